Source: an optimization exercise on an open RTL-to-GDS flow (aim: small area and a short achievable clock period). Production flows keep margins and buffers that such runs may drop.
RTL that was checked went through simulation tests only; none was proved equivalent to the original.
Order is by start time. A run may have started before the one above it ended, and the first run may already hold edits.
Not every run is shown, and edits may drop behaviour that the tests do not exercise.
Only the layout flow was run in run 2; the RTL was not checked for function there.

==> design.v <==
module mul (
	clk,
	reset,
	is_signed,
	is_high,
	go,
	is_mulw,
	src_A,
	src_B,
	rob_ptr_in,
	prf_ptr_in,
	y,
	complete,
	rob_ptr_out,
	prf_ptr_val_out,
	prf_ptr_out
);
	input wire clk;
	input wire reset;
	input wire is_signed;
	input wire is_high;
	input wire go;
	input wire is_mulw;
	input wire [63:0] src_A;
	input wire [63:0] src_B;
	input wire [4:0] rob_ptr_in;
	input wire [6:0] prf_ptr_in;
	output reg [63:0] y;
	output wire complete;
	output wire [4:0] rob_ptr_out;
	output wire prf_ptr_val_out;
	output wire [6:0] prf_ptr_out;
	reg [3:0] r_is_high;
	reg [3:0] r_is_mulw;
	reg [3:0] r_complete;
	reg [3:0] r_gpr_val;
	reg [6:0] r_gpr_ptr [3:0];
	reg [4:0] r_rob_ptr [3:0];
	assign complete = r_complete[3];
	assign rob_ptr_out = r_rob_ptr[3];
	assign prf_ptr_val_out = r_gpr_val[3];
	assign prf_ptr_out = r_gpr_ptr[3];
	reg [127:0] t_mul;
	reg [127:0] r_mul [3:0];
	wire signed [64:0] w_ext_A = {is_signed & src_A[63], src_A};
	wire signed [64:0] w_ext_B = {is_signed & src_B[63], src_B};
	wire signed [129:0] w_prod = w_ext_A * w_ext_B;
	wire [63:0] w_mulw = {{32 {r_mul[3][31]}}, r_mul[3][31:0]};
	always @(*) begin
		t_mul = w_prod[127:0];
		if (r_is_high[3])
			y = r_mul[3][127:64];
		else
			y = (r_is_mulw[3] ? w_mulw : r_mul[3][63:0]);
	end
	always @(posedge clk) begin
		r_mul[0] <= t_mul;
		begin : sv2v_autoblock_1
			integer i;
			for (i = 1; i <= 3; i = i + 1)
				r_mul[i] <= r_mul[i - 1];
		end
	end
	always @(posedge clk)
		if (reset) begin
			begin : sv2v_autoblock_2
				integer i;
				for (i = 0; i <= 3; i = i + 1)
					begin
						r_rob_ptr[i] <= 'd0;
						r_gpr_ptr[i] <= 'd0;
					end
			end
			r_complete <= 'd0;
			r_gpr_val <= 'd0;
			r_is_high <= 'd0;
			r_is_mulw <= 'd0;
		end
		else begin : sv2v_autoblock_3
			integer i;
			for (i = 0; i <= 3; i = i + 1)
				if (i == 0) begin
					r_complete[0] <= go;
					r_is_high[0] <= is_high;
					r_rob_ptr[0] <= rob_ptr_in;
					r_gpr_val[0] <= go;
					r_gpr_ptr[0] <= prf_ptr_in;
					r_is_mulw[0] <= is_mulw;
				end
				else begin
					r_complete[i] <= r_complete[i - 1];
					r_is_high[i] <= r_is_high[i - 1];
					r_rob_ptr[i] <= r_rob_ptr[i - 1];
					r_gpr_val[i] <= r_gpr_val[i - 1];
					r_gpr_ptr[i] <= r_gpr_ptr[i - 1];
					r_is_mulw[i] <= r_is_mulw[i - 1];
				end
		end
endmodule
==> run.sh <==
#!/bin/bash
# synth_recipe.tcl (not shown) runs the flow's synth.tcl, then flattens the netlist and writes it again
# the make line also repeats each setting of config.mk as NAME=value (left out here)
make -C /OpenROAD-flow-scripts/flow DESIGN_CONFIG=/design/flow/config.mk WORK_HOME=/design/flow/orfs CLKGATE_MAP_FILE= SYNTH_SCRIPT=/design/flow/synth_recipe.tcl finish
==> config.mk <==
export PLATFORM = sky130hd
export DESIGN_NAME = mul
export DESIGN_NICKNAME = mul
export VERILOG_FILES = /design/flow/design.v
export SDC_FILE = /design/flow/constraint.sdc
export NUM_CORES = 4
export LEC_CHECK = 0
export ABC_CLOCK_PERIOD_IN_PS = 7000
export CAP_MARGIN = 20
export CORE_MARGIN = 2
export CORE_UTILIZATION = 40
export SETUP_SLACK_MARGIN = 3
export SLEW_MARGIN = 20
export TNS_END_PERCENT = 20
==> constraint.sdc <==
create_clock -name core_clock -period 11.5 [get_ports {clk}]
set_input_delay 2.3000 -clock core_clock [delete_from_list [all_inputs] [get_ports {clk}]]
set_output_delay 2.3000 -clock core_clock [all_outputs]
set_load 0.01 [all_outputs]
==> flow_results.xml, run 1 <==
<?xml version="1.0" encoding="UTF-8"?>
<metrics>
  <group name="route">
    <metric name="dr.first_iter.drc_count" unit="">9701</metric>
    <metric name="route.detailed.wl_per_inst" unit="um">24.85</metric>
    <metric name="drc_markers" unit="">0</metric>
    <metric name="detail_route.first_pass.iterations" unit="">5</metric>
    <metric name="route.vias.total" unit="">110800</metric>
    <metric name="avgViaCountPerCell" unit="">5.069</metric>
    <metric name="route.antenna.remaining_nets" unit="">0</metric>
    <metric name="routed_wirelength" unit="um">543400</metric>
  </group>
  <group name="global_route">
    <metric name="antenna_found_initial" unit="">54</metric>
    <metric name="met1_usage" unit="%">38.87</metric>
    <metric name="busiest_layer" unit="">met2</metric>
    <metric name="wire_length_of_the_first_global_routing_pass" unit="um">790700</metric>
    <metric name="globalRouteMet3Util" unit="%">7.277</metric>
    <metric name="globalRoute.totalOverflow" unit="">0</metric>
    <metric name="grt_pass1_vias" unit="">119200</metric>
    <metric name="groute.usage.overall" unit="%">27.73</metric>
    <metric name="grt_max_degree" unit="">66</metric>
    <metric name="use_met2" unit="%">41.09</metric>
  </group>
  <group name="die">
    <metric name="die-width" unit="um">621.1</metric>
    <metric name="rows" unit="">226</metric>
    <metric name="core" unit="um^2">378900</metric>
    <metric name="die_height" unit="um">621.1</metric>
    <metric name="design.die.area" unit="um^2">385800</metric>
    <metric name="starting_utilization_of_the_core_area" unit="%">40.21</metric>
    <metric name="pin_count" unit="">224</metric>
  </group>
  <group name="placed_design">
    <metric name="buffer_ports.inserted" unit="">223</metric>
    <metric name="detailedPlacementHpwl" unit="um">443900</metric>
    <metric name="globalplace.congestion" unit="">0.9675</metric>
  </group>
  <group name="synth">
    <metric name="synth_top_cells_by_area" unit="">sky130_fd_sc_hd__fa_1 59%, sky130_fd_sc_hd__inv_1 10%, sky130_fd_sc_hd__dfxtp_1 7.5%, sky130_fd_sc_hd__nand2_1 7.2%, sky130_fd_sc_hd__and2_1 5.6%</metric>
    <metric name="seq_area_frac_synth" unit="%">7.516</metric>
    <metric name="synth.yosys.warnings" unit="">4</metric>
    <metric name="synth-async-reset-ratio" unit="%">0</metric>
    <metric name="synth_edf_count" unit="">0</metric>
    <metric name="netlist-cell-type-count" unit="">71</metric>
    <metric name="synth.avg_cell_area" unit="um^2">9.514</metric>
    <metric name="yosys_register_bits" unit="">572</metric>
    <metric name="ys_dominant_reg_cell" unit="">sky130_fd_sc_hd__dfxtp_1</metric>
    <metric name="synth.most_common_cell" unit="">sky130_fd_sc_hd__fa_1</metric>
    <metric name="postSynthCellCount" unit="">16010</metric>
    <metric name="netlist_area_before_placement" unit="um^2">152300</metric>
    <metric name="netlist_top_cells_count" unit="">4468 x sky130_fd_sc_hd__fa_1, 4161 x sky130_fd_sc_hd__inv_1, 2910 x sky130_fd_sc_hd__nand2_1</metric>
    <metric name="synth_largest_type_area_fraction" unit="%">58.71</metric>
    <metric name="synth_largest_area_cell" unit="">sky130_fd_sc_hd__fa_1</metric>
  </group>
  <group name="sta">
    <metric name="fin_worst_hold_slack" unit="ns">0.2809</metric>
    <metric name="timing.final.crit_period" unit="ns">10.84</metric>
    <metric name="timing.final.setup_violations" unit="">0</metric>
    <metric name="final-max-slew-violation-count" unit="">0</metric>
    <metric name="period_share" unit="%">94.29</metric>
    <metric name="maximum_frequency_from_static_timing_analysis" unit="MHz">92.23</metric>
    <metric name="tightestPinTransition" unit="ns">0.9903</metric>
    <metric name="rsz0062_at_grt" unit="">yes</metric>
    <metric name="hold_viol" unit="">0</metric>
    <metric name="final.setup_skew" unit="ns">0.04562</metric>
    <metric name="relSlewSlack" unit="%">33.91</metric>
  </group>
  <group name="critical_path">
    <metric name="r2r_cells" unit="">1</metric>
    <metric name="critical_path.most_common_cell" unit="">sky130_fd_sc_hd__fa_1</metric>
    <metric name="crit_type" unit="">in -&gt; reg</metric>
    <metric name="cp_data_arrival_time" unit="ns">11.35</metric>
    <metric name="setup.worst_path.start_class" unit="">input pin</metric>
    <metric name="worst_setup_path_endpoint" unit="">r_mul[0][126]</metric>
    <metric name="critical_path.slowest_cell" unit="">sky130_fd_sc_hd__fa_2</metric>
    <metric name="worstSetupEndpointType" unit="">flip-flop</metric>
    <metric name="timing.critical_path.required" unit="ns">12.01</metric>
    <metric name="critical_path_peak_fanout" unit="">11</metric>
    <metric name="crit_start" unit="">src_B[29]</metric>
    <metric name="r2r_path_start" unit="">r_is_mulw[2]</metric>
    <metric name="timing.critical_path.slowest_cell_delay" unit="ns">0.63</metric>
    <metric name="worst_r2r_endpoint" unit="">r_is_mulw[3]</metric>
    <metric name="rrSetupSlack" unit="ns">10.90</metric>
  </group>
  <group name="clocking">
    <metric name="worstSkewPairLatency" unit="ns">0.62</metric>
    <metric name="cts-root-to-sink-buffers" unit="">3</metric>
    <metric name="cts_buffers" unit="">54</metric>
    <metric name="ctsHoldBuffers" unit="">0</metric>
    <metric name="cts_tree" unit="">built</metric>
    <metric name="cts-htree-levels" unit="">2</metric>
    <metric name="clockRootBuffer" unit="">sky130_fd_sc_hd__clkbuf_16</metric>
    <metric name="clk_pin_slew_worst_paths" unit="ns">0.06</metric>
    <metric name="clkSinkCount" unit="">572</metric>
  </group>
  <group name="run_status">
    <metric name="status" unit="">finished clean</metric>
  </group>
  <group name="min_path">
    <metric name="timing.hold.worst.class" unit="">reg -&gt; reg</metric>
    <metric name="min_delay_path_depth" unit="">0</metric>
  </group>
  <group name="flow_run">
    <metric name="drv.max_cap_violation_count" unit="">0</metric>
  </group>
  <group name="finish">
    <metric name="nNetsFinal" unit="">21830</metric>
    <metric name="filler_cell_count" unit="">35630</metric>
    <metric name="area.growth.synth_to_final" unit="%">16.49</metric>
    <metric name="post_route_cells_drive_above_1_share" unit="%">13.78</metric>
  </group>
</metrics>
## placed cells by master, fill, tap and decap left out, drive strengths merged, types with 43 or more instances in the layout
cell type / count
a21o: 77
a21oi: 205
and2: 1373
and3: 46
buf: 1568
clkbuf: 106
clkdlybuf4s50: 93
dfxtp: 572
fa: 4468
ha: 445
inv: 4162
nand2: 2910
nand4: 43
nor2: 138
nor2b: 73
o21ai: 115
xnor2: 99
xor2: 50
## how the worst min path moves through the flow
stage,from,slack [ns],end
2_1_floorplan,r_mul[0][0],0.31,r_mul[1][0]
3_3_place_gp,r_mul[2][30],0.31,r_mul[3][30]
3_5_place_dp,r_mul[0][33],0.31,r_mul[1][33]
4_1_cts,r_mul[2][30],0.27,r_mul[3][30]
5_1_grt,r_mul[0][26],0.28,r_mul[1][26]
6_report,r_mul[2][30],0.28,r_mul[3][30]
## flip-flops by register name (all words and copies together) (netlist names)
name        cells
r_rob_ptr      20
r_mul         512
r_complete      4
r_is_mulw       4
r_is_high       4
r_gpr_ptr      28
## per-layer routing
layer | share of wire [%] | vias up
met5 | 0.042 | -
met4 | 5.0 | 22
met3 | 12 | 775
met2 | 42 | 5411
met1 | 41 | 58660
li1 | - | 45950
## repair_timing
item                       in CTS  in global routing
cloned                         11                 25
gates resized for setup       302                591
setup endpoints to repair     112                113
pin swaps                     108                403
setup buffers                  84                 92
## area by class of cell
cell class                 count  area, um^2  area share, %
clock buffer                  72        1510         0.8509
inverter                    4161       15630          8.809
timing repair buffer        1699       18290          10.31
tap                         5016        6276          3.536
antenna                       29       72.57        0.04089
multi-input combinational  10290      123900          69.81
clock inverter                28       345.3         0.1946
sequential                   572       11450          6.454
## cells by family after synthesis
group	count (synthesis)	synth area share (%)
XOR/XNOR	149	0.8566
flip-flops	572	7.516
multiplexers	33	0.2431
AND/OR/NAND/NOR	4675	14.18
buffers and inverters	5153	12.71
adder cells (fa/ha/maj)	4913	62.37
AO/OA/AOI/OAI	517	2.127
## per-stage QoR
stage | instances | setup TNS (ns) | worst slack [ns] | util [%] | instance area, um^2
finish | 21860 | 0 | 0.6570 | 46.84 | 177500
global route | 21850 | 0 | 0.4681 | 46.83 | 177400
CTS | 21720 | 0 | 0.7060 | 45.82 | 173600
detailed placement | 21520 | -6.428 | -0.5836 | 44.64 | 169100
global placement | 21520 | -5.437 | -0.5423 | 44.64 | 169100
floorplan | 16010 | -0.8862 | -0.3518 | - | 152600
## critical path, delay by kind of cell
family	cells	cell delay, ns
multiplexers	1	0.21
AND/OR/NAND/NOR	1	0.22
AO/OA/AOI/OAI	11	1.87
buffers and inverters	11	1.28
adder cells (fa/ha/maj)	11	5.39
Power of run 1 is left out: the tool's default activity adds up to more than one toggle a clock period on the data nets, which glitch-free logic cannot reach.
## Run 2: large edit since run 1, in outline
design.v: 99 -> 11524 lines; modules unchanged: 0
  mul: edited, 99 -> 11507 lines, shown in part
  mul_fa: new, 6 lines
  mul_ha: new, 6 lines
  mul_bsel: new, 5 lines
==> module mul, changes in run 2, first 66 of 11577 lines <==
@@ -1,17 +1,4 @@
 module mul (
-	clk,
-	reset,
-	is_signed,
-	is_high,
-	go,
-	is_mulw,
-	src_A,
-	src_B,
-	rob_ptr_in,
-	prf_ptr_in,
-	y,
-	complete,
-	rob_ptr_out,
-	prf_ptr_val_out,
-	prf_ptr_out
+	clk, reset, is_signed, is_high, go, is_mulw, src_A, src_B, rob_ptr_in, prf_ptr_in,
+	y, complete, rob_ptr_out, prf_ptr_val_out, prf_ptr_out
 );
@@ -27,3 +14,3 @@
 	input wire [6:0] prf_ptr_in;
-	output reg [63:0] y;
+	output wire [63:0] y;
 	output wire complete;
@@ -32,68 +19,11489 @@
 	output wire [6:0] prf_ptr_out;
-	reg [3:0] r_is_high;
-	reg [3:0] r_is_mulw;
-	reg [3:0] r_complete;
-	reg [3:0] r_gpr_val;
-	reg [6:0] r_gpr_ptr [3:0];
-	reg [4:0] r_rob_ptr [3:0];
-	assign complete = r_complete[3];
-	assign rob_ptr_out = r_rob_ptr[3];
-	assign prf_ptr_val_out = r_gpr_val[3];
-	assign prf_ptr_out = r_gpr_ptr[3];
-	reg [127:0] t_mul;
-	reg [127:0] r_mul [3:0];
-	wire signed [64:0] w_ext_A = {is_signed & src_A[63], src_A};
-	wire signed [64:0] w_ext_B = {is_signed & src_B[63], src_B};
-	wire signed [129:0] w_prod = w_ext_A * w_ext_B;
-	wire [63:0] w_mulw = {{32 {r_mul[3][31]}}, r_mul[3][31:0]};
-	always @(*) begin
-		t_mul = w_prod[127:0];
-		if (r_is_high[3])
-			y = r_mul[3][127:64];
-		else
-			y = (r_is_mulw[3] ? w_mulw : r_mul[3][63:0]);
+	reg [3:0] r_v;
+	reg [11:0] r_tag0, r_tag1, r_tag2, r_tag3;
+	always @(posedge clk) begin
+		if (reset) r_v <= 4'd0;
+		else r_v <= {r_v[2:0], go};
+		r_tag0 <= {rob_ptr_in, prf_ptr_in};
+		r_tag1 <= r_tag0;
+		r_tag2 <= r_tag1;
+		r_tag3 <= r_tag2;
+	end
+	assign complete = r_v[3];
+	assign prf_ptr_val_out = r_v[3];
+	assign rob_ptr_out = r_tag3[11:7];
+	assign prf_ptr_out = r_tag3[6:0];
+	wire sa = is_signed & src_A[63];
+	wire sb = is_signed & src_B[63];
+	wire [66:0] bx = {sb, sb, src_B, 1'b0};    
==> module mul_fa as of run 2 <==
module mul_fa (a, b, c, s, co);
	input wire a, b, c;
	output wire s, co;
	assign s = a ^ b ^ c;
	assign co = (a & b) | (a & c) | (b & c);
endmodule
==> module mul_ha as of run 2 <==
module mul_ha (a, b, s, co);
	input wire a, b;
	output wire s, co;
	assign s = a ^ b;
	assign co = a & b;
endmodule
==> module mul_bsel as of run 2 <==
module mul_bsel (xn0, xn1, onen, twon, pp);
	input wire xn0, xn1, onen, twon;
	output wire pp;
	assign pp = ~((onen | xn0) & (twon | xn1));
endmodule
removed: run.sh
==> flow/run.sh (new file) <==
#!/bin/bash
set -euo pipefail
bash standard.sh SETUP_SLACK_MARGIN=8.3 finish > make_finish.log 2>&1
==> standard.sh (new file) <==
#!/bin/bash
# synth_recipe.tcl (not shown) runs the flow's synth.tcl, then flattens the netlist and writes it again
# the make line also repeats each setting of config.mk as NAME=value (left out here)
make -C /OpenROAD-flow-scripts/flow DESIGN_CONFIG=/design/flow/config.mk WORK_HOME=/design/flow/orfs CLKGATE_MAP_FILE= SYNTH_SCRIPT=/design/flow/synth_recipe.tcl "${@:-finish}"
--- a/config.mk
+++ b/config.mk
@@ -7,8 +7,9 @@
 export LEC_CHECK = 0
-export ABC_CLOCK_PERIOD_IN_PS = 7000
+export ABC_CLOCK_PERIOD_IN_PS = 3000
 export CAP_MARGIN = 20
 export CORE_MARGIN = 2
-export CORE_UTILIZATION = 40
+export CORE_UTILIZATION = 60
 export SETUP_SLACK_MARGIN = 3
 export SLEW_MARGIN = 20
-export TNS_END_PERCENT = 20
+export SYNTH_HIERARCHICAL = 1
+export TNS_END_PERCENT = 100
==> flow_results.xml, run 2 <==
<?xml version="1.0" encoding="UTF-8"?>
<metrics>
  <group name="run_status">
    <metric name="status" unit="">stopped before the end</metric>
    <metric name="failing_step" unit="">5_1_grt</metric>
    <metric name="tool.error" unit="">[ERROR GRT-0116] Global routing finished with congestion. Check the congestion regions in the DRC Viewer.</metric>
  </group>
  <group name="synth">
    <metric name="synth.yosys.warnings" unit="">7</metric>
    <metric name="synth-async-reset-ratio" unit="%">0</metric>
    <metric name="synth_top_cells_by_area" unit="">sky130_fd_sc_hd__fa_1 39%, sky130_fd_sc_hd__dfxtp_1 19%, sky130_fd_sc_hd__xnor2_1 19%, sky130_fd_sc_hd__o22ai_1 13%, sky130_fd_sc_hd__ha_1 1.7%</metric>
    <metric name="synth.most_common_cell" unit="">sky130_fd_sc_hd__xnor2_1</metric>
    <metric name="synth_largest_type_area_fraction" unit="%">38.78</metric>
    <metric name="seq_area_frac_synth" unit="%">19.39</metric>
    <metric name="netlist-cell-type-count" unit="">81</metric>
    <metric name="synth_edf_count" unit="">0</metric>
    <metric name="netlist_area_before_placement" unit="um^2">104600</metric>
    <metric name="postSynthCellCount" unit="">9366</metric>
    <metric name="synth_largest_area_cell" unit="">sky130_fd_sc_hd__fa_1</metric>
    <metric name="yosys_register_bits" unit="">1013</metric>
    <metric name="synth.avg_cell_area" unit="um^2">11.17</metric>
    <metric name="post_synth_xor_area_fraction" unit="%">19.39</metric>
    <metric name="main_combinational_cell_family_by_area_after_synthesis" unit="">adder cells</metric>
    <metric name="synth_compound_gate_area_share" unit="%">15.24</metric>
    <metric name="post_synthesis_share_of_cell_area_spent_on_full_adders_half_adders_and_majority_gates" unit="%">40.51</metric>
    <metric name="yosys-mux-area-fraction" unit="%">0.08853</metric>
    <metric name="synthSimpleGateAreaFrac" unit="%">2.546</metric>
    <metric name="netlist_top_cells_count" unit="">2236 x sky130_fd_sc_hd__xnor2_1, 2146 x sky130_fd_sc_hd__o22ai_1, 2026 x sky130_fd_sc_hd__fa_1</metric>
    <metric name="ys_dominant_reg_cell" unit="">sky130_fd_sc_hd__dfxtp_1</metric>
  </group>
  <group name="global_route">
    <metric name="grt_max_degree" unit="">80</metric>
  </group>
  <group name="clocking">
    <metric name="clkSinkCount" unit="">1013</metric>
    <metric name="cts-root-to-sink-buffers" unit="">3</metric>
    <metric name="clockRootBuffer" unit="">sky130_fd_sc_hd__clkbuf_16</metric>
    <metric name="cts-htree-levels" unit="">3</metric>
    <metric name="cts_buffers" unit="">109</metric>
  </group>
  <group name="placed_design">
    <metric name="buffer_ports.inserted" unit="">223</metric>
    <metric name="area_of_placed_instances" unit="um^2">109700</metric>
    <metric name="globalplace.congestion" unit="">1.031</metric>
    <metric name="detailedPlacementHpwl" unit="um">321300</metric>
  </group>
  <group name="die">
    <metric name="pin_count" unit="">224</metric>
    <metric name="starting_utilization_of_the_core_area" unit="%">60.30</metric>
    <metric name="die-width" unit="um">421.5</metric>
    <metric name="die_height" unit="um">421.5</metric>
    <metric name="rows" unit="">153</metric>
  </group>
</metrics>
==> run 2: changes by cell type after synthesis, sizes merged, moves of 441 or more <==
cell and change:
dfxtp +441, and2 -1360, xnor2 +2137, o22ai +2144, inv -3949, clkbuf -597
nand2 -2697, fa -2442
==> run 2: modules after synthesis, one instance, submodules excluded <==
module    flip-flops and latches  cell area [um^2]  cells inside  times used
mul_bsel                       0             6.256             1        2144
mul_ha                         0             12.51             1          28
mul_fa                         0             20.02             1        2026
mul                         1013             50270          5168           1
==> run 2: stage by stage <==
step           setup slack, ns  std cells
3_5_place_dp             6.481      11600
4_1_cts                  7.879      12700
3_3_place_gp             6.352      11600
2_1_floorplan            8.264       9429
==> run 2: cells by family after synthesis <==
logic type	after synthesis
mux	9
other cells	2
flops	1013
simple gates	552
xor+xnor	2316
buf+inv	781
fa+ha+maj	2171
compound gates	2522
==> run 2: how the worst max path moves through the flow <==
stage	endpoint	cells past startpoint	slack [ns]
after CTS	complete	1	7.88
after detailed placement	r1_cs[516]	7	6.48
after global placement	r1_cs[429]	7	6.35
after floorplan	r1_cs[260]	9	8.26
==> run 2: what timing repair did <==
action | in CTS
gates resized for setup | 3001
pin swaps | 688
setup buffers | 646
setup endpoints to repair | 682
cloned | 248
hold buffers | 0
==> inputs of run 3 (changes only) <==
--- a/design.v
+++ b/design.v
@@ -6441,65 +6441,33 @@
 	assign xn0 = ~({r_sa, r_a} ^ {65{r_neg[0]}});
-	assign ps0 = ~((~(r_onen[0] & r_twon[0]) & r_sa) ^ r_neg[0]);
 	assign xn1 = ~({r_sa, r_a} ^ {65{r_neg[1]}});
-	assign ps1 = ~((~(r_onen[1] & r_twon[1]) & r_sa) ^ r_neg[1]);
 	assign xn2 = ~({r_sa, r_a} ^ {65{r_neg[2]}});
-	assign ps2 = ~((~(r_onen[2] & r_twon[2]) & r_sa) ^ r_neg[2]);
 	assign xn3 = ~({r_sa, r_a} ^ {65{r_neg[3]}});
-	assign ps3 = ~((~(r_onen[3] & r_twon[3]) & r_sa) ^ r_neg[3]);
 	assign xn4 = ~({r_sa, r_a} ^ {65{r_neg[4]}});
-	assign ps4 = ~((~(r_onen[4] & r_twon[4]) & r_sa) ^ r_neg[4]);
 	assign xn5 = ~({r_sa, r_a} ^ {65{r_neg[5]}});
-	assign ps5 = ~((~(r_onen[5] & r_twon[5]) & r_sa) ^ r_neg[5]);
 	assign xn6 = ~({r_sa, r_a} ^ {65{r_neg[6]}});
-	assign ps6 = ~((~(r_onen[6] & r_twon[6]) & r_sa) ^ r_neg[6]);
 	assign xn7 = ~({r_sa, r_a} ^ {65{r_neg[7]}});
-	assign ps7 = ~((~(r_onen[7] & r_twon[7]) & r_sa) ^ r_neg[7]);
 	assign xn8 = ~({r_sa, r_a} ^ {65{r_neg[8]}});
-	assign ps8 = ~((~(r_onen[8] & r_twon[8]) & r_sa) ^ r_neg[8]);
 	assign xn9 = ~({r_sa, r_a} ^ {65{r_neg[9]}});
-	assign ps9 = ~((~(r_onen[9] & r_twon[9]) & r_sa) ^ r_neg[9]);
 	assign xn10 = ~({r_sa, r_a} ^ {65{r_neg[10]}});
-	assign ps10 = ~((~(r_onen[10] & r_twon[10]) & r_sa) ^ r_neg[10]);
 	assign xn11 = ~({r_sa, r_a} ^ {65{r_neg[11]}});
-	assign ps11 = ~((~(r_onen[11] & r_twon[11]) & r_sa) ^ r_neg[11]);
 	assign xn12 = ~({r_sa, r_a} ^ {65{r_neg[12]}});
-	assign ps12 = ~((~(r_onen[12] & r_twon[12]) & r_sa) ^ r_neg[12]);
 	assign xn13 = ~({r_sa, r_a} ^ {65{r_neg[13]}});
-	assign ps13 = ~((~(r_onen[13] & r_twon[13]) & r_sa) ^ r_neg[13]);
 	assign xn14 = ~({r_sa, r_a} ^ {65{r_neg[14]}});
-	assign ps14 = ~((~(r_onen[14] & r_twon[14]) & r_sa) ^ r_neg[14]);
 	assign xn15 = ~({r_sa, r_a} ^ {65{r_neg[15]}});
-	assign ps15 = ~((~(r_onen[15] & r_twon[15]) & r_sa) ^ r_neg[15]);
 	assign xn16 = ~({r_sa, r_a} ^ {65{r_neg[16]}});
-	assign ps16 = ~((~(r_onen[16] & r_twon[16]) & r_sa) ^ r_neg[16]);
 	assign xn17 = ~({r_sa, r_a} ^ {65{r_neg[17]}});
-	assign ps17 = ~((~(r_onen[17] & r_twon[17]) & r_sa) ^ r_neg[17]);
 	assign xn18 = ~({r_sa, r_a} ^ {65{r_neg[18]}});
-	assign ps18 = ~((~(r_onen[18] & r_twon[18]) & r_sa) ^ r_neg[18]);
 	assign xn19 = ~({r_sa, r_a} ^ {65{r_neg[19]}});
-	assign ps19 = ~((~(r_onen[19] & r_twon[19]) & r_sa) ^ r_neg[19]);
 	assign xn20 = ~({r_sa, r_a} ^ {65{r_neg[20]}});
-	assign ps20 = ~((~(r_onen[20] & r_twon[20]) & r_sa) ^ r_neg[20]);
 	assign xn21 = ~({r_sa, r_a} ^ {65{r_neg[21]}});
-	assign ps21 = ~((~(r_onen[21] & r_twon[21]) & r_sa) ^ r_neg[21]);
 	assign xn22 = ~({r_sa, r_a} ^ {65{r_neg[22]}});
-	assign ps22 = ~((~(r_onen[22] & r_twon[22]) & r_sa) ^ r_neg[22]);
 	assign xn23 = ~({r_sa, r_a} ^ {65{r_neg[23]}});
-	assign ps23 = ~((~(r_onen[23] & r_twon[23]) & r_sa) ^ r_neg[23]);
 	assign xn24 = ~({r_sa, r_a} ^ {65{r_neg[24]}});
-	assign ps24 = ~((~(r_onen[24] & r_twon[24]) & r_sa) ^ r_neg[24]);
 	assign xn25 = ~({r_sa, r_a} ^ {65{r_neg[25]}});
-	assign ps25 = ~((~(r_onen[25] & r_twon[25]) & r_sa) ^ r_neg[25]);
 	assign xn26 = ~({r_sa, r_a} ^ {65{r_neg[26]}});
-	assign ps26 = ~((~(r_onen[26] & r_twon[26]) & r_sa) ^ r_neg[26]);
 	assign xn27 = ~({r_sa, r_a} ^ {65{r_neg[27]}});
-	assign ps27 = ~((~(r_onen[27] & r_twon[27]) & r_sa) ^ r_neg[27]);
 	assign xn28 = ~({r_sa, r_a} ^ {65{r_neg[28]}});
-	assign ps28 = ~((~(r_onen[28] & r_twon[28]) & r_sa) ^ r_neg[28]);
 	assign xn29 = ~({r_sa, r_a} ^ {65{r_neg[29]}});
-	assign ps29 = ~((~(r_onen[29] & r_twon[29]) & r_sa) ^ r_neg[29]);
 	assign xn30 = ~({r_sa, r_a} ^ {65{r_neg[30]}});
-	assign ps30 = ~((~(r_onen[30] & r_twon[30]) & r_sa) ^ r_neg[30]);
 	assign xn31 = ~({r_sa, r_a} ^ {65{r_neg[31]}});
-	assign ps31 = ~((~(r_onen[31] & r_twon[31]) & r_sa) ^ r_neg[31]);
 	assign xn32 = ~({r_sa, r_a} ^ {65{r_neg[32]}});
@@ -6637,2 +6605,3 @@
 	mul_bsel u_pp0_64 (.xn0(xn0[64]), .xn1(xn0[63]), .onen(r_onen[0]), .twon(r_twon[0]), .pp(pp0_64));
+	mul_bsgn u_ps0 (.xn(xn0[64]), .onen(r_onen[0]), .twon(r_twon[0]), .ps(ps0));
 	mul_bsel u_pp1_0 (.xn0(xn1[0]), .xn1(~r_neg[1]), .onen(r_onen[1]), .twon(r_twon[1]), .pp(pp1_0));
@@ -6702,2 +6671,3 @@
 	mul_bsel u_pp1_64 (.xn0(xn1[64]), .xn1(xn1[63]), .onen(r_onen[1]), .twon(r_twon[1]), .pp(pp1_64));
+	mul_bsgn u_ps1 (.xn(xn1[64]), .onen(r_onen[1]), .twon(r_twon[1]), .ps(ps1));
 	mul_bsel u_pp2_0 (.xn0(xn2[0]), .xn1(~r_neg[2]), .onen(r_onen[2]), .twon(r_twon[2]), .pp(pp2_0));
@@ -6767,2 +6737,3 @@
 	mul_bsel u_pp2_64 (.xn0(xn2[64]), .xn1(xn2[63]), .onen(r_onen[2]), .twon(r_twon[2]), .pp(pp2_64));
+	mul_bsgn u_ps2 (.xn(xn2[64]), .onen(r_onen[2]), .twon(r_twon[2]), .ps(ps2));
 	mul_bsel u_pp3_0 (.xn0(xn3[0]), .xn1(~r_neg[3]), .onen(r_onen[3]), .twon(r_twon[3]), .pp(pp3_0));
@@ -6832,2 +6803,3 @@
 	mul_bsel u_pp3_64 (.xn0(xn3[64]), .xn1(xn3[63]), .onen(r_onen[3]), .twon(r_twon[3]), .pp(pp3_64));
+	mul_bsgn u_ps3 (.xn(xn3[64]), .onen(r_onen[3]), .twon(r_twon[3]), .ps(ps3));
 	mul_bsel u_pp4_0 (.xn0(xn4[0]), .xn1(~r_neg[4]), .onen(r_onen[4]), .twon(r_twon[4]), .pp(pp4_0));
@@ -6897,2 +6869,3 @@
 	mul_bsel u_pp4_64 (.xn0(xn4[64]), .xn1(xn4[63]), .onen(r_onen[4]), .twon(r_twon[4]), .pp(pp4_64));
+	mul_bsgn u_ps4 (.xn(xn4[64]), .onen(r_onen[4]), .twon(r_twon[4]), .ps(ps4));
 	mul_bsel u_pp5_0 (.xn0(xn5[0]), .xn1(~r_neg[5]), .onen(r_onen[5]), .twon(r_twon[5]), .pp(pp5_0));
@@ -6962,2 +6935,3 @@
 	mul_bsel u_pp5_64 (.xn0(xn5[64]), .xn1(xn5[63]), .onen(r_onen[5]), .twon(r_twon[5]), .pp(pp5_64));
+	mul_bsgn u_ps5 (.xn(xn5[64]), .onen(r_onen[5]), .twon(r_twon[5]), .ps(ps5));
 	mul_bsel u_pp6_0 (.xn0(xn6[0]), .xn1(~r_neg[6]), .onen(r_onen[6]), .twon(r_twon[6]), .pp(pp6_0));
@@ -7027,2 +7001,3 @@
 	mul_bsel u_pp6_64 (.xn0(xn6[64]), .xn1(xn6[63]), .onen(r_onen[6]), .twon(r_twon[6]), .pp(pp6_64));
+	mul_bsgn u_ps6 (.xn(xn6[64]), .onen(r_onen[6]), .twon(r_twon[6]), .ps(ps6));
 	mul_bsel u_pp7_0 (.xn0(xn7[0]), .xn1(~r_neg[7]), .onen(r_onen[7]), .twon(r_twon[7]), .pp(pp7_0));
@@ -7092,2 +7067,3 @@
 	mul_bsel u_pp7_64 (.xn0(xn7[64]), .xn1(xn7[63]), .onen(r_onen[7]), .twon(r_twon[7]), .pp(pp7_64));
+	mul_bsgn u_ps7 (.xn(xn7[64]), .onen(r_onen[7]), .twon(r_twon[7]), .ps(ps7));
 	mul_bsel u_pp8_0 (.xn0(xn8[0]), .xn1(~r_neg[8]), .onen(r_onen[8]), .twon(r_twon[8]), .pp(pp8_0));
@@ -7157,2 +7133,3 @@
 	mul_bsel u_pp8_64 (.xn0(xn8[64]), .xn1(xn8[63]), .onen(r_onen[8]), .twon(r_twon[8]), .pp(pp8_64));
+	mul_bsgn u_ps8 (.xn(xn8[64]), .onen(r_onen[8]), .twon(r_twon[8]), .ps(ps8));
 	mul_bsel u_pp9_0 (.xn0(xn9[0]), .xn1(~r_neg[9]), .onen(r_onen[9]), .twon(r_twon[9]), .pp(pp9_0));
@@ -7222,2 +7199,3 @@
 	mul_bsel u_pp9_64 (.xn0(xn9[64]), .xn1(xn9[63]), .onen(r_onen[9]), .twon(r_twon[9]), .pp(pp9_64));
+	mul_bsgn u_ps9 (.xn(xn9[64]), .onen(r_onen[9]), .twon(r_twon[9]), .ps(ps9));
 	mul_bsel u_pp10_0 (.xn0(xn10[0]), .xn1(~r_neg[10]), .onen(r_onen[10]), .twon(r_twon[10]), .pp(pp10_0));
@@ -7287,2 +7265,3 @@
 	mul_bsel u_pp10_64 (.xn0(xn10[64]), .xn1(xn10[63]), .onen(r_onen[10]), .twon(r_twon[10]), .pp(pp10_64));
+	mul_bsgn u_ps10 (.xn(xn10[64]), .onen(r_onen[10]), .twon(r_twon[10]), .ps(ps10));
 	mul_bsel u_pp11_0 (.xn0(xn11[0]), .xn1(~r_neg[11]), .onen(r_onen[11]), .twon(r_twon[11]), .pp(pp11_0));
@@ -7352,2 +7331,3 @@
 	mul_bsel u_pp11_64 (.xn0(xn11[64]), .xn1(xn11[63]), .onen(r_onen[11]), .twon(r_twon[11]), .pp(pp11_64));
+	mul_bsgn u_ps11 (.xn(xn11[64]), .onen(r_onen[11]), .twon(r_twon[11]), .ps(ps11));
 	mul_bsel u_pp12_0 (.xn0(xn12[0]), .xn1(~r_neg[12]), .onen(r_onen[12]), .twon(r_twon[12]), .pp(pp12_0));
@@ -7417,2 +7397,3 @@
 	mul_bsel u_pp12_64 (.xn0(xn12[64]), .xn1(xn12[63]), .onen(r_onen[12]), .twon(r_twon[12]), .pp(pp12_64));
+	mul_bsgn u_ps12 (.xn(xn12[64]), .onen(r_onen[12]), .twon(r_twon[12]), .ps(ps12));
 	mul_bsel u_pp13_0 (.xn0(xn13[0]), .xn1(~r_neg[13]), .onen(r_onen[13]), .twon(r_twon[13]), .pp(pp13_0));
@@ -7482,2 +7463,3 @@
 	mul_bsel u_pp13_64 (.xn0(xn13[64]), .xn1(xn13[63]), .onen(r_onen[13]), .twon(r_twon[13]), .pp(pp13_64));
+	mul_bsgn u_ps13 (.xn(xn13[64]), .onen(r_onen[13]), .twon(r_twon[13]), .ps(ps13));
 	mul_bsel u_pp14_0 (.xn0(xn14[0]), .xn1(~r_neg[14]), .onen(r_onen[14]), .twon(r_twon[14]), .pp(pp14_0));
@@ -7547,2 +7529,3 @@
 	mul_bsel u_pp14_64 (.xn0(xn14[64]), .xn1(xn14[63]), .onen(r_onen[14]), .twon(r_twon[14]), .pp(pp14_64));
+	mul_bsgn u_ps14 (.xn(xn14[64]), .onen(r_onen[14]), .twon(r_twon[14]), .ps(ps14));
 	mul_bsel u_pp15_0 (.xn0(xn15[0]), .xn1(~r_neg[15]), .onen(r_onen[15]), .twon(r_twon[15]), .pp(pp15_0));
@@ -7612,2 +7595,3 @@
 	mul_bsel u_pp15_64 (.xn0(xn15[64]), .xn1(xn15[63]), .onen(r_onen[15]), .twon(r_twon[15]), .pp(pp15_64));
+	mul_bsgn u_ps15 (.xn(xn15[64]), .onen(r_onen[15]), .twon(r_twon[15]), .ps(ps15));
 	mul_bsel u_pp16_0 (.xn0(xn16[0]), .xn1(~r_neg[16]), .onen(r_onen[16]), .twon(r_twon[16]), .pp(pp16_0));
@@ -7677,2 +7661,3 @@
 	mul_bsel u_pp16_64 (.xn0(xn16[64]), .xn1(xn16[63]), .onen(r_onen[16]), .twon(r_twon[16]), .pp(pp16_64));
+	mul_bsgn u_ps16 (.xn(xn16[64]), .onen(r_onen[16]), .twon(r_twon[16]), .ps(ps16));
 	mul_bsel u_pp17_0 (.xn0(xn17[0]), .xn1(~r_neg[17]), .onen(r_onen[17]), .twon(r_twon[17]), .pp(pp17_0));
@@ -7742,2 +7727,3 @@
 	mul_bsel u_pp17_64 (.xn0(xn17[64]), .xn1(xn17[63]), .onen(r_onen[17]), .twon(r_twon[17]), .pp(pp17_64));
+	mul_bsgn u_ps17 (.xn(xn17[64]), .onen(r_onen[17]), .twon(r_twon[17]), .ps(ps17));
 	mul_bsel u_pp18_0 (.xn0(xn18[0]), .xn1(~r_neg[18]), .onen(r_onen[18]), .twon(r_twon[18]), .pp(pp18_0));
@@ -7807,2 +7793,3 @@
 	mul_bsel u_pp18_64 (.xn0(xn18[64]), .xn1(xn18[63]), .onen(r_onen[18]), .twon(r_twon[18]), .pp(pp18_64));
+	mul_bsgn u_ps18 (.xn(xn18[64]), .onen(r_onen[18]), .twon(r_twon[18]), .ps(ps18));
 	mul_bsel u_pp19_0 (.xn0(xn19[0]), .xn1(~r_neg[19]), .onen(r_onen[19]), .twon(r_twon[19]), .pp(pp19_0));
@@ -7872,2 +7859,3 @@
 	mul_bsel u_pp19_64 (.xn0(xn19[64]), .xn1(xn19[63]), .onen(r_onen[19]), .twon(r_twon[19]), .pp(pp19_64));
+	mul_bsgn u_ps19 (.xn(xn19[64]), .onen(r_onen[19]), .twon(r_twon[19]), .ps(ps19));
 	mul_bsel u_pp20_0 (.xn0(xn20[0]), .xn1(~r_neg[20]), .onen(r_onen[20]), .twon(r_twon[20]), .pp(pp20_0));
@@ -7937,2 +7925,3 @@
 	mul_bsel u_pp20_64 (.xn0(xn20[64]), .xn1(xn20[63]), .onen(r_onen[20]), .twon(r_twon[20]), .pp(pp20_64));
+	mul_bsgn u_ps20 (.xn(xn20[64]), .onen(r_onen[20]), .twon(r_twon[20]), .ps(ps20));
 	mul_bsel u_pp21_0 (.xn0(xn21[0]), .xn1(~r_neg[21]), .onen(r_onen[21]), .twon(r_twon[21]), .pp(pp21_0));
@@ -8002,2 +7991,3 @@
 	mul_bsel u_pp21_64 (.xn0(xn21[64]), .xn1(xn21[63]), .onen(r_onen[21]), .twon(r_twon[21]), .pp(pp21_64));
+	mul_bsgn u_ps21 (.xn(xn21[64]), .onen(r_onen[21]), .twon(r_twon[21]), .ps(ps21));
 	mul_bsel u_pp22_0 (.xn0(xn22[0]), .xn1(~r_neg[22]), .onen(r_onen[22]), .twon(r_twon[22]), .pp(pp22_0));
@@ -8067,2 +8057,3 @@
 	mul_bsel u_pp22_64 (.xn0(xn22[64]), .xn1(xn22[63]), .onen(r_onen[22]), .twon(r_twon[22]), .pp(pp22_64));
+	mul_bsgn u_ps22 (.xn(xn22[64]), .onen(r_onen[22]), .twon(r_twon[22]), .ps(ps22));
 	mul_bsel u_pp23_0 (.xn0(xn23[0]), .xn1(~r_neg[23]), .onen(r_onen[23]), .twon(r_twon[23]), .pp(pp23_0));
@@ -8132,2 +8123,3 @@
 	mul_bsel u_pp23_64 (.xn0(xn23[64]), .xn1(xn23[63]), .onen(r_onen[23]), .twon(r_twon[23]), .pp(pp23_64));
+	mul_bsgn u_ps23 (.xn(xn23[64]), .onen(r_onen[23]), .twon(r_twon[23]), .ps(ps23));
 	mul_bsel u_pp24_0 (.xn0(xn24[0]), .xn1(~r_neg[24]), .onen(r_onen[24]), .twon(r_twon[24]), .pp(pp24_0));
@@ -8197,2 +8189,3 @@
 	mul_bsel u_pp24_64 (.xn0(xn24[64]), .xn1(xn24[63]), .onen(r_onen[24]), .twon(r_twon[24]), .pp(pp24_64));
+	mul_bsgn u_ps24 (.xn(xn24[64]), .onen(r_onen[24]), .twon(r_twon[24]), .ps(ps24));
 	mul_bsel u_pp25_0 (.xn0(xn25[0]), .xn1(~r_neg[25]), .onen(r_onen[25]), .twon(r_twon[25]), .pp(pp25_0));
@@ -8262,2 +8255,3 @@
 	mul_bsel u_pp25_64 (.xn0(xn25[64]), .xn1(xn25[63]), .onen(r_onen[25]), .twon(r_twon[25]), .pp(pp25_64));
+	mul_bsgn u_ps25 (.xn(xn25[64]), .onen(r_onen[25]), .twon(r_twon[25]), .ps(ps25));
 	mul_bsel u_pp26_0 (.xn0(xn26[0]), .xn1(~r_neg[26]), .onen(r_onen[26]), .twon(r_twon[26]), .pp(pp26_0));
@@ -8327,2 +8321,3 @@
 	mul_bsel u_pp26_64 (.xn0(xn26[64]), .xn1(xn26[63]), .onen(r_onen[26]), .twon(r_twon[26]), .pp(pp26_64));
+	mul_bsgn u_ps26 (.xn(xn26[64]), .onen(r_onen[26]), .twon(r_twon[26]), .ps(ps26));
 	mul_bsel u_pp27_0 (.xn0(xn27[0]), .xn1(~r_neg[27]), .onen(r_onen[27]), .twon(r_twon[27]), .pp(pp27_0));
@@ -8392,2 +8387,3 @@
 	mul_bsel u_pp27_64 (.xn0(xn27[64]), .xn1(xn27[63]), .onen(r_onen[27]), .twon(r_twon[27]), .pp(pp27_64));
+	mul_bsgn u_ps27 (.xn(xn27[64]), .onen(r_onen[27]), .twon(r_twon[27]), .ps(ps27));
 	mul_bsel u_pp28_0 (.xn0(xn28[0]), .xn1(~r_neg[28]), .onen(r_onen[28]), .twon(r_twon[28]), .pp(pp28_0));
@@ -8457,2 +8453,3 @@
 	mul_bsel u_pp28_64 (.xn0(xn28[64]), .xn1(xn28[63]), .onen(r_onen[28]), .twon(r_twon[28]), .pp(pp28_64));
+	mul_bsgn u_ps28 (.xn(xn28[64]), .onen(r_onen[28]), .twon(r_twon[28]), .ps(ps28));
 	mul_bsel u_pp29_0 (.xn0(xn29[0]), .xn1(~r_neg[29]), .onen(r_onen[29]), .twon(r_twon[29]), .pp(pp29_0));
@@ -8522,2 +8519,3 @@
 	mul_bsel u_pp29_64 (.xn0(xn29[64]), .xn1(xn29[63]), .onen(r_onen[29]), .twon(r_twon[29]), .pp(pp29_64));
+	mul_bsgn u_ps29 (.xn(xn29[64]), .onen(r_onen[29]), .twon(r_twon[29]), .ps(ps29));
 	mul_bsel u_pp30_0 (.xn0(xn30[0]), .xn1(~r_neg[30]), .onen(r_onen[30]), .twon(r_twon[30]), .pp(pp30_0));
@@ -8587,2 +8585,3 @@
 	mul_bsel u_pp30_64 (.xn0(xn30[64]), .xn1(xn30[63]), .onen(r_onen[30]), .twon(r_twon[30]), .pp(pp30_64));
+	mul_bsgn u_ps30 (.xn(xn30[64]), .onen(r_onen[30]), .twon(r_twon[30]), .ps(ps30));
 	mul_bsel u_pp31_0 (.xn0(xn31[0]), .xn1(~r_neg[31]), .onen(r_onen[31]), .twon(r_twon[31]), .pp(pp31_0));
@@ -8652,2 +8651,3 @@
 	mul_bsel u_pp31_64 (.xn0(xn31[64]), .xn1(xn31[63]), .onen(r_onen[31]), .twon(r_twon[31]), .pp(pp31_64));
+	mul_bsgn u_ps31 (.xn(xn31[64]), .onen(r_onen[31]), .twon(r_twon[31]), .ps(ps31));
 	mul_bsel u_pp32_0 (.xn0(xn32[0]), .xn1(~r_neg[32]), .onen(r_onen[32]), .twon(r_twon[32]), .pp(pp32_0));
@@ -11519,2 +11519,7 @@
 endmodule
+module mul_bsgn (xn, onen, twon, ps);
+	input wire xn, onen, twon;
+	output wire ps;
+	assign ps = (onen & twon) | xn;
+endmodule
 module mul_bsel (xn0, xn1, onen, twon, pp);
==> flow/run.sh (replaced) <==
#!/bin/bash
# The standard layout (standard.sh), with two changes to how it is made:
#  - the resizer repairs setup timing as if the clock were 7.96 ns shorter
#    (the SDC, clock period and I/O delays are unchanged);
#  - ports are buffered with sky130_fd_sc_hd__buf_1 (resized later as needed).
set -euo pipefail
bash standard.sh SETUP_SLACK_MARGIN=7.96 "BUFFER_PORTS_ARGS=-buffer_cell sky130_fd_sc_hd__buf_1" finish > make_finish.log 2>&1
--- a/config.mk
+++ b/config.mk
@@ -10,3 +10,5 @@
 export CORE_MARGIN = 2
-export CORE_UTILIZATION = 60
+export CORE_UTILIZATION = 50
+export CTS_CLUSTER_DIAMETER = 100
+export CTS_CLUSTER_SIZE = 20
 export SETUP_SLACK_MARGIN = 3
==> flow_results.xml, run 3 <==
<?xml version="1.0" encoding="UTF-8"?>
<metrics>
  <group name="run_status">
    <metric name="status" unit="">finished clean</metric>
  </group>
  <group name="clocking">
    <metric name="worstSkewPairLatency" unit="ns">0.81</metric>
    <metric name="cts-root-to-sink-buffers" unit="">3</metric>
    <metric name="clockRootBuffer" unit="">sky130_fd_sc_hd__clkbuf_16</metric>
    <metric name="cts_buffers" unit="">70</metric>
    <metric name="clk_pin_slew_worst_paths" unit="ns">0.09</metric>
    <metric name="cts_tree" unit="">built</metric>
    <metric name="ctsHoldBuffers" unit="">0</metric>
    <metric name="cts-htree-levels" unit="">3</metric>
    <metric name="clkSinkCount" unit="">1013</metric>
  </group>
  <group name="global_route">
    <metric name="globalRoute.totalOverflow" unit="">0</metric>
    <metric name="groute.usage.overall" unit="%">45.28</metric>
    <metric name="grt_pass1_vias" unit="">89950</metric>
    <metric name="antenna_found_initial" unit="">44</metric>
    <metric name="grt_max_degree" unit="">84</metric>
    <metric name="wire_length_of_the_first_global_routing_pass" unit="um">677200</metric>
  </group>
  <group name="die">
    <metric name="die_height" unit="um">460.7</metric>
    <metric name="design.die.area" unit="um^2">212200</metric>
    <metric name="core" unit="um^2">207300</metric>
    <metric name="starting_utilization_of_the_core_area" unit="%">50.30</metric>
    <metric name="pin_count" unit="">224</metric>
    <metric name="die-width" unit="um">460.7</metric>
    <metric name="rows" unit="">167</metric>
  </group>
  <group name="critical_path">
    <metric name="cp_data_arrival_time" unit="ns">4.30</metric>
    <metric name="critical_path_peak_fanout" unit="">33</metric>
    <metric name="worstSetupEndpointType" unit="">flip-flop</metric>
    <metric name="timing.critical_path.required" unit="ns">12.14</metric>
    <metric name="crit_type" unit="">reg -&gt; reg</metric>
    <metric name="setup.worst_path.start_class" unit="">flip-flop</metric>
  </group>
  <group name="sta">
    <metric name="rsz0062_at_grt" unit="">yes</metric>
    <metric name="final.setup_skew" unit="ns">0.07938</metric>
    <metric name="final-max-slew-violation-count" unit="">0</metric>
    <metric name="setup_total_negative_slack" unit="ns">0</metric>
    <metric name="tightestPinTransition" unit="ns">1.031</metric>
    <metric name="timing.final.crit_period" unit="ns">3.667</metric>
    <metric name="timing.final.setup_violations" unit="">0</metric>
    <metric name="relSlewSlack" unit="%">31.23</metric>
    <metric name="hold_viol" unit="">0</metric>
    <metric name="period_share" unit="%">31.89</metric>
    <metric name="maximum_frequency_from_static_timing_analysis" unit="MHz">272.7</metric>
  </group>
  <group name="finish">
    <metric name="area.growth.synth_to_final" unit="%">11.33</metric>
    <metric name="largest-register" unit="">r1_cs</metric>
    <metric name="largest_reg_flops" unit="">546</metric>
    <metric name="post_route_cells_drive_above_1_share" unit="%">9.017</metric>
    <metric name="mostFrequentLayoutCells" unit="">2185 x sky130_fd_sc_hd__xnor2_1, 2146 x sky130_fd_sc_hd__o22ai_1, 2023 x sky130_fd_sc_hd__fa_1</metric>
    <metric name="most_common_library_cell_in_the_layout_ignoring_fill_and_taps" unit="">sky130_fd_sc_hd__xnor2_1</metric>
    <metric name="biggest_registers_after_layout" unit="">r1_cs (546), r2_x (128)</metric>
    <metric name="nNetsFinal" unit="">11760</metric>
    <metric name="filler_cell_count" unit="">17910</metric>
  </group>
  <group name="route">
    <metric name="route.detailed.wl_per_inst" unit="um">40.42</metric>
    <metric name="route.vias.total" unit="">90360</metric>
    <metric name="detail_route.first_pass.iterations" unit="">14</metric>
    <metric name="route.antenna.remaining_nets" unit="">0</metric>
    <metric name="routed_wirelength" unit="um">498300</metric>
    <metric name="dr.first_iter.drc_count" unit="">16550</metric>
    <metric name="avgViaCountPerCell" unit="">7.331</metric>
    <metric name="drc_markers" unit="">0</metric>
  </group>
  <group name="synth">
    <metric name="netlist-cell-type-count" unit="">84</metric>
    <metric name="seq_area_frac_synth" unit="%">19.45</metric>
    <metric name="synth_largest_type_area_fraction" unit="%">38.90</metric>
    <metric name="yosys_register_bits" unit="">1013</metric>
    <metric name="synth_largest_area_cell" unit="">sky130_fd_sc_hd__fa_1</metric>
    <metric name="ys_dominant_reg_cell" unit="">sky130_fd_sc_hd__dfxtp_1</metric>
    <metric name="synth_edf_count" unit="">0</metric>
    <metric name="synth_top_cells_by_area" unit="">sky130_fd_sc_hd__fa_1 39%, sky130_fd_sc_hd__dfxtp_1 19%, sky130_fd_sc_hd__xnor2_1 19%, sky130_fd_sc_hd__o22ai_1 13%, sky130_fd_sc_hd__ha_1 1.7%</metric>
    <metric name="synth.yosys.warnings" unit="">7</metric>
    <metric name="synth-async-reset-ratio" unit="%">0</metric>
    <metric name="postSynthCellCount" unit="">9287</metric>
    <metric name="synth.avg_cell_area" unit="um^2">11.23</metric>
    <metric name="netlist_top_cells_count" unit="">2207 x sky130_fd_sc_hd__xnor2_1, 2148 x sky130_fd_sc_hd__o22ai_1, 2026 x sky130_fd_sc_hd__fa_1</metric>
    <metric name="synth.most_common_cell" unit="">sky130_fd_sc_hd__xnor2_1</metric>
    <metric name="netlist_area_before_placement" unit="um^2">104300</metric>
  </group>
  <group name="placed_design">
    <metric name="buffer_ports.inserted" unit="">223</metric>
    <metric name="detailedPlacementHpwl" unit="um">321700</metric>
    <metric name="globalplace.congestion" unit="">1.017</metric>
  </group>
  <group name="min_path">
    <metric name="timing.hold.worst.class" unit="">reg -&gt; reg</metric>
  </group>
  <group name="flow_run">
    <metric name="drv.max_cap_violation_count" unit="">0</metric>
  </group>
</metrics>
run 3: cell count changes after synthesis, sizes merged, moves of 6 or more:
cell    before   now
and2        13    20
nand3       57    50
xnor2     2236  2207
and3        39    28
a31oi       38    32
a21o        14    44
clkbuf     371   350
a22oi        8    14
o21ai       90    68
nand2      213   151
a21oi       95    87
and4         4    13
buf        198   222
run 3: worst paths after layout:
path         startpoint          to  slack [ns]  depth (start not counted)
max              r_a[6]  r1_cs[246]        7.83                          7
min          r_tag1[11]  r_tag2[11]        0.32                          0
max reg2reg      r_a[6]  r1_cs[246]        7.83                          7
min reg2reg  r_tag1[11]  r_tag2[11]        0.32                          0
run 3: cell families (layout without fill, tap and decap cells):
group / Yosys count / after routing / share of synthesized area [%]
and+or+nand+nor: 483 / 483 / 2.311
AOI/OAI and AO/OA: 2541 / 2541 / 15.49
muxes: 7 / 7 / 0.07080
DFF: 1013 / 1013 / 19.45
xor gates and xnor gates: 2286 / 2286 / 19.20
other: 2 / 121 / 0.007203
buffers and inverters: 784 / 916 / 2.831
adders and majority gates: 2171 / 2171 / 40.64
run 3: per-layer routing:
layer,global-route usage [%],wire length (um),vias to the layer above
li1,-,-,33230
met2,61.06,191000,9781
met1,56.07,173200,44720
met5,3.949,1311,-
met4,27.34,42670,60
met3,24.55,90040,2568
run 3: worst max-delay path, stage by stage, from the launching register on:
cell	delay, ns
sky130_fd_sc_hd__dfxtp_2	0.34
sky130_fd_sc_hd__buf_12	0.17
sky130_fd_sc_hd__xnor2_1	0.59
sky130_fd_sc_hd__o22ai_1	0.22
sky130_fd_sc_hd__fa_1	0.56
sky130_fd_sc_hd__fa_1	0.49
sky130_fd_sc_hd__fa_1	0.57
sky130_fd_sc_hd__fa_1	0.41
run 3: cell type report:
cell class                      count  area [um^2]  share of cell area (%)
Timing Repair Buffer              590         6675                   5.751
Clock inverter                     32        511.7                  0.4409
Inverter                          212        795.8                  0.6856
Multi-Input combinational cell   7553        81990                   70.64
Antenna cell                       56        140.1                  0.1207
Clock buffer                       82         1807                   1.557
Tap cell                         2788         3488                   3.005
Sequential cell                  1013        20660                   17.80
run 3: timing repair:
action | in CTS | in global routing
buffers inserted | 109 | 67
cloned | 9 | 13
pin swaps | 11 | 12
endpoints found under the setup margin | 644 | 270
gates resized for setup | 472 | 226
run 3: per-stage QoR:
| stage | area, um^2 | hold slack, ns | setup slack, ns | util, % | instances |
|---|---|---|---|---|---|
| after floorplan | 104700 | 0.3096 | 7.961 | - | 9350 |
| after global placement | 108200 | 0.3095 | 7.055 | 52.21 | 11960 |
| after detailed placement | 108200 | 0.3121 | 7.066 | 52.21 | 11960 |
| after CTS | 114000 | 0.3268 | 7.881 | 55.01 | 12190 |
| after global routing | 116000 | 0.3300 | 7.879 | 55.96 | 12290 |
| final | 116100 | 0.3227 | 7.833 | 56.00 | 12330 |
run 3: Yosys stat by module, one instance, submodules excluded:
module,area [um^2],cells inside,flip-flops and latches
mul,49700,5057,1013
mul_fa,20.02,1,0
mul_ha,12.51,1,0
mul_bsgn,7.507,1,0
mul_bsel,6.256,1,0
Power of run 3 is not shown: the default activity estimate is doubtful for this run.
==> inputs of run 4 (changes only) <==
--- a/design.v
+++ b/design.v
@@ -45,3 +45,4 @@
 	reg r_sa;
-	reg [32:0] r_neg, r_onen, r_twon;
+	reg [32:0] r_neg, r_onen;
+	reg [31:0] r_twon;
 	reg [2:0] r_hi, r_w;
@@ -52,3 +53,3 @@
 		r_onen <= onen;
-		r_twon <= twon;
+		r_twon <= twon[31:0];
 		r_hi <= {r_hi[1:0], is_high};
@@ -8652,66 +8653,66 @@
 	mul_bsgn u_ps31 (.xn(xn31[64]), .onen(r_onen[31]), .twon(r_twon[31]), .ps(ps31));
-	mul_bsel u_pp32_0 (.xn0(xn32[0]), .xn1(~r_neg[32]), .onen(r_onen[32]), .twon(r_twon[32]), .pp(pp32_0));
-	mul_bsel u_pp32_1 (.xn0(xn32[1]), .xn1(xn32[0]), .onen(r_onen[32]), .twon(r_twon[32]), .pp(pp32_1));
-	mul_bsel u_pp32_2 (.xn0(xn32[2]), .xn1(xn32[1]), .onen(r_onen[32]), .twon(r_twon[32]), .pp(pp32_2));
-	mul_bsel u_pp32_3 (.xn0(xn32[3]), .xn1(xn32[2]), .onen(r_onen[32]), .twon(r_twon[32]), .pp(pp32_3));
-	mul_bsel u_pp32_4 (.xn0(xn32[4]), .xn1(xn32[3]), .onen(r_onen[32]), .twon(r_twon[32]), .pp(pp32_4));
-	mul_bsel u_pp32_5 (.xn0(xn32[5]), .xn1(xn32[4]), .onen(r_onen[32]), .twon(r_twon[32]), .pp(pp32_5));
-	mul_bsel u_pp32_6 (.xn0(xn32[6]), .xn1(xn32[5]), .onen(r_onen[32]), .twon(r_twon[32]), .pp(pp32_6));
-	mul_bsel u_pp32_7 (.xn0(xn32[7]), .xn1(xn32[6]), .onen(r_onen[32]), .twon(r_twon[32]), .pp(pp32_7));
-	mul_bsel u_pp32_8 (.xn0(xn32[8]), .xn1(xn32[7]), .onen(r_onen[32]), .twon(r_twon[32]), .pp(pp32_8));
-	mul_bsel u_pp32_9 (.xn0(xn32[9]), .xn1(xn32[8]), .onen(r_onen[32]), .twon(r_twon[32]), .pp(pp32_9));
-	mul_bsel u_pp32_10 (.xn0(xn32[10]), .xn1(xn32[9]), .onen(r_onen[32]), .twon(r_twon[32]), .pp(pp32_10));
-	mul_bsel u_pp32_11 (.xn0(xn32[11]), .xn1(xn32[10]), .onen(r_onen[32]), .twon(r_twon[32]), .pp(pp32_11));
-	mul_bsel u_pp32_12 (.xn0(xn32[12]), .xn1(xn32[11]), .onen(r_onen[32]), .twon(r_twon[32]), .pp(pp32_12));
-	mul_bsel u_pp32_13 (.xn0(xn32[13]), .xn1(xn32[12]), .onen(r_onen[32]), .twon(r_twon[32]), .pp(pp32_13));
-	mul_bsel u_pp32_14 (.xn0(xn32[14]), .xn1(xn32[13]), .onen(r_onen[32]), .twon(r_twon[32]), .pp(pp32_14));
-	mul_bsel u_pp32_15 (.xn0(xn32[15]), .xn1(xn32[14]), .onen(r_onen[32]), .twon(r_twon[32]), .pp(pp32_15));
-	mul_bsel u_pp32_16 (.xn0(xn32[16]), .xn1(xn32[15]), .onen(r_onen[32]), .twon(r_twon[32]), .pp(pp32_16));
-	mul_bsel u_pp32_17 (.xn0(xn32[17]), .xn1(xn32[16]), .onen(r_onen[32]), .twon(r_twon[32]), .pp(pp32_17));
-	mul_bsel u_pp32_18 (.xn0(xn32[18]), .xn1(xn32[17]), .onen(r_onen[32]), .twon(r_twon[32]), .pp(pp32_18));
-	mul_bsel u_pp32_19 (.xn0(xn32[19]), .xn1(xn32[18]), .onen(r_onen[32]), .twon(r_twon[32]), .pp(pp32_19));
-	mul_bsel u_pp32_20 (.xn0(xn32[20]), .xn1(xn32[19]), .onen(r_onen[32]), .twon(r_twon[32]), .pp(pp32_20));
-	mul_bsel u_pp32_21 (.xn0(xn32[21]), .xn1(xn32[20]), .onen(r_onen[32]), .twon(r_twon[32]), .pp(pp32_21));
-	mul_bsel u_pp32_22 (.xn0(xn32[22]), .xn1(xn32[21]), .onen(r_onen[32]), .twon(r_twon[32]), .pp(pp32_22));
-	mul_bsel u_pp32_23 (.xn0(xn32[23]), .xn1(xn32[22]), .onen(r_onen[32]), .twon(r_twon[32]), .pp(pp32_23));
-	mul_bsel u_pp32_24 (.xn0(xn32[24]), .xn1(xn32[23]), .onen(r_onen[32]), .twon(r_twon[32]), .pp(pp32_24));
-	mul_bsel u_pp32_25 (.xn0(xn32[25]), .xn1(xn32[24]), .onen(r_onen[32]), .twon(r_twon[32]), .pp(pp32_25));
-	mul_bsel u_pp32_26 (.xn0(xn32[26]), .xn1(xn32[25]), .onen(r_onen[32]), .twon(r_twon[32]), .pp(pp32_26));
-	mul_bsel u_pp32_27 (.xn0(xn32[27]), .xn1(xn32[26]), .onen(r_onen[32]), .twon(r_twon[32]), .pp(pp32_27));
-	mul_bsel u_pp32_28 (.xn0(xn32[28]), .xn1(xn32[27]), .onen(r_onen[32]), .twon(r_twon[32]), .pp(pp32_28));
-	mul_bsel u_pp32_29 (.xn0(xn32[29]), .xn1(xn32[28]), .onen(r_onen[32]), .twon(r_twon[32]), .pp(pp32_29));
-	mul_bsel u_pp32_30 (.xn0(xn32[30]), .xn1(xn32[29]), .onen(r_onen[32]), .twon(r_twon[32]), .pp(pp32_30));
-	mul_bsel u_pp32_31 (.xn0(xn32[31]), .xn1(xn32[30]), .onen(r_onen[32]), .twon(r_twon[32]), .pp(pp32_31));
-	mul_bsel u_pp32_32 (.xn0(xn32[32]), .xn1(xn32[31]), .onen(r_onen[32]), .twon(r_twon[32]), .pp(pp32_32));
-	mul_bsel u_pp32_33 (.xn0(xn32[33]), .xn1(xn32[32]), .onen(r_onen[32]), .twon(r_twon[32]), .pp(pp32_33));
-	mul_bsel u_pp32_34 (.xn0(xn32[34]), .xn1(xn32[33]), .onen(r_onen[32]), .twon(r_twon[32]), .pp(pp32_34));
-	mul_bsel u_pp32_35 (.xn0(xn32[35]), .xn1(xn32[34]), .onen(r_onen[32]), .twon(r_twon[32]), .pp(pp32_35));
-	mul_bsel u_pp32_36 (.xn0(xn32[36]), .xn1(xn32[35]), .onen(r_onen[32]), .twon(r_twon[32]), .pp(pp32_36));
-	mul_bsel u_pp32_37 (.xn0(xn32[37]), .xn1(xn32[36]), .onen(r_onen[32]), .twon(r_twon[32]), .pp(pp32_37));
-	mul_bsel u_pp32_38 (.xn0(xn32[38]), .xn1(xn32[37]), .onen(r_onen[32]), .twon(r_twon[32]), .pp(pp32_38));
-	mul_bsel u_pp32_39 (.xn0(xn32[39]), .xn1(xn32[38]), .onen(r_onen[32]), .twon(r_twon[32]), .pp(pp32_39));
-	mul_bsel u_pp32_40 (.xn0(xn32[40]), .xn1(xn32[39]), .onen(r_onen[32]), .twon(r_twon[32]), .pp(pp32_40));
-	mul_bsel u_pp32_41 (.xn0(xn32[41]), .xn1(xn32[40]), .onen(r_onen[32]), .twon(r_twon[32]), .pp(pp32_41));
-	mul_bsel u_pp32_42 (.xn0(xn32[42]), .xn1(xn32[41]), .onen(r_onen[32]), .twon(r_twon[32]), .pp(pp32_42));
-	mul_bsel u_pp32_43 (.xn0(xn32[43]), .xn1(xn32[42]), .onen(r_onen[32]), .twon(r_twon[32]), .pp(pp32_43));
-	mul_bsel u_pp32_44 (.xn0(xn32[44]), .xn1(xn32[43]), .onen(r_onen[32]), .twon(r_twon[32]), .pp(pp32_44));
-	mul_bsel u_pp32_45 (.xn0(xn32[45]), .xn1(xn32[44]), .onen(r_onen[32]), .twon(r_twon[32]), .pp(pp32_45));
-	mul_bsel u_pp32_46 (.xn0(xn32[46]), .xn1(xn32[45]), .onen(r_onen[32]), .twon(r_twon[32]), .pp(pp32_46));
-	mul_bsel u_pp32_47 (.xn0(xn32[47]), .xn1(xn32[46]), .onen(r_onen[32]), .twon(r_twon[32]), .pp(pp32_47));
-	mul_bsel u_pp32_48 (.xn0(xn32[48]), .xn1(xn32[47]), .onen(r_onen[32]), .twon(r_twon[32]), .pp(pp32_48));
-	mul_bsel u_pp32_49 (.xn0(xn32[49]), .xn1(xn32[48]), .onen(r_onen[32]), .twon(r_twon[32]), .pp(pp32_49));
-	mul_bsel u_pp32_50 (.xn0(xn32[50]), .xn1(xn32[49]), .onen(r_onen[32]), .twon(r_twon[32]), .pp(pp32_50));
-	mul_bsel u_pp32_51 (.xn0(xn32[51]), .xn1(xn32[50]), .onen(r_onen[32]), .twon(r_twon[32]), .pp(pp32_51));
-	mul_bsel u_pp32_52 (.xn0(xn32[52]), .xn1(xn32[51]), .onen(r_onen[32]), .twon(r_twon[32]), .pp(pp32_52));
-	mul_bsel u_pp32_53 (.xn0(xn32[53]), .xn1(xn32[52]), .onen(r_onen[32]), .twon(r_twon[32]), .pp(pp32_53));
-	mul_bsel u_pp32_54 (.xn0(xn32[54]), .xn1(xn32[53]), .onen(r_onen[32]), .twon(r_twon[32]), .pp(pp32_54));
-	mul_bsel u_pp32_55 (.xn0(xn32[55]), .xn1(xn32[54]), .onen(r_onen[32]), .twon(r_twon[32]), .pp(pp32_55));
-	mul_bsel u_pp32_56 (.xn0(xn32[56]), .xn1(xn32[55]), .onen(r_onen[32]), .twon(r_twon[32]), .pp(pp32_56));
-	mul_bsel u_pp32_57 (.xn0(xn32[57]), .xn1(xn32[56]), .onen(r_onen[32]), .twon(r_twon[32]), .pp(pp32_57));
-	mul_bsel u_pp32_58 (.xn0(xn32[58]), .xn1(xn32[57]), .onen(r_onen[32]), .twon(r_twon[32]), .pp(pp32_58));
-	mul_bsel u_pp32_59 (.xn0(xn32[59]), .xn1(xn32[58]), .onen(r_onen[32]), .twon(r_twon[32]), .pp(pp32_59));
-	mul_bsel u_pp32_60 (.xn0(xn32[60]), .xn1(xn32[59]), .onen(r_onen[32]), .twon(r_twon[32]), .pp(pp32_60));
-	mul_bsel u_pp32_61 (.xn0(xn32[61]), .xn1(xn32[60]), .onen(r_onen[32]), .twon(r_twon[32]), .pp(pp32_61));
-	mul_bsel u_pp32_62 (.xn0(xn32[62]), .xn1(xn32[61]), .onen(r_onen[32]), .twon(r_twon[32]), .pp(pp32_62));
-	mul_bsel u_pp32_63 (.xn0(xn32[63]), .xn1(xn32[62]), .onen(r_onen[32]), .twon(r_twon[32]), .pp(pp32_63));
+	mul_bsel1 u_pp32_0 (.xn0(xn32[0]), .onen(r_onen[32]), .pp(pp32_0));
+	mul_bsel1 u_pp32_1 (.xn0(xn32[1]), .onen(r_onen[32]), .pp(pp32_1));
+	mul_bsel1 u_pp32_2 (.xn0(xn32[2]), .onen(r_onen[32]), .pp(pp32_2));
+	mul_bsel1 u_pp32_3 (.xn0(xn32[3]), .onen(r_onen[32]), .pp(pp32_3));
+	mul_bsel1 u_pp32_4 (.xn0(xn32[4]), .onen(r_onen[32]), .pp(pp32_4));
+	mul_bsel1 u_pp32_5 (.xn0(xn32[5]), .onen(r_onen[32]), .pp(pp32_5));
+	mul_bsel1 u_pp32_6 (.xn0(xn32[6]), .onen(r_onen[32]), .pp(pp32_6));
+	mul_bsel1 u_pp32_7 (.xn0(xn32[7]), .onen(r_onen[32]), .pp(pp32_7));
+	mul_bsel1 u_pp32_8 (.xn0(xn32[8]), .onen(r_onen[32]), .pp(pp32_8));
+	mul_bsel1 u_pp32_9 (.xn0(xn32[9]), .onen(r_onen[32]), .pp(pp32_9));
+	mul_bsel1 u_pp32_10 (.xn0(xn32[10]), .onen(r_onen[32]), .pp(pp32_10));
+	mul_bsel1 u_pp32_11 (.xn0(xn32[11]), .onen(r_onen[32]), .pp(pp32_11));
+	mul_bsel1 u_pp32_12 (.xn0(xn32[12]), .onen(r_onen[32]), .pp(pp32_12));
+	mul_bsel1 u_pp32_13 (.xn0(xn32[13]), .onen(r_onen[32]), .pp(pp32_13));
+	mul_bsel1 u_pp32_14 (.xn0(xn32[14]), .onen(r_onen[32]), .pp(pp32_14));
+	mul_bsel1 u_pp32_15 (.xn0(xn32[15]), .onen(r_onen[32]), .pp(pp32_15));
+	mul_bsel1 u_pp32_16 (.xn0(xn32[16]), .onen(r_onen[32]), .pp(pp32_16));
+	mul_bsel1 u_pp32_17 (.xn0(xn32[17]), .onen(r_onen[32]), .pp(pp32_17));
+	mul_bsel1 u_pp32_18 (.xn0(xn32[18]), .onen(r_onen[32]), .pp(pp32_18));
+	mul_bsel1 u_pp32_19 (.xn0(xn32[19]), .onen(r_onen[32]), .pp(pp32_19));
+	mul_bsel1 u_pp32_20 (.xn0(xn32[20]), .onen(r_onen[32]), .pp(pp32_20));
+	mul_bsel1 u_pp32_21 (.xn0(xn32[21]), .onen(r_onen[32]), .pp(pp32_21));
+	mul_bsel1 u_pp32_22 (.xn0(xn32[22]), .onen(r_onen[32]), .pp(pp32_22));
+	mul_bsel1 u_pp32_23 (.xn0(xn32[23]), .onen(r_onen[32]), .pp(pp32_23));
+	mul_bsel1 u_pp32_24 (.xn0(xn32[24]), .onen(r_onen[32]), .pp(pp32_24));
+	mul_bsel1 u_pp32_25 (.xn0(xn32[25]), .onen(r_onen[32]), .pp(pp32_25));
+	mul_bsel1 u_pp32_26 (.xn0(xn32[26]), .onen(r_onen[32]), .pp(pp32_26));
+	mul_bsel1 u_pp32_27 (.xn0(xn32[27]), .onen(r_onen[32]), .pp(pp32_27));
+	mul_bsel1 u_pp32_28 (.xn0(xn32[28]), .onen(r_onen[32]), .pp(pp32_28));
+	mul_bsel1 u_pp32_29 (.xn0(xn32[29]), .onen(r_onen[32]), .pp(pp32_29));
+	mul_bsel1 u_pp32_30 (.xn0(xn32[30]), .onen(r_onen[32]), .pp(pp32_30));
+	mul_bsel1 u_pp32_31 (.xn0(xn32[31]), .onen(r_onen[32]), .pp(pp32_31));
+	mul_bsel1 u_pp32_32 (.xn0(xn32[32]), .onen(r_onen[32]), .pp(pp32_32));
+	mul_bsel1 u_pp32_33 (.xn0(xn32[33]), .onen(r_onen[32]), .pp(pp32_33));
+	mul_bsel1 u_pp32_34 (.xn0(xn32[34]), .onen(r_onen[32]), .pp(pp32_34));
+	mul_bsel1 u_pp32_35 (.xn0(xn32[35]), .onen(r_onen[32]), .pp(pp32_35));
+	mul_bsel1 u_pp32_36 (.xn0(xn32[36]), .onen(r_onen[32]), .pp(pp32_36));
+	mul_bsel1 u_pp32_37 (.xn0(xn32[37]), .onen(r_onen[32]), .pp(pp32_37));
+	mul_bsel1 u_pp32_38 (.xn0(xn32[38]), .onen(r_onen[32]), .pp(pp32_38));
+	mul_bsel1 u_pp32_39 (.xn0(xn32[39]), .onen(r_onen[32]), .pp(pp32_39));
+	mul_bsel1 u_pp32_40 (.xn0(xn32[40]), .onen(r_onen[32]), .pp(pp32_40));
+	mul_bsel1 u_pp32_41 (.xn0(xn32[41]), .onen(r_onen[32]), .pp(pp32_41));
+	mul_bsel1 u_pp32_42 (.xn0(xn32[42]), .onen(r_onen[32]), .pp(pp32_42));
+	mul_bsel1 u_pp32_43 (.xn0(xn32[43]), .onen(r_onen[32]), .pp(pp32_43));
+	mul_bsel1 u_pp32_44 (.xn0(xn32[44]), .onen(r_onen[32]), .pp(pp32_44));
+	mul_bsel1 u_pp32_45 (.xn0(xn32[45]), .onen(r_onen[32]), .pp(pp32_45));
+	mul_bsel1 u_pp32_46 (.xn0(xn32[46]), .onen(r_onen[32]), .pp(pp32_46));
+	mul_bsel1 u_pp32_47 (.xn0(xn32[47]), .onen(r_onen[32]), .pp(pp32_47));
+	mul_bsel1 u_pp32_48 (.xn0(xn32[48]), .onen(r_onen[32]), .pp(pp32_48));
+	mul_bsel1 u_pp32_49 (.xn0(xn32[49]), .onen(r_onen[32]), .pp(pp32_49));
+	mul_bsel1 u_pp32_50 (.xn0(xn32[50]), .onen(r_onen[32]), .pp(pp32_50));
+	mul_bsel1 u_pp32_51 (.xn0(xn32[51]), .onen(r_onen[32]), .pp(pp32_51));
+	mul_bsel1 u_pp32_52 (.xn0(xn32[52]), .onen(r_onen[32]), .pp(pp32_52));
+	mul_bsel1 u_pp32_53 (.xn0(xn32[53]), .onen(r_onen[32]), .pp(pp32_53));
+	mul_bsel1 u_pp32_54 (.xn0(xn32[54]), .onen(r_onen[32]), .pp(pp32_54));
+	mul_bsel1 u_pp32_55 (.xn0(xn32[55]), .onen(r_onen[32]), .pp(pp32_55));
+	mul_bsel1 u_pp32_56 (.xn0(xn32[56]), .onen(r_onen[32]), .pp(pp32_56));
+	mul_bsel1 u_pp32_57 (.xn0(xn32[57]), .onen(r_onen[32]), .pp(pp32_57));
+	mul_bsel1 u_pp32_58 (.xn0(xn32[58]), .onen(r_onen[32]), .pp(pp32_58));
+	mul_bsel1 u_pp32_59 (.xn0(xn32[59]), .onen(r_onen[32]), .pp(pp32_59));
+	mul_bsel1 u_pp32_60 (.xn0(xn32[60]), .onen(r_onen[32]), .pp(pp32_60));
+	mul_bsel1 u_pp32_61 (.xn0(xn32[61]), .onen(r_onen[32]), .pp(pp32_61));
+	mul_bsel1 u_pp32_62 (.xn0(xn32[62]), .onen(r_onen[32]), .pp(pp32_62));
+	mul_bsel1 u_pp32_63 (.xn0(xn32[63]), .onen(r_onen[32]), .pp(pp32_63));
 	mul_fa u_s1 (.a(r_neg[1]), .b(pp0_2), .c(pp1_0), .s(s1), .co(c2));
@@ -11519,2 +11520,7 @@
 endmodule
+module mul_bsel1 (xn0, onen, pp);
+	input wire xn0, onen;
+	output wire pp;
+	assign pp = ~(onen | xn0);
+endmodule
 module mul_bsgn (xn, onen, twon, ps);
==> flow/run.sh (replaced) <==
#!/bin/bash
# The standard layout (standard.sh), with two changes to how it is made:
#  - the resizer repairs setup timing as if the clock were 7.93 ns shorter
#    (the SDC, clock period and I/O delays are unchanged);
#  - ports are buffered with sky130_fd_sc_hd__buf_1 (resized later as needed).
set -euo pipefail
bash standard.sh SETUP_SLACK_MARGIN=7.93 "BUFFER_PORTS_ARGS=-buffer_cell sky130_fd_sc_hd__buf_1" finish > make_finish.log 2>&1
--- a/config.mk
+++ b/config.mk
@@ -8,5 +8,5 @@
 export ABC_CLOCK_PERIOD_IN_PS = 3000
-export CAP_MARGIN = 20
+export CAP_MARGIN = 10
 export CORE_MARGIN = 2
-export CORE_UTILIZATION = 50
+export CORE_UTILIZATION = 58
 export CTS_CLUSTER_DIAMETER = 100
@@ -14,3 +14,3 @@
 export SETUP_SLACK_MARGIN = 3
-export SLEW_MARGIN = 20
+export SLEW_MARGIN = 10
 export SYNTH_HIERARCHICAL = 1
==> flow_results.xml, run 4 <==
<?xml version="1.0" encoding="UTF-8"?>
<metrics>
  <group name="synth">
    <metric name="postSynthCellCount" unit="">9385</metric>
    <metric name="post_synthesis_share_of_cell_area_spent_on_full_adders_half_adders_and_majority_gates" unit="%">40.50</metric>
    <metric name="synth_largest_type_area_fraction" unit="%">38.77</metric>
    <metric name="yosys_register_bits" unit="">1013</metric>
    <metric name="netlist-cell-type-count" unit="">86</metric>
    <metric name="synth.most_common_cell" unit="">sky130_fd_sc_hd__xnor2_1</metric>
    <metric name="yosys-mux-area-fraction" unit="%">0.06817</metric>
    <metric name="synth.yosys.warnings" unit="">7</metric>
    <metric name="netlist_top_cells_count" unit="">2200 x sky130_fd_sc_hd__xnor2_1, 2082 x sky130_fd_sc_hd__o22ai_1, 2026 x sky130_fd_sc_hd__fa_1</metric>
    <metric name="synthSimpleGateAreaFrac" unit="%">2.873</metric>
    <metric name="synth_compound_gate_area_share" unit="%">15.12</metric>
    <metric name="synth.avg_cell_area" unit="um^2">11.15</metric>
    <metric name="seq_area_frac_synth" unit="%">19.38</metric>
    <metric name="ys_dominant_reg_cell" unit="">sky130_fd_sc_hd__dfxtp_1</metric>
    <metric name="synth-async-reset-ratio" unit="%">0</metric>
    <metric name="post_synth_xor_area_fraction" unit="%">19.11</metric>
    <metric name="main_combinational_cell_family_by_area_after_synthesis" unit="">adder cells</metric>
    <metric name="netlist_area_before_placement" unit="um^2">104600</metric>
    <metric name="synth_largest_area_cell" unit="">sky130_fd_sc_hd__fa_1</metric>
    <metric name="synth_edf_count" unit="">0</metric>
    <metric name="synth_top_cells_by_area" unit="">sky130_fd_sc_hd__fa_1 39%, sky130_fd_sc_hd__dfxtp_1 19%, sky130_fd_sc_hd__xnor2_1 18%, sky130_fd_sc_hd__o22ai_1 12%, sky130_fd_sc_hd__ha_1 1.7%</metric>
  </group>
  <group name="sta">
    <metric name="tightestPinTransition" unit="ns">1.165</metric>
    <metric name="hold_viol" unit="">0</metric>
    <metric name="final-max-slew-violation-count" unit="">0</metric>
    <metric name="rsz0062_at_grt" unit="">yes</metric>
    <metric name="relSlewSlack" unit="%">22.25</metric>
    <metric name="maximum_frequency_from_static_timing_analysis" unit="MHz">268.2</metric>
    <metric name="final.setup_skew" unit="ns">0.07034</metric>
    <metric name="period_share" unit="%">32.42</metric>
    <metric name="setup_total_negative_slack" unit="ns">0</metric>
    <metric name="timing.final.crit_period" unit="ns">3.728</metric>
    <metric name="timing.final.setup_violations" unit="">0</metric>
  </group>
  <group name="route">
    <metric name="dr.first_iter.drc_count" unit="">18800</metric>
    <metric name="route.vias.total" unit="">92510</metric>
    <metric name="drc_markers" unit="">0</metric>
    <metric name="route.antenna.remaining_nets" unit="">0</metric>
    <metric name="route.detailed.wl_per_inst" unit="um">41.97</metric>
    <metric name="routed_wirelength" unit="um">500100</metric>
    <metric name="post_route_m1_wl" unit="um">163100</metric>
    <metric name="routed-wl-met3" unit="um">96160</metric>
    <metric name="wl_met2" unit="um">189100</metric>
    <metric name="detail_route.first_pass.iterations" unit="">20</metric>
    <metric name="routed.top_layer" unit="">met5</metric>
    <metric name="avgViaCountPerCell" unit="">7.764</metric>
  </group>
  <group name="min_path">
    <metric name="worst_hold_path.endpoint" unit="">r_tag1[3]</metric>
    <metric name="min_delay_path_depth" unit="">0</metric>
    <metric name="hold_start" unit="">r_tag0[3]</metric>
    <metric name="timing.hold.worst.class" unit="">reg -&gt; reg</metric>
  </group>
  <group name="finish">
    <metric name="area.growth.synth_to_final" unit="%">9.729</metric>
    <metric name="largest-register" unit="">r1_cs</metric>
    <metric name="biggest_registers_after_layout" unit="">r1_cs (546), r2_x (128)</metric>
    <metric name="layout.cell_area.non_filler" unit="um^2">114800</metric>
    <metric name="largest_reg_flops" unit="">546</metric>
    <metric name="most_common_library_cell_in_the_layout_ignoring_fill_and_taps" unit="">sky130_fd_sc_hd__xnor2_1</metric>
    <metric name="post_route_cells_drive_above_1_share" unit="%">7.774</metric>
    <metric name="mostFrequentLayoutCells" unit="">2175 x sky130_fd_sc_hd__xnor2_1, 2074 x sky130_fd_sc_hd__o22ai_1, 2023 x sky130_fd_sc_hd__fa_1</metric>
    <metric name="nNetsFinal" unit="">11760</metric>
    <metric name="utilization" unit="%">64.20</metric>
  </group>
  <group name="die">
    <metric name="die_height" unit="um">428.7</metric>
    <metric name="die-width" unit="um">428.7</metric>
    <metric name="design.die.area" unit="um^2">183800</metric>
    <metric name="pin_count" unit="">224</metric>
    <metric name="core" unit="um^2">178800</metric>
    <metric name="starting_utilization_of_the_core_area" unit="%">58.51</metric>
    <metric name="rows" unit="">155</metric>
  </group>
  <group name="critical_path">
    <metric name="setup.worst_path.start_class" unit="">flip-flop</metric>
    <metric name="critical_path.most_common_cell" unit="">sky130_fd_sc_hd__fa_1</metric>
    <metric name="worst_r2r_endpoint" unit="">r1_cs[311]</metric>
    <metric name="timing.critical_path.required" unit="ns">12.15</metric>
    <metric name="critical_path_peak_fanout" unit="">43</metric>
    <metric name="r2r_path_start" unit="">r_neg[17]</metric>
    <metric name="critical_path.slowest_cell" unit="">sky130_fd_sc_hd__xnor2_1</metric>
    <metric name="crit_type" unit="">reg -&gt; reg</metric>
    <metric name="cp_cell_sequence" unit="">buf_16, xnor2_1, o22ai_1, fa_1, fa_1, fa_1, fa_1</metric>
    <metric name="cp_data_arrival_time" unit="ns">4.38</metric>
    <metric name="r2r_cells" unit="">7</metric>
    <metric name="worstSetupEndpointType" unit="">flip-flop</metric>
    <metric name="rrSetupSlack" unit="ns">7.77</metric>
    <metric name="timing.critical_path.slowest_cell_delay" unit="ns">0.62</metric>
  </group>
  <group name="flow_run">
    <metric name="drv.max_cap_violation_count" unit="">0</metric>
  </group>
  <group name="placed_design">
    <metric name="area_of_placed_instances" unit="um^2">107700</metric>
    <metric name="globalplace.congestion" unit="">1.030</metric>
    <metric name="buffer_ports.inserted" unit="">223</metric>
    <metric name="detailedPlacementHpwl" unit="um">319400</metric>
  </group>
  <group name="clocking">
    <metric name="cts_buffers" unit="">70</metric>
    <metric name="cts_tree" unit="">built</metric>
    <metric name="cts-htree-levels" unit="">3</metric>
    <metric name="worstSkewPairLatency" unit="ns">0.78</metric>
    <metric name="cts-root-to-sink-buffers" unit="">3</metric>
    <metric name="clk_pin_slew_worst_paths" unit="ns">0.09</metric>
    <metric name="clkSinkCount" unit="">1013</metric>
    <metric name="clockRootBuffer" unit="">sky130_fd_sc_hd__clkbuf_16</metric>
    <metric name="ctsHoldBuffers" unit="">0</metric>
  </group>
  <group name="run_status">
    <metric name="status" unit="">finished clean</metric>
  </group>
  <group name="global_route">
    <metric name="grt_pass1_vias" unit="">92370</metric>
    <metric name="grt_max_degree" unit="">67</metric>
    <metric name="groute.usage.overall" unit="%">52.56</metric>
    <metric name="wire_length_of_the_first_global_routing_pass" unit="um">682500</metric>
    <metric name="antenna_found_initial" unit="">56</metric>
    <metric name="globalRoute.totalOverflow" unit="">0</metric>
  </group>
</metrics>
run 4: changes by cell type in the layout (fill, tap and decap cells not counted), sizes merged, moves of 14 or more:
cell	previous run	this run
nor2	84	166
nand4	26	51
a21oi	87	101
buf	565	536
diode	56	80
conb	65	1
o22ai	2148	2083
run 4: logic make-up (layout without fill, tap and decap cells):
group	count (synthesis)	in the layout
adder cells (fa/ha/maj)	2171	2171
multiplexers	7	7
AND/OR/NAND/NOR	617	617
flip-flops	1013	1013
buffers and inverters	791	885
AO/OA/AOI/OAI	2502	2503
other	1	81
XOR/XNOR	2283	2283
run 4: worst max path at each step:
stage          cells after the start         end  slack, ns  startpoint
5_1_grt                            7  r1_cs[305]       7.91   r_neg[19]
6_report                           7  r1_cs[311]       7.77   r_neg[17]
3_5_place_dp                       7  r1_cs[344]       7.15   r_neg[20]
2_1_floorplan                      9  r1_cs[325]       7.94   r_neg[18]
3_3_place_gp                       7  r1_cs[108]       7.19    r_neg[4]
4_1_cts                            7  r1_cs[344]       7.89     r_a[31]
run 4: critical path: cells and delay by family (launching register included):
kind | cells | cell delay, ns
compound gates | 1 | 0.24
xor+xnor | 1 | 0.62
fa+ha+maj | 4 | 2.03
buf+inv | 1 | 0.19
flops | 1 | 0.40
run 4: layout make-up:
class	count	area, um^2
multi-input cells	7582	81900
well taps	2355	2947
flip-flops and latches	1013	20630
repair buffers	563	6086
inverters	211	792.0
fillers	14250	64010
clock inverters	30	427.9
diodes	80	200.2
clock buffers	81	1824
run 4: modules after synthesis, one instance, submodules excluded:
module     area [um^2]  cells inside  times used  flops+latches
mul_bsgn         7.507             1          32              0
mul_ha           12.51             1          28              0
mul_bsel         6.256             1        2080              0
mul_fa           20.02             1        2026              0
mul              50220          5155           1           1013
mul_bsel1        3.754             1          64              0
run 4: layer usage:
metal	global-route usage [%]	vias to the layer above
met5	7.989	-
met1	61.22	45290
met2	69.51	10560
met3	33.10	3264
li1	-	33290
met4	36.45	106
run 4: timing repair:
action | CTS | global route
pin swaps | 7 | 10
cloned | 9 | 9
gates resized for setup | 360 | 216
buffers inserted | 101 | 52
endpoints found under the setup margin | 568 | 240
run 4: metrics by stage:
stage | instances | setup WS (ns) | hold slack, ns
finish | 11920 | 7.772 | 0.3272
global placement | 11550 | 7.192 | 0.3098
global route | 11890 | 7.907 | 0.3346
CTS | 11770 | 7.890 | 0.3298
detailed placement | 11550 | 7.151 | 0.3121
floorplan | 9385 | 7.942 | 0.3096
Power of run 4 is not shown: the default activity estimate is doubtful for this run.
## Run 5: large edit since run 4, in outline
design.v: 11535 -> 11561 lines; modules unchanged: 5
  mul: edited, 11508 -> 11534 lines, shown in part
==> module mul, changes in run 5, first 57 of 5144 lines <==
@@ -5640,2 +5640,3 @@
 	wire c3374;
+	reg [566:0] r1_cs;
 	wire s3375;
@@ -5672,3 +5673,2 @@
 	wire c3406;
-	reg [545:0] r1_cs;
 	wire s3407;
@@ -6439,2 +6439,6 @@
 	wire c4172;
+	wire s4173;
+	wire c4174;
+	wire s4175;
+	wire c4176;
 	reg [127:0] r2_x, r2_y;
@@ -6474,68 +6478,68 @@
 	assign xn32 = ~({r_sa, r_a} ^ {65{r_neg[32]}});
-	assign s1681 = ~(ps0 ^ pp1_63);
-	assign c1682 = ps0 | pp1_63;
-	assign s1733 = ~(pp1_64 ^ pp2_62);
-	assign c1734 = pp1_64 | pp2_62;
-	assign s1835 = ~(pp2_64 ^ pp3_62);
-	assign c1836 = pp2_64 | pp3_62;
-	assign s1933 = ~(pp3_64 ^ pp4_62);
-	assign c1934 = pp3_64 | pp4_62;
-	assign s2029 = ~(pp4_64 ^ pp5_62);
-	assign c2030 = pp4_64 | pp5_62;
-	assign s2121 = ~(pp5_64 ^ pp6_62);
-	assign c2122 = pp5_64 | pp6_62;
-	assign s2211 = ~(pp6_64 ^ pp7_62);
-	assign c2212 = pp6_64 | pp7_62;
-	assign s2297 = ~(pp7_64 ^ pp8_62);
-	assign c2298 = pp7_64 | pp8_62;
-	assign s2381 = ~(pp8_64 ^ pp9_62);
-	assign c2382 = pp8_64 | pp9_62;
-	assign s2461 = ~(pp9_64 ^ pp10_62);
-	assign c2462 = pp9_64 | pp10_62;
-	assign s2537 = ~(pp10_64 ^ pp11_62);
-	assign c2538 = pp10_64 | pp11_62;
-	assign s2609 = ~(pp11_64 ^ pp12_62);
-	assign c2610 = pp11_64 | pp12_62;
-	assign s2679 = ~(pp12_64 ^ pp13_62);
-	assign c2680 = pp12_64 | pp13_62;
-	assign s2745 = ~(pp13_64 ^ pp14_62);
-	assign c2746 = pp13_64 | pp14_62;
-	assign s2809 = ~(pp14_64 ^ pp15_62);
-	assign c2810 = pp14_64 | pp15_62;
-	assign s2869 = ~(pp15_64 ^ pp16_62);
-	assign c2870 = pp15_64 | pp16_62;
-	assign s2927 = ~(pp16_64 ^ pp17_62);
-	assign c2928 = pp16_64 | pp17_62;
-	assign s2981 = ~(pp17_64 ^ pp18_62);
-	assign c2982 = pp17_64 | pp18_62;
-	assign s3031 = ~(pp18_64 ^ pp19_62);
-	assign c3032 = pp18_64 | pp19_62;
-	assign s3077 = ~(pp19_64 ^ pp20_62);
-	assign c3078 = pp19_64 | pp20_62;
==> flow/run.sh (replaced) <==
#!/bin/bash
# The standard layout (standard.sh), with two changes to how it is made:
#  - the resizer repairs setup timing as if the clock were 7.98 ns shorter
#    (the SDC, clock period and I/O delays are unchanged);
#  - ports are buffered with sky130_fd_sc_hd__buf_1 (resized later as needed).
set -euo pipefail
bash standard.sh SETUP_SLACK_MARGIN=7.98 "BUFFER_PORTS_ARGS=-buffer_cell sky130_fd_sc_hd__buf_1" finish > make_finish.log 2>&1
==> flow_results.xml, run 5 <==
<?xml version="1.0" encoding="UTF-8"?>
<metrics>
  <group name="die">
    <metric name="pin_count" unit="">224</metric>
    <metric name="die_height" unit="um">428.7</metric>
    <metric name="die-width" unit="um">428.7</metric>
    <metric name="core" unit="um^2">178800</metric>
    <metric name="design.die.area" unit="um^2">183800</metric>
    <metric name="rows" unit="">155</metric>
    <metric name="starting_utilization_of_the_core_area" unit="%">58.50</metric>
  </group>
  <group name="finish">
    <metric name="most_common_library_cell_in_the_layout_ignoring_fill_and_taps" unit="">sky130_fd_sc_hd__xnor2_1</metric>
    <metric name="filler_cell_count" unit="">14290</metric>
    <metric name="utilization" unit="%">64.36</metric>
    <metric name="largest_reg_flops" unit="">567</metric>
    <metric name="area.growth.synth_to_final" unit="%">10.02</metric>
    <metric name="largest-register" unit="">r1_cs</metric>
    <metric name="post_route_cells_drive_above_1_share" unit="%">8.605</metric>
    <metric name="nNetsFinal" unit="">11700</metric>
    <metric name="mostFrequentLayoutCells" unit="">2187 x sky130_fd_sc_hd__xnor2_1, 2079 x sky130_fd_sc_hd__o22ai_1, 2018 x sky130_fd_sc_hd__fa_1</metric>
    <metric name="biggest_registers_after_layout" unit="">r1_cs (567), r2_x (128)</metric>
    <metric name="layout.cell_area.non_filler" unit="um^2">115100</metric>
  </group>
  <group name="clocking">
    <metric name="clockRootBuffer" unit="">sky130_fd_sc_hd__clkbuf_16</metric>
    <metric name="ctsHoldBuffers" unit="">0</metric>
    <metric name="worstSkewPairLatency" unit="ns">0.77</metric>
    <metric name="cts-root-to-sink-buffers" unit="">3</metric>
    <metric name="clkSinkCount" unit="">1033</metric>
    <metric name="clk_pin_slew_worst_paths" unit="ns">0.09</metric>
    <metric name="cts_buffers" unit="">69</metric>
    <metric name="cts_tree" unit="">built</metric>
    <metric name="cts-htree-levels" unit="">3</metric>
  </group>
  <group name="sta">
    <metric name="rsz0062_at_grt" unit="">yes</metric>
    <metric name="timing.final.crit_period" unit="ns">3.706</metric>
    <metric name="period_share" unit="%">32.23</metric>
    <metric name="setup_total_negative_slack" unit="ns">0</metric>
    <metric name="maximum_frequency_from_static_timing_analysis" unit="MHz">269.8</metric>
    <metric name="fin_worst_hold_slack" unit="ns">0.3257</metric>
    <metric name="relSlewSlack" unit="%">11.44</metric>
    <metric name="tightestPinTransition" unit="ns">1.328</metric>
    <metric name="hold_viol" unit="">0</metric>
    <metric name="final-max-slew-violation-count" unit="">0</metric>
    <metric name="final.setup_skew" unit="ns">0.04713</metric>
    <metric name="timing.final.setup_violations" unit="">0</metric>
  </group>
  <group name="synth">
    <metric name="ys_dominant_reg_cell" unit="">sky130_fd_sc_hd__dfxtp_1</metric>
    <metric name="yosys_register_bits" unit="">1033</metric>
    <metric name="synth.avg_cell_area" unit="um^2">11.20</metric>
    <metric name="synth_largest_area_cell" unit="">sky130_fd_sc_hd__fa_1</metric>
    <metric name="synth_largest_type_area_fraction" unit="%">38.80</metric>
    <metric name="seq_area_frac_synth" unit="%">19.77</metric>
    <metric name="netlist_top_cells_count" unit="">2213 x sky130_fd_sc_hd__xnor2_1, 2084 x sky130_fd_sc_hd__o22ai_1, 2027 x sky130_fd_sc_hd__fa_1</metric>
    <metric name="synth_edf_count" unit="">0</metric>
    <metric name="synth_top_cells_by_area" unit="">sky130_fd_sc_hd__fa_1 39%, sky130_fd_sc_hd__dfxtp_1 20%, sky130_fd_sc_hd__xnor2_1 19%, sky130_fd_sc_hd__o22ai_1 12%, sky130_fd_sc_hd__ha_1 1.7%</metric>
    <metric name="synth.yosys.warnings" unit="">7</metric>
    <metric name="netlist-cell-type-count" unit="">90</metric>
    <metric name="postSynthCellCount" unit="">9335</metric>
    <metric name="synth.most_common_cell" unit="">sky130_fd_sc_hd__xnor2_1</metric>
    <metric name="synth-async-reset-ratio" unit="%">0</metric>
    <metric name="netlist_area_before_placement" unit="um^2">104600</metric>
  </group>
  <group name="min_path">
    <metric name="hold_start" unit="">r_hi[1]</metric>
    <metric name="timing.hold.worst.class" unit="">reg -&gt; reg</metric>
  </group>
  <group name="placed_design">
    <metric name="globalplace.congestion" unit="">1.032</metric>
    <metric name="area_of_placed_instances" unit="um^2">107700</metric>
    <metric name="buffer_ports.inserted" unit="">223</metric>
    <metric name="detailedPlacementHpwl" unit="um">313300</metric>
  </group>
  <group name="flow_run">
    <metric name="drv.max_cap_violation_count" unit="">0</metric>
  </group>
  <group name="critical_path">
    <metric name="crit_start" unit="">r_a[20]</metric>
    <metric name="critical_path_peak_fanout" unit="">33</metric>
    <metric name="worstSetupEndpointType" unit="">flip-flop</metric>
    <metric name="r2r_path_start" unit="">r_a[20]</metric>
    <metric name="crit_type" unit="">reg -&gt; reg</metric>
    <metric name="cp_data_arrival_time" unit="ns">4.34</metric>
    <metric name="timing.critical_path.required" unit="ns">12.14</metric>
    <metric name="setup.worst_path.start_class" unit="">flip-flop</metric>
  </group>
  <group name="global_route">
    <metric name="grt_max_degree" unit="">67</metric>
    <metric name="grt_pass1_vias" unit="">90880</metric>
    <metric name="globalRoute.totalOverflow" unit="">0</metric>
    <metric name="antenna_found_initial" unit="">48</metric>
    <metric name="groute.usage.overall" unit="%">51.86</metric>
    <metric name="wire_length_of_the_first_global_routing_pass" unit="um">673600</metric>
  </group>
  <group name="route">
    <metric name="dr.first_iter.drc_count" unit="">17590</metric>
    <metric name="avgViaCountPerCell" unit="">7.680</metric>
    <metric name="drc_markers" unit="">0</metric>
    <metric name="route.vias.total" unit="">91080</metric>
    <metric name="detail_route.first_pass.iterations" unit="">20</metric>
    <metric name="routed_wirelength" unit="um">490100</metric>
    <metric name="route.antenna.remaining_nets" unit="">0</metric>
    <metric name="route.detailed.wl_per_inst" unit="um">41.32</metric>
  </group>
  <group name="run_status">
    <metric name="status" unit="">finished clean</metric>
  </group>
</metrics>
-- run 5: cell types whose count changed in the layout (fill, tap and decap cells not counted), sizes merged, moves of 9 or more --
cell / delta
dfxtp: +20
xnor2: +13
xor2: -16
nand2: -28
nor4: -9
a21boi: -11
o21ai: +11
-- run 5: kinds of logic after synthesis --
| kind of cell | synth area share [%] |
|---|---|
| buf+inv | 2.858 |
| xor+xnor | 19.09 |
| other cells | 0.003585 |
| mux | 0.05144 |
| compound gates | 14.98 |
| simple gates | 2.719 |
| fa+ha+maj | 40.53 |
| flops | 19.77 |
-- run 5: modules after synthesis (local to each module, per instance) --
module	flops+latches	cells
mul_ha	0	1
mul_bsel1	0	1
mul_fa	0	1
mul_bsgn	0	1
mul	1033	5103
mul_bsel	0	1
-- run 5: critical path, cell delays in order (launching register included) --
cell and delay (ns):
sky130_fd_sc_hd__dfxtp_2 0.34, sky130_fd_sc_hd__buf_12 0.21, sky130_fd_sc_hd__xnor2_1 0.75, sky130_fd_sc_hd__o22ai_1 0.24, sky130_fd_sc_hd__fa_1 0.47, sky130_fd_sc_hd__fa_1 0.52, sky130_fd_sc_hd__fa_1 0.49, sky130_fd_sc_hd__fa_1 0.45
-- run 5: layout make-up --
type	count	area, um^2	share of cell area, %
Multi-Input combinational cell	7516	81450	70.78
Antenna cell	79	197.7	0.1718
Sequential cell	1033	21040	18.28
Tap cell	2355	2947	2.561
Inverter	209	784.5	0.6817
Clock buffer	84	1823	1.584
Clock inverter	27	455.4	0.3958
Timing Repair Buffer	556	6376	5.541
-- run 5: worst paths after layout --
path | endpoint | slack, ns | cells past startpoint
worst min register to register | r_hi[2] | 0.33 | 0
worst min-delay path | r_hi[2] | 0.33 | 0
worst max-delay path | r1_cs[392] | 7.79 | 7
worst max register to register | r1_cs[392] | 7.79 | 7
-- run 5: what timing repair did --
action,4_1_cts,5_1_grt
pin swaps,8,15
gates resized for setup,439,237
gates cloned,7,8
buffers inserted,116,31
hold endpoints to repair,0,0
setup endpoints to repair,657,235
-- run 5: layer usage --
metal / track usage, % / routed length [um] / up-vias
met3: 31.11 / 94930 / 3063
li1: - / - / 33110
met1: 61.39 / 160400 / 44410
met2: 68.17 / 185500 / 10430
met5: 7.156 / 1550 / -
met4: 37.20 / 47670 / 67
-- run 5: metrics by stage --
step,instances,setup slack [ns]
4_1_cts,11740,7.912
3_3_place_gp,11510,7.085
3_5_place_dp,11510,7.041
6_report,11860,7.794
5_1_grt,11830,7.963
2_1_floorplan,9335,7.984
Power of run 5 is not shown: the default activity estimate is doubtful for this run.
==> inputs of run 6 (changes only) <==
==> flow/run.sh (replaced) <==
#!/bin/bash
# The standard layout (standard.sh), with two changes to how it is made:
#  - the resizer repairs setup timing as if the clock were 8.05 ns shorter
#    (the SDC, clock period and I/O delays are unchanged);
#  - ports are buffered with sky130_fd_sc_hd__buf_1 (resized later as needed).
set -euo pipefail
bash standard.sh SETUP_SLACK_MARGIN=8.05 "BUFFER_PORTS_ARGS=-buffer_cell sky130_fd_sc_hd__buf_1" finish > make_finish.log 2>&1
--- a/config.mk
+++ b/config.mk
@@ -10,3 +10,3 @@
 export CORE_MARGIN = 2
-export CORE_UTILIZATION = 58
+export CORE_UTILIZATION = 50
 export CTS_CLUSTER_DIAMETER = 100
==> flow_results.xml, run 6 <==
<?xml version="1.0" encoding="UTF-8"?>
<metrics>
  <group name="critical_path">
    <metric name="critical_path.most_common_cell" unit="">sky130_fd_sc_hd__fa_1</metric>
    <metric name="crit_start" unit="">r_a[44]</metric>
    <metric name="setup.worst_path.start_class" unit="">flip-flop</metric>
    <metric name="cp_cell_sequence" unit="">buf_12, xnor2_1, o22ai_1, fa_1, fa_1, fa_1, fa_1</metric>
    <metric name="timing.critical_path.required" unit="ns">12.13</metric>
    <metric name="critical_path.slowest_cell" unit="">sky130_fd_sc_hd__fa_1</metric>
    <metric name="rrSetupSlack" unit="ns">7.89</metric>
    <metric name="cp_data_arrival_time" unit="ns">4.24</metric>
    <metric name="worst_r2r_endpoint" unit="">r1_cs[299]</metric>
    <metric name="r2r_cells" unit="">7</metric>
    <metric name="critical_path_peak_fanout" unit="">33</metric>
    <metric name="r2r_path_start" unit="">r_a[44]</metric>
    <metric name="worstSetupEndpointType" unit="">flip-flop</metric>
    <metric name="timing.critical_path.slowest_cell_delay" unit="ns">0.54</metric>
    <metric name="crit_type" unit="">reg -&gt; reg</metric>
  </group>
  <group name="die">
    <metric name="design.die.area" unit="um^2">212900</metric>
    <metric name="rows" unit="">167</metric>
    <metric name="core" unit="um^2">207500</metric>
    <metric name="die_height" unit="um">461.4</metric>
    <metric name="starting_utilization_of_the_core_area" unit="%">50.41</metric>
    <metric name="die-width" unit="um">461.4</metric>
    <metric name="pin_count" unit="">224</metric>
  </group>
  <group name="finish">
    <metric name="layout.cell_area.non_filler" unit="um^2">116600</metric>
    <metric name="most_common_library_cell_in_the_layout_ignoring_fill_and_taps" unit="">sky130_fd_sc_hd__xnor2_1</metric>
    <metric name="area.growth.synth_to_final" unit="%">11.44</metric>
    <metric name="nNetsFinal" unit="">11740</metric>
    <metric name="mostFrequentLayoutCells" unit="">2176 x sky130_fd_sc_hd__xnor2_1, 2077 x sky130_fd_sc_hd__o22ai_1, 2016 x sky130_fd_sc_hd__fa_1</metric>
    <metric name="largest-register" unit="">r1_cs</metric>
    <metric name="filler_cell_count" unit="">17730</metric>
    <metric name="utilization" unit="%">56.18</metric>
    <metric name="biggest_registers_after_layout" unit="">r1_cs (567), r2_x (128)</metric>
    <metric name="largest_reg_flops" unit="">567</metric>
    <metric name="post_route_cells_drive_above_1_share" unit="%">9.423</metric>
    <metric name="multiInputGateArea" unit="um^2">81620</metric>
    <metric name="register_area" unit="um^2">21080</metric>
  </group>
  <group name="clocking">
    <metric name="clkSinkCount" unit="">1033</metric>
    <metric name="clockRootBuffer" unit="">sky130_fd_sc_hd__clkbuf_16</metric>
    <metric name="worstSkewPairLatency" unit="ns">0.81</metric>
    <metric name="cts-htree-levels" unit="">3</metric>
    <metric name="clk_pin_slew_worst_paths" unit="ns">0.08</metric>
    <metric name="cts_buffers" unit="">71</metric>
    <metric name="cts-root-to-sink-buffers" unit="">3</metric>
    <metric name="cts_tree" unit="">built</metric>
  </group>
  <group name="run_status">
    <metric name="status" unit="">finished clean</metric>
  </group>
  <group name="synth">
    <metric name="yosys_register_bits" unit="">1033</metric>
    <metric name="synth-async-reset-ratio" unit="%">0</metric>
    <metric name="synth.avg_cell_area" unit="um^2">11.20</metric>
    <metric name="postSynthCellCount" unit="">9335</metric>
    <metric name="seq_area_frac_synth" unit="%">19.77</metric>
    <metric name="ys_dominant_reg_cell" unit="">sky130_fd_sc_hd__dfxtp_1</metric>
    <metric name="netlist_top_cells_count" unit="">2213 x sky130_fd_sc_hd__xnor2_1, 2084 x sky130_fd_sc_hd__o22ai_1, 2027 x sky130_fd_sc_hd__fa_1</metric>
    <metric name="synth.yosys.warnings" unit="">7</metric>
    <metric name="synth_largest_area_cell" unit="">sky130_fd_sc_hd__fa_1</metric>
    <metric name="synth_top_cells_by_area" unit="">sky130_fd_sc_hd__fa_1 39%, sky130_fd_sc_hd__dfxtp_1 20%, sky130_fd_sc_hd__xnor2_1 19%, sky130_fd_sc_hd__o22ai_1 12%, sky130_fd_sc_hd__ha_1 1.7%</metric>
    <metric name="synth.most_common_cell" unit="">sky130_fd_sc_hd__xnor2_1</metric>
    <metric name="netlist-cell-type-count" unit="">90</metric>
    <metric name="synth_edf_count" unit="">0</metric>
    <metric name="synth_largest_type_area_fraction" unit="%">38.80</metric>
    <metric name="netlist_area_before_placement" unit="um^2">104600</metric>
  </group>
  <group name="min_path">
    <metric name="hold_start" unit="">r1_cs[13]</metric>
    <metric name="timing.hold.worst.class" unit="">reg -&gt; reg</metric>
    <metric name="worst_hold_path.endpoint" unit="">r2_x[10]</metric>
    <metric name="min_delay_path_depth" unit="">0</metric>
  </group>
  <group name="route">
    <metric name="drc_markers" unit="">0</metric>
    <metric name="dr.first_iter.drc_count" unit="">16500</metric>
    <metric name="route.antenna.remaining_nets" unit="">0</metric>
    <metric name="avgViaCountPerCell" unit="">7.332</metric>
    <metric name="detail_route.first_pass.iterations" unit="">12</metric>
    <metric name="routed_wirelength" unit="um">491900</metric>
    <metric name="route.vias.total" unit="">90560</metric>
    <metric name="route.detailed.wl_per_inst" unit="um">39.83</metric>
  </group>
  <group name="sta">
    <metric name="timing.final.setup_violations" unit="">0</metric>
    <metric name="setup_total_negative_slack" unit="ns">0</metric>
    <metric name="rsz0062_at_grt" unit="">yes</metric>
    <metric name="relSlewSlack" unit="%">30.57</metric>
    <metric name="fin_worst_hold_slack" unit="ns">0.3264</metric>
    <metric name="hold_viol" unit="">0</metric>
    <metric name="final-max-slew-violation-count" unit="">0</metric>
    <metric name="period_share" unit="%">31.38</metric>
    <metric name="final.setup_skew" unit="ns">0.06680</metric>
    <metric name="tightestPinTransition" unit="ns">1.040</metric>
    <metric name="maximum_frequency_from_static_timing_analysis" unit="MHz">277.1</metric>
    <metric name="timing.final.crit_period" unit="ns">3.609</metric>
  </group>
  <group name="placed_design">
    <metric name="detailedPlacementHpwl" unit="um">315200</metric>
    <metric name="globalplace.congestion" unit="">1.024</metric>
    <metric name="area_of_placed_instances" unit="um^2">108300</metric>
    <metric name="buffer_ports.inserted" unit="">223</metric>
  </group>
  <group name="global_route">
    <metric name="globalRoute.totalOverflow" unit="">0</metric>
    <metric name="groute.usage.overall" unit="%">44.72</metric>
    <metric name="antenna_found_initial" unit="">43</metric>
    <metric name="wire_length_of_the_first_global_routing_pass" unit="um">670100</metric>
    <metric name="grt_pass1_vias" unit="">89790</metric>
    <metric name="grt_max_degree" unit="">67</metric>
  </group>
  <group name="flow_run">
    <metric name="drv.max_cap_violation_count" unit="">0</metric>
  </group>
</metrics>
## run 6: repair_timing
item                                    in CTS  in global routing
gates cloned                                 8                 13
hold buffers                                 0                  0
endpoints found under the setup margin     669                306
gates resized for setup                    477                260
pin swaps                                   12                 18
buffers inserted                           119                 61
## run 6: through the flow
step	worst slack, ns	instances
finish	7.891	12350
detailed placement	7.155	11940
CTS	7.963	12180
global placement	7.166	11940
global route	7.905	12280
floorplan	8.053	9335
## run 6: worst max-delay path by stage
| stage | slack [ns] | to | depth (start not counted) |
|---|---|---|---|
| finish | 7.89 | r1_cs[299] | 7 |
| global route | 7.91 | r2_x[84] | 5 |
| CTS | 7.96 | y[8] | 1 |
| detailed placement | 7.15 | r1_cs[352] | 7 |
| global placement | 7.17 | r1_cs[352] | 7 |
| floorplan | 8.05 | r1_cs[555] | 9 |
## run 6: layout make-up
type,instances,area share [%]
Antenna cell,97,0.2082
Inverter,209,0.6730
Clock inverter,27,0.2705
Multi-Input combinational cell,7516,70.02
Tap cell,2788,2.993
Sequential cell,1033,18.08
Timing Repair Buffer,590,6.076
Clock buffer,91,1.676
## run 6: per-module statistics from Yosys, one instance, submodules excluded
module     cell area [um^2]  cells  flip-flops and latches
mul_bsel              6.256      1                       0
mul_ha                12.51      1                       0
mul                   50160   5103                    1033
mul_bsgn              7.507      1                       0
mul_fa                20.02      1                       0
mul_bsel1             3.754      1                       0
## run 6: metal layers
metal	vias up	share of wire, %	track usage (%)
met5	-	0.22	3.077
met4	51	9.0	29.20
met3	2716	18	24.80
met2	9985	39	60.43
met1	44640	34	54.05
li1	33170	-	-
## run 6: logic make-up after synthesis
logic type	count (synthesis)	synth area share, %
compound gates	2483	14.98
xor+xnor	2280	19.09
fa+ha+maj	2172	40.53
flops	1033	19.77
buf+inv	786	2.858
simple gates	575	2.719
mux	5	0.05144
other cells	1	0.003585
## run 6: critical path: cells and delay by family (launching register included)
| kind | cells | cell delay [ns] |
|---|---|---|
| buf+inv | 1 | 0.41 |
| flops | 1 | 0.35 |
| xor+xnor | 1 | 0.21 |
| compound gates | 1 | 0.44 |
| fa+ha+maj | 4 | 1.96 |
Power of run 6 is not shown: the default activity estimate is doubtful for this run.

separate check: timing with driven ports:
The flow's constraints put no driver on any port. The routed layouts listed below were extracted and timed again, unchanged, in two steps. Step 1: set_driving_cell puts a clkbuf_16 on clk and a buf_2 on each other input, an assumption about the parent block. Step 2 moves the port delays by t, midway between the first and last clock arrival at a register: inputs arrive t later, outputs are due t later. That takes back most of the time a late clock gives input paths. Three values: no drivers, after step 1, after step 2; two values: the first two.
run	t (ns)	setup slack, ns	clock arrival spread, ns	cell pins on the clock port's net
run 1	0.695	0.657 / 0.629 / -0.066	0.064 / 0.064	1
run 3	0.869	7.833 / 7.828 / 7.833	0.080 / 0.080	1
run 4	0.834	7.772 / 7.772 / 7.718	0.072 / 0.071	1
run 5	0.841	7.794 / 7.794 / 7.454	0.047 / 0.047	1
run 6	0.860	7.891 / 7.891 / 7.644	0.067 / 0.068	1
With both steps, setup timing fails in run 1, where it was met with ideal ports. The setup slack of run 1, which loses most, moves by -0.028 ns with the drivers and by -0.723 ns with both steps.
